What follows belongs to an exercise in optimizing a design on an open flow for small area, a short achievable clock period and few clock cycles; a production flow would make more cautious choices. Only simulation tests tie the RTL to the original design; equivalence was not proved. Runs are listed by start time; runs that overlapped did not see each other's results, and the first one shown may already differ from the original design. Not every run is shown, and edits may drop behaviour that the tests do not exercise. Power is estimated from default activity; no workload was simulated.

===== flow/run.sh =====
#!/bin/bash
# synth_recipe.tcl (not shown) runs the flow's synth.tcl, then flattens the netlist and writes it again
# the make line also repeats each setting of config.mk as NAME=value (left out here)
make -C /OpenROAD-flow-scripts/flow DESIGN_CONFIG=/design/flow/config.mk WORK_HOME=/design/flow/orfs CLKGATE_MAP_FILE= SYNTH_SCRIPT=/design/flow/synth_recipe.tcl finish

===== flow/config.mk =====
export PLATFORM = sky130hd
export DESIGN_NAME = lm32_top
export DESIGN_NICKNAME = lm32_top
export VERILOG_FILES = /design/flow/design.v
export SDC_FILE = /design/flow/constraint.sdc
export NUM_CORES = 4
export LEC_CHECK = 0
export ABC_CLOCK_PERIOD_IN_PS = 5000
export CAP_MARGIN = 20
export CORE_MARGIN = 2
export CORE_UTILIZATION = 40
export SETUP_SLACK_MARGIN = 4.0
export SLEW_MARGIN = 20

===== flow/constraint.sdc =====
create_clock -name core_clock -period 9.0 [get_ports {clk_i}]
set_input_delay 1.8000 -clock core_clock [delete_from_list [all_inputs] [get_ports {clk_i}]]
set_output_delay 1.8000 -clock core_clock [all_outputs]
set_load 0.01 [all_outputs]

===== flow/design.v =====
module lm32_top (
    clk_i,
    rst_i,
    interrupt,
    I_DAT_I,
    I_ACK_I,
    I_ERR_I,
    I_RTY_I,
    D_DAT_I,
    D_ACK_I,
    D_ERR_I,
    D_RTY_I,
    I_DAT_O,
    I_ADR_O,
    I_CYC_O,
    I_SEL_O,
    I_STB_O,
    I_WE_O,
    I_CTI_O,
    I_LOCK_O,
    I_BTE_O,
    D_DAT_O,
    D_ADR_O,
    D_CYC_O,
    D_SEL_O,
    D_STB_O,
    D_WE_O,
    D_CTI_O,
    D_LOCK_O,
    D_BTE_O
    );
input clk_i;
input rst_i;
input [31:0] interrupt;
input [31:0] I_DAT_I;
input I_ACK_I;
input I_ERR_I;
input I_RTY_I;
input [31:0] D_DAT_I;
input D_ACK_I;
input D_ERR_I;
input D_RTY_I;
output [31:0] I_DAT_O;
output [31:0] I_ADR_O;
output I_CYC_O;
output [3:0] I_SEL_O;
output I_STB_O;
output I_WE_O;
output [2:0] I_CTI_O;
output I_LOCK_O;
output [1:0] I_BTE_O;
output [31:0] D_DAT_O;
output [31:0] D_ADR_O;
output D_CYC_O;
output [3:0] D_SEL_O;
output D_STB_O;
output D_WE_O;
output [2:0] D_CTI_O;
output D_LOCK_O;
output [1:0] D_BTE_O;
reg boot;                
reg ex;                  
reg [1:0] mc;            
reg i_pend;              
reg i_got;               
reg d_pend;              
reg [29:0] pc;           
reg [31:0] ir;
reg [31:0] opa;          
reg [31:0] opb;          
reg [31:0] sd;           
reg c_sub, c_load, c_store, c_mul, c_we, c_pcsel;
reg c_bcond, c_bimm, c_breg, c_eret, c_wcsr, c_scall;
reg s_csr, s_sext, s_logic, s_cmp, s_shift, s_link;
reg [4:0] c_wa;
reg [1:0] c_size;
reg c_sx;
reg [29:0] c_off;
reg [31:0] macc;
reg ie, eie;
reg [31:0] im, ip;
reg [23:0] eba;
reg irq_q;
reg [31:0] rf [0:31];
wire [31:0] bx = opb ^ {32{c_sub}};
wire [32:0] sum33 = {1'b0, opa} + {1'b0, bx} + {32'd0, c_sub};
wire [31:0] sum = sum33[31:0];
wire cmp_carry = sum33[32];
wire cmp_zero = opa == opb;
wire cmp_neg = sum[31];
wire cmp_ovf = (opa[31] == bx[31]) & (sum[31] != opa[31]);
wire i_ok = i_pend ? I_ACK_I : i_got;
wire d_ok = !d_pend | D_ACK_I;
wire ready = !ex & (mc == 2'd0) & !boot & i_ok & d_ok;
wire [31:0] inst = i_pend ? I_DAT_I : ir;
wire ld_ack = !ex & d_pend & D_ACK_I & c_load;
reg [31:0] ld_data;
always @(*)
begin
    casez ({c_size, sum[1:0]})
    4'b0011: ld_data = {{24{c_sx & D_DAT_I[7]}}, D_DAT_I[7:0]};
    4'b0010: ld_data = {{24{c_sx & D_DAT_I[15]}}, D_DAT_I[15:8]};
    4'b0001: ld_data = {{24{c_sx & D_DAT_I[23]}}, D_DAT_I[23:16]};
    4'b0000: ld_data = {{24{c_sx & D_DAT_I[31]}}, D_DAT_I[31:24]};
    4'b111?: ld_data = {{16{c_sx & D_DAT_I[15]}}, D_DAT_I[15:0]};
    4'b110?: ld_data = {{16{c_sx & D_DAT_I[31]}}, D_DAT_I[31:16]};
    default: ld_data = D_DAT_I;
    endcase
end
wire [4:0] ra = inst[25:21];
wire [4:0] rb = inst[20:16];
wire [31:0] va = (ld_ack && c_wa == ra) ? ld_data : rf[ra];
wire [31:0] vb = (ld_ack && c_wa == rb) ? ld_data : rf[rb];
wire [5:0] op = inst[31:26];
wire [4:0] op5 = inst[30:26];
wire d_and   = op5 == 5'h08;
wire d_nor   = op5 == 5'h01;
wire d_or    = op5 == 5'h0e;
wire d_xor   = op5 == 5'h06;
wire d_xnor  = op5 == 5'h09;
wire d_andhi = op == 6'h18;
wire d_orhi  = op == 6'h1e;
wire d_logic = d_and | d_nor | d_or | d_xor | d_xnor | d_andhi | d_orhi;
wire d_cmpu  = (op5 == 5'h1c) | (op5 == 5'h1d);
wire d_cmp   = (op5 == 5'h19) | (op5 == 5'h1a) | (op5 == 5'h1b) | d_cmpu | (op5 == 5'h1f);
wire d_bcond = (op == 6'h11) | (op == 6'h12) | (op == 6'h13) | (op == 6'h14) | (op == 6'h15) | (op == 6'h17);
wire d_bi    = op == 6'h38;
wire d_b     = op == 6'h30;
wire d_call  = op == 6'h36;
wire d_calli = op == 6'h3e;
wire d_bra   = d_b | d_bi | d_bcond;
wire d_shift = (op5 == 5'h0f) | (op5 == 5'h05) | (op5 == 5'h00);
wire d_mul   = op5 == 5'h02;
wire d_sext  = (op == 6'h2c) | (op == 6'h37);
wire d_load  = (op == 6'h04) | (op == 6'h10) | (op == 6'h07) | (op == 6'h0b) | (op == 6'h0a);
wire d_store = (op == 6'h0c) | (op == 6'h03) | (op == 6'h16);
wire d_sub   = op == 6'h32;
wire d_raise = op == 6'h2b;
wire d_scall = d_raise & inst[2];
wire d_rcsr  = op == 6'h24;
wire d_wcsr  = op == 6'h34;
wire d_use_imm = !inst[31] & !d_bra;
wire d_sx_imm = !(d_and | d_cmpu | d_nor | d_or | d_xnor | d_xor);
wire [31:0] d_imm = (d_andhi | d_orhi) ? {inst[15:0], 16'h0000}
                                       : {{16{d_sx_imm & inst[15]}}, inst[15:0]};
wire d_wen = !(d_bra | d_raise | d_store | d_wcsr);
wire [4:0] d_wa = (d_call | d_calli) ? 5'd29 : (!inst[31] ? inst[20:16] : inst[15:11]);
wire [29:0] d_off = (d_bi | d_calli) ? {{4{inst[25]}}, inst[25:0]} : {{14{inst[15]}}, inst[15:0]};
reg [31:0] d_sd;
always @(*)
begin
    case (inst[27:26])
    2'b00:   d_sd = {4{vb[7:0]}};
    2'b11:   d_sd = {2{vb[15:0]}};
    default: d_sd = vb;
    endcase
end
wire irq_take = ex & irq_q;
reg cond;
always @(*)
begin
    case (ir[28:26])
    3'b001:  cond = cmp_zero;
    3'b111:  cond = !cmp_zero;
    3'b010:  cond = !cmp_zero && (cmp_neg == cmp_ovf);
    3'b011:  cond = cmp_neg == cmp_ovf;
    3'b100:  cond = cmp_carry;
    3'b101:  cond = cmp_carry && !cmp_zero;
    default: cond = 1'b1;
    endcase
end
reg [31:0] logic_r;
integer li;
always @(*)
    for (li = 0; li < 32; li = li + 1)
        logic_r[li] = ir[26 + {opb[li], opa[li]}];
wire sh_left = ir[29];
wire sh_fill = ir[28] & !sh_left & opa[31];
reg [31:0] sh_in, sh_out;
integer si;
always @(*)
    for (si = 0; si < 32; si = si + 1)
        sh_in[si] = sh_left ? opa[31 - si] : opa[si];
wire [31:0] sh_1 = opb[0] ? {sh_fill, sh_in[31:1]} : sh_in;
wire [31:0] sh_2 = opb[1] ? {{2{sh_fill}}, sh_1[31:2]} : sh_1;
wire [31:0] sh_4 = opb[2] ? {{4{sh_fill}}, sh_2[31:4]} : sh_2;
wire [31:0] sh_8 = opb[3] ? {{8{sh_fill}}, sh_4[31:8]} : sh_4;
wire [31:0] sh_r = opb[4] ? {{16{sh_fill}}, sh_8[31:16]} : sh_8;
always @(*)
    for (si = 0; si < 32; si = si + 1)
        sh_out[si] = sh_left ? sh_r[31 - si] : sh_r[si];
wire [31:0] sext_r = (ir[27:26] == 2'b00) ? {{24{opa[7]}}, opa[7:0]} : {{16{opa[15]}}, opa[15:0]};
reg [31:0] csr_r;
always @(*)
begin
    case (ir[24:21])
    4'h0:    csr_r = {30'd0, eie, ie};
    4'h1:    csr_r = im;
    4'h2:    csr_r = ip;
    4'h6:    csr_r = 32'h0802000d;
    4'h7:    csr_r = {eba, 8'h00};
    default: csr_r = 32'd0;
    endcase
end
wire pcsel = irq_take | c_pcsel;
reg [31:0] e_res;
always @(*)
begin
    if (pcsel)        e_res = {pc, 2'b00};
    else if (s_link)  e_res = {pcn, 2'b00};
    else if (s_cmp)   e_res = {31'd0, cond};
    else if (s_logic) e_res = logic_r;
    else if (s_shift) e_res = sh_out;
    else if (s_sext)  e_res = sext_r;
    else if (s_csr)   e_res = csr_r;
    else              e_res = sum;
end
wire [29:0] pcn = pc + 30'd1;
wire [29:0] btgt = pc + c_off;
wire [29:0] next_pc = (irq_take | c_scall) ? {eba, 2'b11, !irq_take, 3'b000}
                    : (c_bimm | (c_bcond & cond)) ? btgt
                    : c_breg ? opa[31:2]
                    : pcn;
wire mem_go = ex & (c_load | c_store) & !irq_take;
reg [3:0] sel_c;
always @(*)
begin
    casez ({c_size, sum[1:0]})
    4'b0011: sel_c = 4'b0001;
    4'b0010: sel_c = 4'b0010;
    4'b0001: sel_c = 4'b0100;
    4'b0000: sel_c = 4'b1000;
    4'b111?: sel_c = 4'b0011;
    4'b110?: sel_c = 4'b1100;
    default: sel_c = 4'b1111;
    endcase
end
wire [31:0] mres = (ex ? 32'd0 : macc) + opa * opb[7:0];
wire m_last = mc == 2'd1;
wire rf_we = ld_ack | m_last | (ex & (irq_take | c_we));
wire [4:0] rf_wa = irq_take ? 5'd30 : c_wa;
wire [31:0] rf_wd = ld_ack ? ld_data : m_last ? mres : e_res;
always @(posedge clk_i)
    if (rf_we)
        rf[rf_wa] <= rf_wd;
always @(posedge clk_i)
begin
    if (rst_i) begin
        boot <= 1'b1;
        ex <= 1'b0;
        mc <= 2'd0;
        i_pend <= 1'b0;
        i_got <= 1'b0;
        d_pend <= 1'b0;
        pc <= 30'd0;
    end else begin
        boot <= 1'b0;
        if (mc != 2'd0)
            mc <= mc - 2'd1;
        if (boot)
            i_pend <= 1'b1;
        if (ex) begin
            ex <= 1'b0;
            pc <= next_pc;
            i_pend <= 1'b1;
            d_pend <= mem_go;
            if (c_mul & !irq_take)
                mc <= 2'd3;
        end else begin
            if (i_pend & I_ACK_I) begin
                i_pend <= 1'b0;
                i_got <= !ready;
            end else if (ready)
                i_got <= 1'b0;
            if (d_pend & D_ACK_I)
                d_pend <= 1'b0;
            if (ready)
                ex <= 1'b1;
        end
    end
end
always @(posedge clk_i)
begin
    if (!ex && I_ACK_I && i_pend)
        ir <= I_DAT_I;
    if (ready) begin
        opa <= va;
        opb <= d_use_imm ? d_imm : vb;
        sd <= d_sd;
        c_off <= d_off;
        c_size <= inst[27:26];
        c_sx <= inst[28];
        c_sub <= d_sub | d_cmp | d_bra;
        c_load <= d_load;
        c_store <= d_store;
        c_mul <= d_mul;
        c_we <= (d_wen & !d_load & !d_mul) | d_scall;
        c_pcsel <= d_scall;
        c_wa <= d_scall ? 5'd30 : d_wa;
        c_bcond <= d_bcond;
        c_bimm <= d_bi | d_calli;
        c_breg <= d_b | d_call;
        c_eret <= d_b & (inst[25:21] == 5'd30);
        c_wcsr <= d_wcsr;
        c_scall <= d_scall;
        s_csr <= d_rcsr;
        s_sext <= d_sext;
        s_logic <= d_logic;
        s_cmp <= d_cmp;
        s_shift <= d_shift;
        s_link <= d_call | d_calli;
    end
    if ((ex & c_mul) | (mc != 2'd0)) begin
        macc <= mres;
        opa <= {opa[23:0], 8'h00};
        opb <= {8'h00, opb[31:8]};
    end
end
always @(posedge clk_i)
begin
    if (rst_i) begin
        ie <= 1'b0;
        eie <= 1'b0;
        im <= 32'd0;
        ip <= 32'd0;
        eba <= 24'd0;
        irq_q <= 1'b0;
    end else begin
        ip <= ip | interrupt;
        irq_q <= ie & (|(ip & im));
        if (ex) begin
            if (irq_take | c_scall) begin
                eie <= ie;
                ie <= 1'b0;
            end else if (c_eret)
                ie <= eie;
            else if (c_wcsr) begin
                case (ir[24:21])
                4'h0: begin
                    ie <= opb[0];
                    eie <= opb[1];
                end
                4'h1: im <= opb;
                4'h2: ip <= (ip | interrupt) & ~opb;
                4'h7: eba <= opb[31:8];
                default: ;
                endcase
            end
        end
    end
end
assign I_ADR_O = {ex ? next_pc : pc, 2'b00};
assign I_CYC_O = ex | i_pend;
assign I_STB_O = ex | i_pend;
assign I_DAT_O = 32'd0;
assign I_SEL_O = 4'b1111;
assign I_WE_O = 1'b0;
assign I_CTI_O = 3'b111;
assign I_LOCK_O = 1'b0;
assign I_BTE_O = 2'b00;
assign D_ADR_O = sum;
assign D_SEL_O = sel_c;
assign D_WE_O = c_store;
assign D_CYC_O = mem_go | d_pend;
assign D_STB_O = mem_go | d_pend;
assign D_DAT_O = sd;
assign D_CTI_O = 3'b111;
assign D_LOCK_O = 1'b0;
assign D_BTE_O = 2'b00;
endmodule

==> summary.txt, run 1 <==
Logic synthesis
  • Top post-synthesis cells by area: edfxtp_1 (44%), mux4_2 (9.1%), nand2_1 (6.4%), fa_1 (4.5%), dfxtp_1 (3.5%)
  • Fraction of registers with async set/reset: 0%
  • Count of cell types in the netlist: 92
  • Post-Syn Area: 0.0828 mm^2
  • Top cell type by total area after synthesis: edfxtp_1
  • Syn Area/Cell: 10.8 um^2
  • Primary FF master, synth: edfxtp_1
  • Synth top cells by count: nand2_1 (1422), edfxtp_1 (1219), clkbuf_1 (469)
  • Yosys top cell area share: between 40% and 50%
  • Post-synthesis sequential area ratio: 47.7%
  • Top-count cell post-synth: nand2_1
  • EDFF count, synth: approximately 1.2k
  • Yosys warnings: 1
  • FF+latch count, synth: between 1k and 1.5k
  • Syn Inst Count: 7672

Die
  • Core Rows: 167
  • Core area: 0.206 mm^2
  • Die Height: between 400 and 500 um
  • Die ar.: 0.211 mm^2
  • Die W: 459 um
  • # IOs: around 260
  • Initial Util: 40.1%

STA
  • Slew HR: -63.6%
  • Slew @ Worst Pin: ~2.4 ns
  • Final number of setup-violating endpoints: 0
  • Max-slew violations: 20
  • Setup_tns: 0 ns
  • Fmax: 147 MHz
  • Final Hold Fails: 0
  • RSZ-0062 raised after global routing: yes
  • Setup Skew: 0.0739 ns
  • Tmin final: 6.79 ns
  • Worst setup margin: between 2 and 2.5 ns
  • Fin crit share: 75.5%

Status
  • Status: failed layout checks
  • SO Viols: max-capacitance violations, max-slew violations

Worst setup path
  • Delay of the slowest critical-path stage: 0.42 ns
  • Crit Path Max Fanout: 8
  • Worst Path Arrival: about 5 ns
  • Worst reg2reg path endpoint: rf[7][31]
  • Worst r2r src: opb[3]
  • Setup CP Type: flop to primary output
  • Reg2reg setup slack: 2.56 ns
  • Worst Path Buf+Inv: 7
  • Endpoint type of the worst setup path: primary output
  • Critical path cell sequence: buf_12 -> clkbuf_16 -> xor2_1 -> ha_4 -> and4_1 -> nor4b_4 -> nand2_2 -> nor4b_4 -> buf_4 -> o31ai_4 -> buf_6 -> buf_6 -> buf_12 -> o311a_4 -> o31ai_4 -> nor2_2 -> o31ai_4 -> buf_2
  • Worst path required time: 7.20 ns
  • FF-to-FF path depth: 27
  • Crit path top cell by count: o31ai_4
  • CP delay by family, top: buffers and inverters
  • Crit path max-delay cell type: edfxtp_1
  • Critical path launch point type: flop

Finish
  • Share of cells above drive strength 1: between 20% and 30%
  • NumNets Final: 8469
  • Layout area overhead: 23.0%
  • # fillers: about 18k
  • Fin cells: 10.9k
  • Fin util: 49.4%

Global route
  • GRT Total Usage: 33.7%
  • Initial antenna violation count: 11
  • Number of global-route vias before repair: 66.9k
  • First-pass GRT wire length: 507000 um
  • Largest net degree at the start of global routing: 145
  • Remaining Overflow, GRT: 0

CTS
  • Clk sinks: approximately 1.4k
  • Hold buffers post-CTS: 0
  • Inserted Clock Buffers: 151
  • CTS tree: built
  • Clock slew at reported path FFs: 0.06 ns
  • Worst-Skew Late Latency: 0.84 ns
  • H-tree depth: 4
  • Max Buffers Root-to-Sink: 3
  • Root buffer cell: clkbuf_16

Power
  • Combinational Power Share: 60.6%
  • Pint: between 0.02 and 0.025 W
  • Clock share of power: 17.8%
  • NetSw: 0.0153 W
  • Sequential share of power: 21.6%
  • Power Density: 354 mW/mm^2
  • Peak VDD IR: 711 uV
  • Sw Ratio: 42.4%
  • PnR Total Power: 0.0361 W
  • Leak pwr: 36.3 nW

Detailed routing
  • Antenna Nets Post-Route: 0
  • DR iter-0 viols: 11.7k
  • Routed WL: 377000 um
  • Vias post-DR: 71.8k
  • Drt first pass iters: 9
  • Post-DR wirelength/cell: 34.6 um
  • Vias per cell: 6.59
  • DRC violations left: 0

Min path
  • Hold Path Cell Cnt: 2
  • Hold path endpoint: opb[28]
  • HP Start: opb[28]
  • Hold Crit Class: flop to flop

Run
  • Maxcap violations: 4

Place
  • DPL Wire Length: 224000 um
  • DP Cell Count: around 10k
  • I/O Buffers: around 200
  • GPL Wtd Cong: 1.07
  • Worst slack at placement: between 1.5 and 2 ns
-- per-layer routing --
metal / vias to the layer above / GRT usage [%] / wire (um)
met2: 5416 / 50.4 / 162000
met1: 35900 / 41.7 / 131000
met3: 1262 / 10.4 / 51200
met4: 4 / 23.6 / 31800
li1: 29300 / - / -
met5: - / 0 / 23
-- registers in the layout (all words and copies together) (netlist names), 2 cells and up --
name / count
ip: 32
pc: 30
sd: 32
c_size: 2
rf: 1024
mc: 2
c_wa: 5
eba: 24
macc: 32
im: 32
ir: 32
opb: 32
opa: 32
c_off: 26
-- worst max-delay path by stage --
stage	start	to	slack (ns)	cells past startpoint
floorplan	opb[3]	rf[0][31]	3.09	25
global placement	opa[10]	rf[23][31]	1.59	21
detailed placement	opa[10]	rf[22][31]	1.60	21
CTS	c_sub	I_ADR_O[22]	2.32	15
global route	c_sub	I_ADR_O[27]	2.16	18
finish	c_sub	I_ADR_O[5]	2.21	18
-- power by group through the flow --
| stage | Combinational, W | Sequential, W | Clock [W] |
|---|---|---|---|
| 2_1_floorplan | 0.00773 | 0.00776 | 0 |
| 3_3_place_gp | 0.0117 | 0.00795 | 0 |
| 3_5_place_dp | 0.0117 | 0.00796 | 0 |
| 4_1_cts | 0.0169 | 0.00777 | 0.00644 |
| 5_1_grt | 0.0226 | 0.00778 | 0.00668 |
| 6_report | 0.0219 | 0.00780 | 0.00642 |
-- worst reg2reg max path: stages (launching register included) --
cell and delay (ns):
edfxtp_1 0.53, buf_12 0.22, buf_8 0.14, buf_12 0.11, and2_4 0.15, fa_2 0.55
fa_2 0.44, fa_1 0.51, inv_2 0.04, fa_1 0.49, inv_2 0.05, ha_4 0.27
buf_6 0.09, o21ai_4 0.07, o2bb2ai_4 0.15, a211oi_4 0.23, o21ai_4 0.11, a31oi_4 0.31
buf_6 0.16, a311oi_4 0.09, o41ai_2 0.38, a21oi_2 0.13, xnor2_2 0.33, nor2_4 0.08
buf_6 0.14, o22ai_4 0.19, buf_12 0.18, clkbuf_16 0.15
-- cell type report --
type,instances,area (um^2),share of cell area [%]
sequential,1363,39500,38.8
clock buffer,190,4010,3.93
tap,2704,3380,3.32
timing repair inverter,1,6.26,0.00614
multi-input combinational,5441,44400,43.5
clock inverter,83,1030,1.01
inverter,273,1070,1.05
timing repair buffer,831,8560,8.39
antenna,6,15.0,0.0147
-- repair_timing --
item,CTS,global route
gates resized for setup,543,443
hold endpoints to repair,0,0
cloned,54,33
endpoints found under the setup margin,1226,1110
buffers inserted,202,130
pin swaps,98,171
-- layout by cell type (no fill, tap or decap), types with 224 or more instances in the layout --
cell and instances:
inv_1 244, o21ai_0 224, mux4_2 334, and2_1 308, a21oi_1 377, nand2_1 1398, a211oi_1 241, nor2_1 285
buf_4 406, edfxtp_1 1219
-- logic make-up after synthesis --
group	share of synthesized area, %
buffers and inverters	4.86
adder cells (fa/ha/maj)	6.28
other	0.00907
XOR/XNOR	1.95
AND/OR/NAND/NOR	13.7
flip-flops	47.7
AO/OA/AOI/OAI	14.1
multiplexers	11.5
-- stage by stage --
step | instance area (um^2) | hold slack, ns
finish | 102000 | 0.461
floorplan | 84000 | 0.444
CTS | 98400 | 0.460
detailed placement | 88700 | 0.451
global route | 102000 | 0.481
global placement | 88600 | 0.443
Testbench counts, summed over its fixed seeds: cycles 144,853.
==> run 2: changes to the inputs <==
--- a/flow/design.v
+++ b/flow/design.v
@@ -62,13 +62,14 @@
 reg ex;                  
-reg [1:0] mc;            
-reg i_pend;              
+reg [2:0] mc;            
+reg [29:0] fpc;          
+reg i_req;               
 reg i_got;               
-reg d_pend;              
-reg [29:0] pc;           
-reg [31:0] ir;
+reg kill;                
+reg kill_irq;            
+reg [29:0] epc;          
+reg [31:0] ir;           
 reg [31:0] opa;          
 reg [31:0] opb;          
-reg [31:0] sd;           
 reg c_sub, c_load, c_store, c_mul, c_we, c_pcsel;
-reg c_bcond, c_bimm, c_breg, c_eret, c_wcsr, c_scall;
+reg c_bcond, c_pred, c_eret, c_wcsr, c_scall;
 reg s_csr, s_sext, s_logic, s_cmp, s_shift, s_link;
@@ -77,3 +78,12 @@
 reg c_sx;
-reg [29:0] c_off;
+reg [29:0] c_alt;        
+reg [15:0] c_imm;
+reg [8:0] c_fn;          
+reg d_req;
+reg d_ld;
+reg [31:0] dadr;
+reg [31:0] ddat;
+reg [3:0] dsel;
+reg dwe;
+reg [31:0] p_s, p_c;
 reg [31:0] macc;
@@ -84,14 +94,7 @@
 reg [31:0] rf [0:31];
-wire [31:0] bx = opb ^ {32{c_sub}};
-wire [32:0] sum33 = {1'b0, opa} + {1'b0, bx} + {32'd0, c_sub};
-wire [31:0] sum = sum33[31:0];
-wire cmp_carry = sum33[32];
-wire cmp_zero = opa == opb;
-wire cmp_neg = sum[31];
-wire cmp_ovf = (opa[31] == bx[31]) & (sum[31] != opa[31]);
-wire i_ok = i_pend ? I_ACK_I : i_got;
-wire d_ok = !d_pend | D_ACK_I;
-wire ready = !ex & (mc == 2'd0) & !boot & i_ok & d_ok;
-wire [31:0] inst = i_pend ? I_DAT_I : ir;
-wire ld_ack = !ex & d_pend & D_ACK_I & c_load;
+wire i_ack = i_req & I_ACK_I;
+wire ld_ack = d_req & D_ACK_I & d_ld;
+wire ready = !ex & (mc == 3'd0) & !boot & ((i_ack & !kill) | i_got)
+           & !(d_req & d_ld & !D_ACK_I);
+wire [31:0] inst = i_got ? ir : I_DAT_I;
 reg [31:0] ld_data;
@@ -99,3 +102,3 @@
 begin
-    casez ({c_size, sum[1:0]})
+    casez ({c_size, dadr[1:0]})
     4'b0011: ld_data = {{24{c_sx & D_DAT_I[7]}}, D_DAT_I[7:0]};
@@ -141,3 +144,3 @@
 wire d_wcsr  = op == 6'h34;
-wire d_use_imm = !inst[31] & !d_bra;
+wire d_use_imm = !inst[31] & !d_bra & !d_store;
 wire d_sx_imm = !(d_and | d_cmpu | d_nor | d_or | d_xnor | d_xor);
@@ -147,13 +150,20 @@
 wire [4:0] d_wa = (d_call | d_calli) ? 5'd29 : (!inst[31] ? inst[20:16] : inst[15:11]);
-wire [29:0] d_off = (d_bi | d_calli) ? {{4{inst[25]}}, inst[25:0]} : {{14{inst[15]}}, inst[15:0]};
-reg [31:0] d_sd;
-always @(*)
-begin
-    case (inst[27:26])
-    2'b00:   d_sd = {4{vb[7:0]}};
-    2'b11:   d_sd = {2{vb[15:0]}};
-    default: d_sd = vb;
-    endcase
-end
+wire d_long = d_bi | d_calli;
+wire [29:0] d_off = d_long ? {{4{inst[25]}}, inst[25:0]} : {{14{inst[15]}}, inst[15:0]};
+wire d_pred = d_bcond & inst[15];
+wire [29:0] f_inc = fpc + 30'd1;
+wire [29:0] f_tgt = fpc + d_off;
+wire [29:0] pred = d_scall ? {eba, 6'b111000}
+                 : (d_b | d_call) ? va[31:2]
+                 : (d_long | d_pred) ? f_tgt
+                 : f_inc;
+wire [29:0] d_alt = (d_bcond & !d_pred) ? f_tgt : f_inc;
 wire irq_take = ex & irq_q;
+wire e_go = ex & (irq_q | !((c_load | c_store) & d_req & !D_ACK_I));
+wire [31:0] bx = opb ^ {32{c_sub}};
+wire [32:0] sum33 = {opa, 1'b1} + {bx, c_sub};
+wire [31:0] sum = sum33[32:1];
+wire cmp_eq = opa == opb;
+wire cmp_ltu = opa < opb;
+wire cmp_lt = (opa[31] != opb[31]) ? opa[31] : cmp_ltu;
 reg cond;
@@ -161,9 +171,9 @@
 begin
-    case (ir[28:26])
-    3'b001:  cond = cmp_zero;
-    3'b111:  cond = !cmp_zero;
-    3'b010:  cond = !cmp_zero && (cmp_neg == cmp_ovf);
-    3'b011:  cond = cmp_neg == cmp_ovf;
-    3'b100:  cond = cmp_carry;
-    3'b101:  cond = cmp_carry && !cmp_zero;
+    case (c_fn[7:5])
+    3'b001:  cond = cmp_eq;
+    3'b111:  cond = !cmp_eq;
+    3'b010:  cond = !cmp_eq && !cmp_lt;
+    3'b011:  cond = !cmp_lt;
+    3'b100:  cond = !cmp_ltu;
+    3'b101:  cond = !cmp_ltu && !cmp_eq;
     default: cond = 1'b1;
@@ -175,5 +185,5 @@
     for (li = 0; li < 32; li = li + 1)
-        logic_r[li] = ir[26 + {opb[li], opa[li]}];
-wire sh_left = ir[29];
-wire sh_fill = ir[28] & !sh_left & opa[31];
+        logic_r[li] = c_fn[5 + {opb[li], opa[li]}];
+wire sh_left = c_fn[8];
+wire sh_fill = c_fn[7] & !sh_left & opa[31];
 reg [31:0] sh_in, sh_out;
@@ -191,3 +201,3 @@
         sh_out[si] = sh_left ? sh_r[31 - si] : sh_r[si];
-wire [31:0] sext_r = (ir[27:26] == 2'b00) ? {{24{opa[7]}}, opa[7:0]} : {{16{opa[15]}}, opa[15:0]};
+wire [31:0] sext_r = (c_size == 2'b00) ? {{24{opa[7]}}, opa[7:0]} : {{16{opa[15]}}, opa[15:0]};
 reg [31:0] csr_r;
@@ -195,3 +205,3 @@
 begin
-    case (ir[24:21])
+    case (c_fn[3:0])
     4'h0:    csr_r = {30'd0, eie, ie};
@@ -208,4 +218,4 @@
 begin
-    if (pcsel)        e_res = {pc, 2'b00};
-    else if (s_link)  e_res = {pcn, 2'b00};
+    if (pcsel)        e_res = {epc, 2'b00};
+    else if (s_link)  e_res = {c_alt, 2'b00};
     else if (s_cmp)   e_res = {31'd0, cond};
@@ -217,9 +227,6 @@
 end
-wire [29:0] pcn = pc + 30'd1;
-wire [29:0] btgt = pc + c_off;
-wire [29:0] next_pc = (irq_take | c_scall) ? {eba, 2'b11, !irq_take, 3'b000}
-                    : (c_bimm | (c_bcond & cond)) ? btgt
-                    : c_breg ? opa[31:2]
-                    : pcn;
-wire mem_go = ex & (c_load | c_store) & !irq_take;
+wire redirect = irq_take | (c_bcond & (cond != c_pred));
+wire [29:0] target = irq_take ? {eba, 6'b110000} : c_alt;
+wire mem_go = e_go & (c_load | c_store) & !irq_take;
+wire [31:0] addr = opa + {{16{c_imm[15]}}, c_imm};
 reg [3:0] sel_c;
@@ -227,3 +234,3 @@
 begin
-    casez ({c_size, sum[1:0]})
+    casez ({c_size, addr[1:0]})
     4'b0011: sel_c = 4'b0001;
@@ -237,5 +244,36 @@
 end
-wire [31:0] mres = (ex ? 32'd0 : macc) + opa * opb[7:0];
-wire m_last = mc == 2'd1;
-wire rf_we = ld_ack | m_last | (ex & (irq_take | c_we));
+reg [31:0] st_data;
+always @(*)
+begin
+    case (c_size)
+    2'b00:   st_data = {4{opb[7:0]}};
+    2'b11:   st_data = {2{opb[15:0]}};
+    default: st_data = opb;
+    endcase
+end
+wire [31:0] pr0 = opb[0] ? opa : 32'd0;
+wire [31:0] pr1 = opb[1] ? {opa[30:0], 1'b0} : 32'd0;
+wire [31:0] pr2 = opb[2] ? {opa[29:0], 2'b0} : 32'd0;
+wire [31:0] pr3 = opb[3] ? {opa[28:0], 3'b0} : 32'd0;
+wire [31:0] pr4 = opb[4] ? {opa[27:0], 4'b0} : 32'd0;
+wire [31:0] pr5 = opb[5] ? {opa[26:0], 5'b0} : 32'd0;
+wire [31:0] pr6 = opb[6] ? {opa[25:0], 6'b0} : 32'd0;
+wire [31:0] pr7 = opb[7] ? {opa[24:0], 7'b0} : 32'd0;
+wire [31:0] sa = pr0 ^ pr1 ^ pr2;
+wire [31:0] ca = {((pr0 & pr1) | (pr0 & pr2) | (pr1 & pr2)), 1'b0};
+wire [31:0] sb = pr3 ^ pr4 ^ pr5;
+wire [31:0] cb = {((pr3 & pr4) | (pr3 & pr5) | (pr4 & pr5)), 1'b0};
+wire [31:0] sc = sa ^ ca ^ sb;
+wire [31:0] cc = {((sa & ca) | (sa & sb) | (ca & sb)), 1'b0};
+wire [31:0] sd = cb ^ pr6 ^ pr7;
+wire [31:0] cd = {((cb & pr6) | (cb & pr7) | (pr6 & pr7)), 1'b0};
+wire [31:0] se = sc ^ cc ^ sd;
+wire [31:0] ce = {((sc & cc) | (sc & sd) | (cc & sd)), 1'b0};
+wire [31:0] sf = se ^ ce ^ cd;
+wire [31:0] cf = {((se & ce) | (se & cd) | (ce & cd)), 1'b0};
+wire [31:0] sg = macc ^ p_s ^ p_c;
+wire [31:0] cg = {((macc & p_s) | (macc & p_c) | (p_s & p_c)), 1'b0};
+wire [31:0] mres = sg + cg;
+wire m_last = mc == 3'd1;
+wire rf_we = ld_ack | m_last | (e_go & (irq_take | c_we));
 wire [4:0] rf_wa = irq_take ? 5'd30 : c_wa;
@@ -250,31 +288,48 @@
         ex <= 1'b0;
-        mc <= 2'd0;
-        i_pend <= 1'b0;
+        mc <= 3'd0;
+        fpc <= 30'd0;
+        i_req <= 1'b0;
         i_got <= 1'b0;
-        d_pend <= 1'b0;
-        pc <= 30'd0;
+        kill <= 1'b0;
+        d_req <= 1'b0;
     end else begin
         boot <= 1'b0;
-        if (mc != 2'd0)
-            mc <= mc - 2'd1;
         if (boot)
-            i_pend <= 1'b1;
-        if (ex) begin
+            i_req <= 1'b1;
+        if (mc != 3'd0)
+            mc <= mc - 3'd1;
+        if (i_ack) begin
+            i_req <= 1'b0;
+            if (kill) begin
+                kill <= 1'b0;
+                fpc <= kill_irq ? {eba, 6'b110000} : c_alt;
+                i_req <= 1'b1;
+            end else if (!ready)
+                i_got <= 1'b1;
+        end
+        if (ready) begin
+            i_got <= 1'b0;
+            fpc <= pred;
+            i_req <= 1'b1;
+            ex <= 1'b1;
+        end
+        if (e_go) begin
             ex <= 1'b0;
-            pc <= next_pc;
-            i_pend <= 1'b1;
-            d_pend <= mem_go;
             if (c_mul & !irq_take)
-                mc <= 2'd3;
-        end else begin
-            if (i_pend & I_ACK_I) begin
-                i_pend <= 1'b0;
-                i_got <= !ready;
-            end else if (ready)
-                i_got <= 1'b0;
-            if (d_pend & D_ACK_I)
-                d_pend <= 1'b0;
-            if (ready)
-                ex <= 1'b1;
+                mc <= 3'd4;
+            if (redirect) begin
+                if (i_req & !I_ACK_I) begin
+                    kill <= 1'b1;
+                    kill_irq <= irq_take;
+                end else begin
+                    fpc <= target;
+                    i_req <= 1'b1;
+                    i_got <= 1'b0;
+                end
+            end
         end
+        if (d_req & D_ACK_I)
+            d_req <= 1'b0;
+        if (mem_go)
+            d_req <= 1'b1;
     end
@@ -283,12 +338,14 @@
 begin
-    if (!ex && I_ACK_I && i_pend)
+    if (i_ack & !kill)
         ir <= I_DAT_I;
     if (ready) begin
+        epc <= fpc;
         opa <= va;
         opb <= d_use_imm ? d_imm : vb;
-        sd <= d_sd;
-        c_off <= d_off;
+        c_alt <= d_alt;
+        c_imm <= inst[15:0];
+        c_fn <= inst[29:21];
         c_size <= inst[27:26];
         c_sx <= inst[28];
-        c_sub <= d_sub | d_cmp | d_bra;
+        c_sub <= d_sub;
         c_load <= d_load;
@@ -300,4 +357,3 @@
         c_bcond <= d_bcond;
-        c_bimm <= d_bi | d_calli;
-        c_breg <= d_b | d_call;
+        c_pred <= d_pred;
         c_eret <= d_b & (inst[25:21] == 5'd30);
@@ -312,4 +368,6 @@
     end
-    if ((ex & c_mul) | (mc != 2'd0)) begin
-        macc <= mres;
+    p_s <= sf;
+    p_c <= cf;
+    if ((ex & c_mul) | (mc != 3'd0)) begin
+        macc <= ex ? 32'd0 : mres;
         opa <= {opa[23:0], 8'h00};
@@ -317,2 +375,9 @@
     end
+    if (mem_go) begin
+        dadr <= addr;
+        dsel <= sel_c;
+        dwe <= c_store;
+        d_ld <= c_load;
+        ddat <= st_data;
+    end
 end
@@ -330,3 +395,3 @@
         irq_q <= ie & (|(ip & im));
-        if (ex) begin
+        if (e_go) begin
             if (irq_take | c_scall) begin
@@ -337,3 +402,3 @@
             else if (c_wcsr) begin
-                case (ir[24:21])
+                case (c_fn[3:0])
                 4'h0: begin
@@ -351,5 +416,5 @@
 end
-assign I_ADR_O = {ex ? next_pc : pc, 2'b00};
-assign I_CYC_O = ex | i_pend;
-assign I_STB_O = ex | i_pend;
+assign I_ADR_O = {fpc, 2'b00};
+assign I_CYC_O = i_req;
+assign I_STB_O = i_req;
 assign I_DAT_O = 32'd0;
@@ -360,8 +425,8 @@
 assign I_BTE_O = 2'b00;
-assign D_ADR_O = sum;
-assign D_SEL_O = sel_c;
-assign D_WE_O = c_store;
-assign D_CYC_O = mem_go | d_pend;
-assign D_STB_O = mem_go | d_pend;
-assign D_DAT_O = sd;
+assign D_ADR_O = dadr;
+assign D_SEL_O = dsel;
+assign D_WE_O = dwe;
+assign D_CYC_O = d_req;
+assign D_STB_O = d_req;
+assign D_DAT_O = ddat;
 assign D_CTI_O = 3'b111;
--- a/flow/config.mk
+++ b/flow/config.mk
@@ -7,3 +7,3 @@
 export LEC_CHECK = 0
-export ABC_CLOCK_PERIOD_IN_PS = 5000
+export ABC_CLOCK_PERIOD_IN_PS = 4000
 export CAP_MARGIN = 20
@@ -11,3 +11,3 @@
 export CORE_UTILIZATION = 40
-export SETUP_SLACK_MARGIN = 4.0
+export SETUP_SLACK_MARGIN = 5.0
 export SLEW_MARGIN = 20
==> run 2 against run 1 <==
Net effect: setup slack improved by 2.3 ns; wire length increased by 15%; utilization is 1.3 points higher; die area is 8.7% higher; sequential share of layout area shrank 0.49 points; sequential power rose by 28%; synthesized cell count increased by 6.8%; now clean on timing, DRC and antenna.
==> summary.txt, run 2 <==
CTS
  • Root buffer cell: clkbuf_16
  • Hold buffers post-CTS: 0
  • H-tree depth: 4
  • Max Buffers Root-to-Sink: 3
  • Clk sinks: 1517
  • CTS tree: built
  • Clock slew at reported path FFs: 0.06 ns
  • Inserted Clock Buffers: 169
  • Worst-Skew Late Latency: ~0.86 ns

Global route
  • Largest net degree at the start of global routing: 95
  • GRT Total Usage: 35.6%
  • Number of global-route vias before repair: around 73k
  • Remaining Overflow, GRT: 0
  • Initial antenna violation count: 31
  • First-pass GRT wire length: 574000 um

Detailed routing
  • Antenna Nets Post-Route: 0
  • Routed WL: 431000 um
  • Post-DR wirelength/cell: ~36 um
  • DR iter-0 viols: ~14k
  • Drt first pass iters: 7
  • DRC violations left: 0
  • Vias post-DR: 79.3k
  • Vias per cell: 6.66

STA
  • Fmax: 222 MHz
  • Fin crit share: 50.1%
  • Tmin final: about 4.5 ns
  • Final number of setup-violating endpoints: 0
  • Setup_tns: 0 ns
  • Final Hold Fails: 0
  • Max-slew violations: 0
  • Slew @ Worst Pin: 1.26 ns
  • Setup Skew: 0.0599 ns
  • Slew HR: between 15 and 20%
  • RSZ-0062 raised after global routing: yes

Finish
  • Largest reg by FF count: rf
  • Commonest non-fill, non-tap cell in the layout: nand2_1
  • Layout area overhead: 26.3%
  • Share of cells above drive strength 1: about a quarter
  • NumNets Final: 9235
  • Most frequent cells in the layout: nand2_1 (1419), edfxtp_1 (1312), buf_4 (482), nand3_1 (459), a21oi_1 (416)
  • Max reg flops: 1024

Worst setup path
  • Worst path required time: 9.73 ns
  • Endpoint type of the worst setup path: flop
  • Critical path launch point type: input pin
  • Worst Path Arrival: 5.24 ns
  • Crit Path Max Fanout: 5
  • Setup CP Type: input pin to flop

Die
  • Core Rows: 174
  • # IOs: 258
  • Core area: 0.224 mm^2
  • Die Height: 479 um
  • Die W: ~480 um
  • Initial Util: 40.1%
  • Die ar.: between 0.2 and 0.25 mm^2

Logic synthesis
  • Post-Syn Area: between 0.09 and 0.1 mm^2
  • Fraction of registers with async set/reset: 0%
  • Yosys top cell area share: between 40% and 50%
  • Count of cell types in the netlist: 92
  • Syn Inst Count: 8197
  • Synth Area in Adders: 6.69%
  • Largest family of logic cells by synthesized area: simple AND/OR/NAND/NOR gates
  • Primary FF master, synth: edfxtp_1
  • Syn Area/Cell: 11.0 um^2
  • Top post-synthesis cells by area: edfxtp_1 (44%), mux4_2 (9.9%), nand2_1 (6.0%), dfxtp_1 (4.6%), fa_1 (4.1%)
  • Yosys warnings: 1
  • Top-count cell post-synth: nand2_1
  • Portion of netlist area occupied by mux cells: about an eighth
  • Post-synthesis sequential area ratio: 48.3%
  • EDFF count, synth: around 1.3k
  • Synth Area in Compound Gates: 11.8%
  • Synth top cells by count: nand2_1 (1441), edfxtp_1 (1312), a21oi_1 (479)
  • FF+latch count, synth: 1517
  • XOR/XNOR share of the synthesized area: 1.95%
  • Simple-gate portion of the synthesized area: 14.2%
  • Top cell type by total area after synthesis: edfxtp_1

Power
  • Pint: around 0.022 W
  • Combinational Power Share: 55.8%
  • Sw Ratio: around 44%
  • PnR Total Power: 0.0391 W
  • Leak pwr: 41.4 nW
  • Clock share of power: a little under a fifth
  • Power Density: 344 mW/mm^2
  • NetSw: 0.0172 W
  • Sequential share of power: roughly 26%
  • Peak VDD IR: 535 uV

Min path
  • Hold Crit Class: flop to flop

Place
  • I/O Buffers: ~200
  • DPL Wire Length: 243000 um
  • GPL Wtd Cong: 0.996

Run
  • Maxcap violations: 0

Status
  • Status: no timing/DRC/antenna violations
==> run 2: changes by cell type in the layout (fill, tap and decap cells not counted), sizes merged, moves of 63 or more <==
cell	change
mux2i	+63
a211oi	-129
buf	+81
and2	-153
nand3	+294
a31oi	-80
edfxtp	+93
ha	+69
==> run 2: layer usage <==
metal	vias to the layer above	GRT usage, %	routed length (um)
li1	31600	-	-
met1	39200	43.5	145000
met2	6743	51.2	180000
met3	1708	13.5	66400
met4	26	26.2	39600
met5	-	0	279
==> run 2: cells by family (layout without fill, tap and decap cells) <==
group           Yosys count  in the layout
simple gates           2879           2881
other cells               2             65
flops                  1517           1517
compound gates         1623           1639
xor+xnor                201            201
mux                     644            647
buf+inv                 961           1597
fa+ha+maj               370            370
==> run 2: timing repair <==
action / 4_1_cts / 5_1_grt
buffers inserted: 303 / 166
resized for setup: 768 / 329
setup endpoints to repair: 2291 / 1451
gates cloned: 76 / 30
pin swaps: 152 / 130
==> run 2: area by class of cell <==
| cell class | count | area, um^2 |
|---|---|---|
| repair buffers | 995 | 11900 |
| flip-flops and latches | 1517 | 43500 |
| clock buffers | 205 | 4570 |
| fillers | 19300 | 111000 |
| clock inverters | 108 | 1180 |
| repair inverters | 9 | 91.3 |
| multi-input cells | 5789 | 47500 |
| diodes | 14 | 35.0 |
| inverters | 280 | 1180 |
| well taps | 2992 | 3740 |
==> run 2: critical path, cell delays in order <==
cell	delay, ns
clkdlybuf4s50_1	0.43
mux2_4	0.32
ha_2	0.32
a2111oi_2	0.43
o21ai_1	0.14
a32o_2	0.28
buf_4	0.14
buf_4	0.12
buf_6	0.13
a41oi_4	0.17
o21a_1	0.20
o21ai_1	0.08
xnor2_1	0.13
buf_4	0.15
o21a_1	0.19
o32ai_2	0.20
==> run 2: stage by stage <==
| step | utilization, % | hold slack [ns] | setup WS (ns) | instance area (um^2) | cells |
|---|---|---|---|---|---|
| finish | 50.7 | 0.473 | 4.49 | 114000 | 11900 |
| global route | 50.7 | 0.492 | 4.42 | 114000 | 11900 |
| CTS | 49.1 | 0.476 | 4.49 | 110000 | 11700 |
| detailed placement | 42.9 | 0.467 | 2.34 | 96400 | 11000 |
| global placement | 42.9 | 0.456 | 2.43 | 96200 | 11000 |
| floorplan | - | 0.446 | 4.21 | 91500 | 8246 |
==> run 2: power groups by stage <==
stage | Combinational (W) | Sequential (W) | Clock (W)
6_report | 0.0218 | 0.0100 | 0.00725
5_1_grt | 0.0227 | 0.0100 | 0.00754
4_1_cts | 0.0195 | 0.00999 | 0.00727
3_5_place_dp | 0.0155 | 0.0104 | 0
3_3_place_gp | 0.0153 | 0.0104 | 0
2_1_floorplan | 0.00987 | 0.0100 | 0
==> run 2: worst paths after layout <==
| check | slack, ns | depth (start not counted) | endpoint | from |
|---|---|---|---|---|
| max reg2reg | 4.74 | 11 | rf[16][29] | c_size[0] |
| min reg2reg | 0.47 | 2 | im[24] | im[24] |
| max | 4.49 | 16 | fpc[26] | I_DAT_I[13] |
| min | 0.47 | 2 | im[24] | im[24] |
Testbench counts for the RTL of run 2, summed over its fixed seeds: cycles 159,743.
==> run 3: changes to the inputs <==
--- a/flow/design.v
+++ b/flow/design.v
@@ -87,2 +87,7 @@
 reg dwe;
+reg [4:0] lrd;           
+reg [1:0] lsz;
+reg lsx;
+reg [31:0] lbuf;         
+reg lbuf_v;
 reg [31:0] p_s, p_c;
@@ -96,4 +101,2 @@
 wire ld_ack = d_req & D_ACK_I & d_ld;
-wire ready = !ex & (mc == 3'd0) & !boot & ((i_ack & !kill) | i_got)
-           & !(d_req & d_ld & !D_ACK_I);
 wire [31:0] inst = i_got ? ir : I_DAT_I;
@@ -102,9 +105,9 @@
 begin
-    casez ({c_size, dadr[1:0]})
-    4'b0011: ld_data = {{24{c_sx & D_DAT_I[7]}}, D_DAT_I[7:0]};
-    4'b0010: ld_data = {{24{c_sx & D_DAT_I[15]}}, D_DAT_I[15:8]};
-    4'b0001: ld_data = {{24{c_sx & D_DAT_I[23]}}, D_DAT_I[23:16]};
-    4'b0000: ld_data = {{24{c_sx & D_DAT_I[31]}}, D_DAT_I[31:24]};
-    4'b111?: ld_data = {{16{c_sx & D_DAT_I[15]}}, D_DAT_I[15:0]};
-    4'b110?: ld_data = {{16{c_sx & D_DAT_I[31]}}, D_DAT_I[31:16]};
+    casez ({lsz, dadr[1:0]})
+    4'b0011: ld_data = {{24{lsx & D_DAT_I[7]}}, D_DAT_I[7:0]};
+    4'b0010: ld_data = {{24{lsx & D_DAT_I[15]}}, D_DAT_I[15:8]};
+    4'b0001: ld_data = {{24{lsx & D_DAT_I[23]}}, D_DAT_I[23:16]};
+    4'b0000: ld_data = {{24{lsx & D_DAT_I[31]}}, D_DAT_I[31:24]};
+    4'b111?: ld_data = {{16{lsx & D_DAT_I[15]}}, D_DAT_I[15:0]};
+    4'b110?: ld_data = {{16{lsx & D_DAT_I[31]}}, D_DAT_I[31:16]};
     default: ld_data = D_DAT_I;
@@ -114,4 +117,4 @@
 wire [4:0] rb = inst[20:16];
-wire [31:0] va = (ld_ack && c_wa == ra) ? ld_data : rf[ra];
-wire [31:0] vb = (ld_ack && c_wa == rb) ? ld_data : rf[rb];
+wire [31:0] va = (ld_ack && lrd == ra) ? ld_data : rf[ra];
+wire [31:0] vb = (ld_ack && lrd == rb) ? ld_data : rf[rb];
 wire [5:0] op = inst[31:26];
@@ -150,7 +153,20 @@
 wire [4:0] d_wa = (d_call | d_calli) ? 5'd29 : (!inst[31] ? inst[20:16] : inst[15:11]);
+wire ld_busy = (d_req & d_ld & !D_ACK_I) | lbuf_v;
+wire ld_dep = (inst[25:21] == lrd) | (inst[20:16] == lrd) | (d_wa == lrd);
+wire ready = !ex & (mc == 3'd0) & !boot & ((i_ack & !kill) | i_got)
+           & !(ld_busy & ld_dep);
 wire d_long = d_bi | d_calli;
-wire [29:0] d_off = d_long ? {{4{inst[25]}}, inst[25:0]} : {{14{inst[15]}}, inst[15:0]};
 wire d_pred = d_bcond & inst[15];
 wire [29:0] f_inc = fpc + 30'd1;
-wire [29:0] f_tgt = fpc + d_off;
+wire [16:0] t_lo = {1'b0, fpc[15:0]} + {1'b0, inst[15:0]};
+wire [10:0] t_mid0 = {1'b0, fpc[25:16]} + {1'b0, inst[25:16]};
+wire [10:0] t_mid1 = {1'b0, fpc[25:16]} + {1'b0, inst[25:16]} + 11'd1;
+wire [10:0] t_mid = t_lo[16] ? t_mid1 : t_mid0;
+wire [13:0] h16_p = fpc[29:16] + 14'd1;
+wire [13:0] h16_m = fpc[29:16] - 14'd1;
+wire [13:0] t_h16 = inst[15] ? (t_lo[16] ? fpc[29:16] : h16_m) : (t_lo[16] ? h16_p : fpc[29:16]);
+wire [3:0] h26_p = fpc[29:26] + 4'd1;
+wire [3:0] h26_m = fpc[29:26] - 4'd1;
+wire [3:0] t_h26 = inst[25] ? (t_mid[10] ? fpc[29:26] : h26_m) : (t_mid[10] ? h26_p : fpc[29:26]);
+wire [29:0] f_tgt = d_long ? {t_h26, t_mid[9:0], t_lo[15:0]} : {t_h16, t_lo[15:0]};
 wire [29:0] pred = d_scall ? {eba, 6'b111000}
@@ -160,4 +176,4 @@
 wire [29:0] d_alt = (d_bcond & !d_pred) ? f_tgt : f_inc;
-wire irq_take = ex & irq_q;
-wire e_go = ex & (irq_q | !((c_load | c_store) & d_req & !D_ACK_I));
+wire irq_take = ex & irq_q & !(d_req & d_ld) & !lbuf_v;
+wire e_go = ex & (irq_take | !((c_load | c_store) & d_req & !D_ACK_I));
 wire [31:0] bx = opb ^ {32{c_sub}};
@@ -277,5 +293,7 @@
 wire m_last = mc == 3'd1;
-wire rf_we = ld_ack | m_last | (e_go & (irq_take | c_we));
-wire [4:0] rf_wa = irq_take ? 5'd30 : c_wa;
-wire [31:0] rf_wd = ld_ack ? ld_data : m_last ? mres : e_res;
+wire e_wr = e_go & (irq_take | c_we);
+wire ld_now = ld_ack & !e_wr & !m_last;
+wire rf_we = lbuf_v | ld_now | m_last | e_wr;
+wire [4:0] rf_wa = (lbuf_v | ld_now) ? lrd : irq_take ? 5'd30 : c_wa;
+wire [31:0] rf_wd = lbuf_v ? lbuf : ld_now ? ld_data : m_last ? mres : e_res;
 always @(posedge clk_i)
@@ -294,3 +312,5 @@
         d_req <= 1'b0;
+        lbuf_v <= 1'b0;
     end else begin
+        lbuf_v <= ld_ack & !ld_now;
         boot <= 1'b0;
@@ -368,2 +388,4 @@
     end
+    if (ld_ack)
+        lbuf <= ld_data;
     p_s <= sf;
@@ -381,2 +403,5 @@
         ddat <= st_data;
+        lrd <= c_wa;
+        lsz <= c_size;
+        lsx <= c_sx;
     end
--- a/flow/config.mk
+++ b/flow/config.mk
@@ -13 +13,2 @@
 export SLEW_MARGIN = 20
+export TNS_END_PERCENT = 10
==> run 3 against run 2 <==
Net effect: sequential share of layout area is 2.1 points higher; first-iteration DRC count is 11% lower; wire length is 6.3% lower; synthesized area is 2.9% higher; design area is 2.5% lower; non-clock buffer count is 206 lower; largest cell class unchanged; register-to-register slack worse by 0.48 ns.
==> summary.txt, run 3 <==
Worst setup path
  • CP startpoint: I_DAT_I[17]
  • Worst r2r src: i_got
  • Critical path launch point type: input pin
  • Crit path max-delay cell type: o311ai_0
  • Stages on worst setup path: 11
  • Worst Path Arrival: 5.37 ns
  • FF-to-FF path depth: 11
  • CP delay by family, top: compound AO/OA/AOI/OAI gates
  • Setup CP Type: input pin to flop
  • Endpoint type of the worst setup path: flop
  • Worst path required time: 9.55 ns
  • Critical path cell sequence: buf_2 -> mux2i_4 -> buf_12 -> buf_4 -> buf_12 -> and3_1 -> a311oi_1 -> o311ai_0 -> a311oi_1 -> a311oi_1 -> a21oi_1
  • Crit path top cell by count: a311oi_1
  • Worst Path Buf+Inv: 4
  • Delay of the slowest critical-path stage: about 0.8 ns
  • Crit Path Max Fanout: ~110

Die
  • Core area: 0.230 mm^2
  • Die Height: 485 um
  • Core Rows: 176
  • Die W: 485 um
  • # IOs: 258
  • Die ar.: 0.236 mm^2
  • Initial Util: 40.3%

Logic synthesis
  • Fraction of registers with async set/reset: 0%
  • Synth top cells by count: nand2_1 (1837), edfxtp_1 (1352), clkbuf_1 (475)
  • Post-Syn Area: 0.0927 mm^2
  • Yosys warnings: 1
  • Count of cell types in the netlist: 102
  • FF+latch count, synth: between 1.5k and 2k
  • Syn Area/Cell: about 11 um^2
  • Top cell type by total area after synthesis: edfxtp_1
  • Primary FF master, synth: edfxtp_1
  • Top-count cell post-synth: nand2_1
  • Yosys top cell area share: about 44%
  • EDFF count, synth: 1352
  • Top post-synthesis cells by area: edfxtp_1 (44%), mux4_2 (7.8%), nand2_1 (7.4%), dfxtp_1 (4.4%), fa_1 (4.0%)
  • Syn Inst Count: 8647
  • Post-synthesis sequential area ratio: 48.2%

Finish
  • # fillers: between 20k and 25k
  • Fin util: 48.2%
  • Multi-input logic area: 0.0464 mm^2
  • Share of cells above drive strength 1: 18.0%
  • Register area: 0.0447 mm^2
  • Fin cells: 12.1k
  • Max reg flops: around 1.0k
  • Most frequent cells in the layout: nand2_1 (1812), edfxtp_1 (1352), a21oi_1 (382), buf_4 (375), nor2_1 (337)
  • Largest reg by FF count: rf
  • NumNets Final: 9430
  • Commonest non-fill, non-tap cell in the layout: nand2_1
  • Layout area overhead: 19.7%
  • Final instance area: around 0.11 mm^2

STA
  • RSZ-0062 raised after global routing: yes
  • Fin crit share: 53.6%
  • Final number of setup-violating endpoints: 0
  • Setup_tns: 0 ns
  • Max-slew violations: 0
  • Worst setup margin: 4.18 ns
  • Fmax: between 200 and 250 MHz
  • Slew HR: 14.0%
  • Tmin final: about 4.8 ns
  • Setup Skew: between 0.04 and 0.05 ns
  • Slew @ Worst Pin: 1.28 ns
  • Final Hold Fails: 0

Detailed routing
  • Routed WL: 404000 um
  • DR iter-0 viols: 12.4k
  • Drt first pass iters: 9
  • Antenna Nets Post-Route: 0
  • Post-DR wirelength/cell: 33.3 um
  • Vias post-DR: 79.3k
  • Vias per cell: 6.54
  • DRC violations left: 0

Place
  • Area post-placement: 0.0983 mm^2
  • I/O Buffers: around 200
  • DPL Wire Length: 242000 um
  • Worst slack at placement: about 2.0 ns
  • GPL Wtd Cong: 1.03
  • DP Cell Count: 11.5k

CTS
  • Clock slew at reported path FFs: approximately 0.060 ns
  • CTS tree: built
  • Root buffer cell: clkbuf_16
  • Inserted Clock Buffers: 172
  • Max Buffers Root-to-Sink: 3
  • Worst-Skew Late Latency: 0.86 ns
  • H-tree depth: 4
  • Clk sinks: 1558

Global route
  • Number of global-route vias before repair: 74.7k
  • Remaining Overflow, GRT: 0
  • Largest net degree at the start of global routing: around 140
  • Initial antenna violation count: 23
  • First-pass GRT wire length: approximately 550000 um
  • GRT Total Usage: 32.8%

Min path
  • Hold Path Cell Cnt: 2
  • HP Start: opa[5]
  • Hold Crit Class: flop to flop

Power
  • Leak pwr: ~40 nW
  • Peak VDD IR: just over 500 uV
  • Power Density: 325 mW/mm^2

Status
  • Status: no timing/DRC/antenna violations

Run
  • Maxcap violations: 0
[run 3: metrics by stage]
stage	power, W	hold WS (ns)
5_1_grt	0.0374	0.475
2_1_floorplan	0.0195	0.419
3_3_place_gp	0.0252	0.436
6_report	0.0361	0.463
3_5_place_dp	0.0253	0.446
4_1_cts	0.0337	0.461
[run 3: tightest hold or removal path, cell delays in order, from the launching register on]
cell and delay (ns):
dfxtp_1 0.31, nand2_1 0.05, o21ai_1 0.05
[run 3: layout make-up]
type                            instances  share of cell area [%]
Multi-Input combinational cell       6120                    41.8
Clock inverter                         86                   0.790
Inverter                              300                    1.15
Clock buffer                          225                    4.25
Sequential cell                      1558                    40.3
Timing Repair inverter                 12                   0.173
Antenna cell                            7                  0.0158
Tap cell                             3026                    3.41
Timing Repair Buffer                  789                    8.05
[run 3: where the power goes]
group	switching [W]	leakage, nW	total (W)	internal, W
Sequential	0.000471	14.0	0.0102	0.00975
Clock	0.00307	2.72	0.00712	0.00404
Combinational	0.0119	23.5	0.0187	0.00684
Total	0.0154	40.2	0.0361	0.0206
[run 3: cell families after synthesis]
group                    share of synthesized area (%)
AO/OA/AOI/OAI                                     12.9
adder cells (fa/ha/maj)                           6.56
buffers and inverters                             4.92
multiplexers                                      9.88
flip-flops                                        48.2
XOR/XNOR                                          2.08
AND/OR/NAND/NOR                                   15.5
other                                          0.00810
[run 3: final timing paths]
path                   to  slack, ns
setup reg to reg  opb[12]       4.26
hold / removal     opa[5]       0.46
hold reg to reg    opa[5]       0.46
setup / recovery  opb[12]       4.18
[run 3: metal layers]
metal | vias to the layer above | GRT usage [%] | share of wire [%] | routed length (um)
met3 | 1449 | 10.0 | 14 | 55000
met1 | 39200 | 40.4 | 35 | 140000
li1 | 32500 | - | - | -
met4 | 14 | 23.0 | 8.7 | 35100
met2 | 6081 | 49.1 | 43 | 174000
met5 | - | 0 | 0.022 | 88
[run 3: repair_timing]
item	CTS	global route
hold endpoints to repair	0	0
buffers inserted	199	77
cloned	46	24
setup endpoints to repair	2420	2338
hold buffers	0	0
pin swaps	102	69
gates resized for setup	439	172
Testbench counts for the RTL of run 3, summed over its fixed seeds: cycles 153,383.
==> run 4: changes to the inputs <==
--- a/flow/design.v
+++ b/flow/design.v
@@ -90,4 +90,3 @@
 reg lsx;
-reg [31:0] lbuf;         
-reg lbuf_v;
+reg lbuf_v;              
 reg [31:0] p_s, p_c;
@@ -155,4 +154,4 @@
 wire ld_dep = (inst[25:21] == lrd) | (inst[20:16] == lrd) | (d_wa == lrd);
-wire ready = !ex & (mc == 3'd0) & !boot & ((i_ack & !kill) | i_got)
-           & !(ld_busy & ld_dep);
+wire ready_b = !ex & (mc == 3'd0) & !boot & ((i_ack & !kill) | i_got);
+wire ready = ready_b & !(ld_busy & ld_dep);
 wire d_long = d_bi | d_calli;
@@ -293,3 +292,3 @@
 wire m_last = mc == 3'd1;
-wire e_wr = e_go & (irq_take | c_we);
+wire e_wr = ex & (irq_take | c_we);
 wire ld_now = ld_ack & !e_wr & !m_last;
@@ -297,3 +296,3 @@
 wire [4:0] rf_wa = (lbuf_v | ld_now) ? lrd : irq_take ? 5'd30 : c_wa;
-wire [31:0] rf_wd = lbuf_v ? lbuf : ld_now ? ld_data : m_last ? mres : e_res;
+wire [31:0] rf_wd = lbuf_v ? ddat : ld_now ? ld_data : m_last ? macc : e_res;
 always @(posedge clk_i)
@@ -335,6 +334,7 @@
         end
-        if (e_go) begin
+        if (e_go)
             ex <= 1'b0;
+        if (ex) begin
             if (c_mul & !irq_take)
-                mc <= 3'd4;
+                mc <= 3'd5;
             if (redirect) begin
@@ -360,3 +360,3 @@
         ir <= I_DAT_I;
-    if (ready) begin
+    if (ready_b) begin
         epc <= fpc;
@@ -388,4 +388,4 @@
     end
-    if (ld_ack)
-        lbuf <= ld_data;
+    if (ld_ack & !ld_now)
+        ddat <= ld_data;
     p_s <= sf;
@@ -420,3 +420,3 @@
         irq_q <= ie & (|(ip & im));
-        if (e_go) begin
+        if (ex) begin
             if (irq_take | c_scall) begin
==> run 4 against run 3 <==
Net effect: wire length increased by 14%; global-route usage increased by 4.9 points; still clean on timing, DRC and antenna; register-to-register slack improved by 0.25 ns; worst hold slack improved by 0.0040 ns; synthesized cell count increased by 12%; largest power group unchanged; combinational power decreased by 9%; utilization increased by 0.75 points; highest routed layer unchanged.
==> summary.txt, run 4 <==
STA
  • Final Hold Fails: 0
  • Fmax: 223 MHz
  • RSZ-0062 raised after global routing: yes
  • Setup Skew: 0.0651 ns
  • Setup_tns: 0 ns
  • Final number of setup-violating endpoints: 0
  • WHS: 0.467 ns
  • Slew HR: 11.2%
  • Max-slew violations: 0
  • Tmin final: roughly 4.5 ns
  • Slew @ Worst Pin: 1.32 ns
  • Fin crit share: approximately 50%

Finish
  • Commonest non-fill, non-tap cell in the layout: nand2_1
  • Most frequent cells in the layout: nand2_1 (2364), edfxtp_1 (1320), nand3_1 (845), buf_4 (428), a21oi_1 (377)
  • Share of cells above drive strength 1: 15.4%
  • Max reg flops: just over 1k
  • # fillers: 20.7k
  • Layout area overhead: 22.0%
  • NumNets Final: 10.5k
  • Largest reg by FF count: rf

Place
  • I/O Buffers: 202
  • DPL Wire Length: 270000 um
  • GPL Wtd Cong: 1.04

Logic synthesis
  • Primary FF master, synth: edfxtp_1
  • Count of cell types in the netlist: 107
  • FF+latch count, synth: around 1.5k
  • Synth top cells by count: nand2_1 (2374), edfxtp_1 (1320), nand3_1 (856)
  • Yosys warnings: 1
  • Top-count cell post-synth: nand2_1
  • Fraction of registers with async set/reset: 0%
  • EDFF count, synth: 1320
  • Post-Syn Area: a little over 0.09 mm^2
  • Top cell type by total area after synthesis: edfxtp_1
  • Syn Area/Cell: 9.58 um^2
  • Yosys top cell area share: 42.6%
  • Top post-synthesis cells by area: edfxtp_1 (43%), nand2_1 (9.6%), nand3_1 (4.6%), dfxtp_1 (4.4%), fa_1 (4.0%)
  • Syn Inst Count: ~10k
  • Post-synthesis sequential area ratio: a little under half

Worst setup path
  • Delay of the slowest critical-path stage: 0.90 ns
  • Worst path required time: 9.71 ns
  • Critical path launch point type: flop
  • Crit path top cell by count: buf_4
  • Endpoint type of the worst setup path: flop
  • Worst Path Arrival: between 5 and 6 ns
  • Crit Path Max Fanout: 45
  • Crit path max-delay cell type: o21ai_0
  • Critical path cell sequence: clkinv_1 -> buf_4 -> nand4_1 -> buf_4 -> inv_1 -> nor2_4 -> buf_4 -> nor2_1 -> o21ai_0 -> nor2_1 -> o311a_1 -> a211oi_4 -> buf_12 -> buf_16
  • Setup CP Type: flop to flop

CTS
  • Clock slew at reported path FFs: 0.07 ns
  • Inserted Clock Buffers: 174
  • Max Buffers Root-to-Sink: 3
  • Hold buffers post-CTS: 0
  • Clk sinks: about 1.5k
  • Root buffer cell: clkbuf_16
  • CTS tree: built
  • Worst-Skew Late Latency: 0.89 ns
  • H-tree depth: 4

Die
  • Core Rows: 177
  • Die Height: around 490 um
  • Initial Util: 40.1%
  • Core area: 0.232 mm^2
  • Die W: between 400 and 500 um
  • Die ar.: 0.236 mm^2
  • # IOs: 258

Global route
  • Largest net degree at the start of global routing: 119
  • Met1 Usage GRT: 46.5%
  • GRT busiest layer: met2
  • Initial antenna violation count: 34
  • Remaining Overflow, GRT: 0
  • M3 GR Usage: 13.1%
  • GRT Total Usage: between 30% and 40%
  • Grt met2 use: 53.7%
  • Number of global-route vias before repair: 81.8k
  • First-pass GRT wire length: 633000 um

Detailed routing
  • Vias post-DR: 88.4k
  • DR iter-0 viols: about 15k
  • Antenna Nets Post-Route: 0
  • Vias per cell: 6.67
  • Drt first pass iters: 8
  • DRC violations left: 0
  • Post-DR wirelength/cell: 34.9 um
  • Routed WL: 462000 um

Min path
  • Hold Crit Class: flop to flop

Power
  • Clock share of power: 21.1%
  • NetSw: 0.0145 W
  • Sequential share of power: 28.7%
  • Power Density: 300 mW/mm^2
  • Peak VDD IR: 183 uV
  • Sw Ratio: 42.6%
  • Combinational Power Share: about 50%
  • Pint: 0.0196 W
  • PnR Total Power: 0.0341 W
  • Leak pwr: 42.6 nW

Status
  • Status: no timing/DRC/antenna violations

Run
  • Maxcap violations: 0
[run 4: final timing paths]
kind | startpoint | endpoint | slack, ns | cells past startpoint
worst max-delay path | lbuf_v | rf[6][23] | 4.51 | 14
worst min-delay path | c_wa[1] | lrd[1] | 0.47 | 0
worst max register to register | lbuf_v | rf[6][23] | 4.51 | 14
worst min register to register | c_wa[1] | lrd[1] | 0.47 | 0
[run 4: timing repair]
item                                    4_1_cts  5_1_grt
setup buffers                               282       35
resized for setup                           737      129
cloned                                       69       14
pin swaps                                   163       54
endpoints found under the setup margin     2357     1982
[run 4: area by class of cell]
cell class	count	area, um^2	area share [%]
Multi-Input combinational cell	7127	47900	42.2
Sequential cell	1526	43800	38.6
Timing Repair Buffer	898	10900	9.57
Clock buffer	222	4680	4.12
Tap cell	3043	3810	3.35
Inverter	305	1320	1.16
Clock inverter	91	960	0.845
Timing Repair inverter	16	143	0.126
Antenna cell	23	57.6	0.0507
[run 4: critical path, delay by kind of cell, from the launching register on]
family	cells	cell delay (ns)
AOI/OAI and AO/OA	3	1.44
buffers and inverters	7	1.72
DFF	1	0.34
and+or+nand+nor	4	0.74
[run 4: cell families after synthesis]
family,share of synthesized area [%]
buf+inv,5.06
fa+ha+maj,6.54
flops,47.0
xor+xnor,1.91
other cells,0.00807
mux,5.44
compound gates,13.7
simple gates,20.3
[run 4: power groups by stage]
stage / Combinational, W / Sequential, W / Clock [W]
2_1_floorplan: 0.00912 / 0.00969 / 0
3_3_place_gp: 0.0139 / 0.0100 / 0
3_5_place_dp: 0.0140 / 0.0100 / 0
4_1_cts: 0.0160 / 0.00975 / 0.00721
5_1_grt: 0.0181 / 0.00979 / 0.00752
6_report: 0.0171 / 0.00979 / 0.00720
[run 4: per-stage QoR]
stage	area (um^2)	util (%)	cells	setup slack, ns
after floorplan	93800	-	9762	3.88
after global placement	99000	42.7	12500	2.38
after detailed placement	99100	42.8	12500	2.36
after CTS	112000	48.4	13200	4.69
after global routing	113000	48.9	13200	4.46
final	114000	49.0	13300	4.51
[run 4: routing by layer]
layer  vias up  wire length, um  share of wire [%]
li1      36000                -                  -
met2      7355           189000                 41
met1     43100           159000                 34
met3      1925            67400                 15
met4        28            46200                 10
met5         -              389              0.084
Testbench counts for the RTL of run 4, summed over its fixed seeds: cycles 154,606.
==> run 5: changes to the inputs <==
--- a/flow/design.v
+++ b/flow/design.v
@@ -74,2 +74,3 @@
 reg c_bcond, c_pred, c_eret, c_wcsr, c_scall;
+reg c_breg;              
 reg s_csr, s_sext, s_logic, s_cmp, s_shift, s_link;
@@ -91,4 +92,3 @@
 reg lbuf_v;              
-reg [31:0] p_s, p_c;
-reg [31:0] macc;
+reg [31:0] ms, mcy;
 reg ie, eie;
@@ -116,4 +116,4 @@
 wire [4:0] rb = inst[20:16];
-wire [31:0] va = (ld_ack && lrd == ra) ? ld_data : rf[ra];
-wire [31:0] vb = (ld_ack && lrd == rb) ? ld_data : rf[rb];
+wire [31:0] va = rf[ra];
+wire [31:0] vb = rf[rb];
 wire [5:0] op = inst[31:26];
@@ -152,3 +152,3 @@
 wire [4:0] d_wa = (d_call | d_calli) ? 5'd29 : (!inst[31] ? inst[20:16] : inst[15:11]);
-wire ld_busy = (d_req & d_ld & !D_ACK_I) | lbuf_v;
+wire ld_busy = (d_req & d_ld) | lbuf_v;
 wire ld_dep = (inst[25:21] == lrd) | (inst[20:16] == lrd) | (d_wa == lrd);
@@ -171,3 +171,2 @@
 wire [29:0] pred = d_scall ? {eba, 6'b111000}
-                 : (d_b | d_call) ? va[31:2]
                  : (d_long | d_pred) ? f_tgt
@@ -276,17 +275,21 @@
 wire [31:0] pr7 = opb[7] ? {opa[24:0], 7'b0} : 32'd0;
-wire [31:0] sa = pr0 ^ pr1 ^ pr2;
-wire [31:0] ca = {((pr0 & pr1) | (pr0 & pr2) | (pr1 & pr2)), 1'b0};
-wire [31:0] sb = pr3 ^ pr4 ^ pr5;
-wire [31:0] cb = {((pr3 & pr4) | (pr3 & pr5) | (pr4 & pr5)), 1'b0};
-wire [31:0] sc = sa ^ ca ^ sb;
-wire [31:0] cc = {((sa & ca) | (sa & sb) | (ca & sb)), 1'b0};
-wire [31:0] sd = cb ^ pr6 ^ pr7;
-wire [31:0] cd = {((cb & pr6) | (cb & pr7) | (pr6 & pr7)), 1'b0};
-wire [31:0] se = sc ^ cc ^ sd;
-wire [31:0] ce = {((sc & cc) | (sc & sd) | (cc & sd)), 1'b0};
-wire [31:0] sf = se ^ ce ^ cd;
-wire [31:0] cf = {((se & ce) | (se & cd) | (ce & cd)), 1'b0};
-wire [31:0] sg = macc ^ p_s ^ p_c;
-wire [31:0] cg = {((macc & p_s) | (macc & p_c) | (p_s & p_c)), 1'b0};
-wire [31:0] mres = sg + cg;
+wire [31:0] as = ex ? 32'd0 : ms;
+wire [31:0] ac = ex ? 32'd0 : mcy;
+wire [31:0] l1a_s = pr0 ^ pr1 ^ pr2;
+wire [31:0] l1a_c = {((pr0 & pr1) | (pr0 & pr2) | (pr1 & pr2)), 1'b0};
+wire [31:0] l1b_s = pr3 ^ pr4 ^ pr5;
+wire [31:0] l1b_c = {((pr3 & pr4) | (pr3 & pr5) | (pr4 & pr5)), 1'b0};
+wire [31:0] l1c_s = pr6 ^ pr7 ^ as;
+wire [31:0] l1c_c = {((pr6 & pr7) | (pr6 & as) | (pr7 & as)), 1'b0};
+wire [31:0] l2a_s = l1a_s ^ l1a_c ^ l1b_s;
+wire [31:0] l2a_c = {((l1a_s & l1a_c) | (l1a_s & l1b_s) | (l1a_c & l1b_s)), 1'b0};
+wire [31:0] l2b_s = l1b_c ^ l1c_s ^ l1c_c;
+wire [31:0] l2b_c = {((l1b_c & l1c_s) | (l1b_c & l1c_c) | (l1c_s & l1c_c)), 1'b0};
+wire [31:0] l3_s = l2a_s ^ l2a_c ^ l2b_s;
+wire [31:0] l3_c = {((l2a_s & l2a_c) | (l2a_s & l2b_s) | (l2a_c & l2b_s)), 1'b0};
+wire [31:0] l4_s = l3_s ^ l3_c ^ l2b_c;
+wire [31:0] l4_c = {((l3_s & l3_c) | (l3_s & l2b_c) | (l3_c & l2b_c)), 1'b0};
+wire [31:0] l5_s = l4_s ^ l4_c ^ ac;
+wire [31:0] l5_c = {((l4_s & l4_c) | (l4_s & ac) | (l4_c & ac)), 1'b0};
+wire [31:0] mres = ms + mcy;
 wire m_last = mc == 3'd1;
@@ -296,3 +299,3 @@
 wire [4:0] rf_wa = (lbuf_v | ld_now) ? lrd : irq_take ? 5'd30 : c_wa;
-wire [31:0] rf_wd = lbuf_v ? ddat : ld_now ? ld_data : m_last ? macc : e_res;
+wire [31:0] rf_wd = lbuf_v ? ddat : ld_now ? ld_data : m_last ? mres : e_res;
 always @(posedge clk_i)
@@ -336,5 +339,7 @@
             ex <= 1'b0;
+        if (ex & c_breg)
+            fpc <= opa[31:2];
         if (ex) begin
             if (c_mul & !irq_take)
-                mc <= 3'd5;
+                mc <= 3'd4;
             if (redirect) begin
@@ -377,2 +382,3 @@
         c_bcond <= d_bcond;
+        c_breg <= d_b | d_call;
         c_pred <= d_pred;
@@ -390,6 +396,5 @@
         ddat <= ld_data;
-    p_s <= sf;
-    p_c <= cf;
     if ((ex & c_mul) | (mc != 3'd0)) begin
-        macc <= ex ? 32'd0 : mres;
+        ms <= l5_s;
+        mcy <= l5_c;
         opa <= {opa[23:0], 8'h00};
@@ -441,3 +446,3 @@
 end
-assign I_ADR_O = {fpc, 2'b00};
+assign I_ADR_O = {(ex & c_breg) ? opa[31:2] : fpc, 2'b00};
 assign I_CYC_O = i_req;
--- a/flow/config.mk
+++ b/flow/config.mk
@@ -7,2 +7,3 @@
 export LEC_CHECK = 0
+export ABC_AREA = 1
 export ABC_CLOCK_PERIOD_IN_PS = 4000
==> run 5 against run 4 <==
Net effect: clock skew is 0.013 ns lower; combinational power increased by 18%; global-route usage decreased by 2.8 points; non-clock buffer count fell by 205; largest cell class unchanged; first-iteration DRC count decreased by 6.9%; clock power shrank 2%; worst hold slack lost 0.017 ns; register-to-register slack gained 0.25 ns; design area down 2.9%; power is 10% higher.
==> summary.txt, run 5 <==
Place
  • I/O Buffers: a little over 200
  • DPL Wire Length: 266000 um
  • Worst slack at placement: 2.13 ns
  • GPL Wtd Cong: 1.03

Logic synthesis
  • Post-Syn Area: 0.0939 mm^2
  • Top post-synthesis cells by area: edfxtp_1 (43%), nand2_1 (8.9%), o21ai_0 (7.0%), a21oi_1 (4.9%), fa_1 (4.6%)
  • Syn Inst Count: 11.1k
  • Top cell type by total area after synthesis: edfxtp_1
  • EDFF count, synth: 1350
  • FF+latch count, synth: 1497
  • Largest family of logic cells by synthesized area: compound AO/OA/AOI/OAI gates
  • Count of cell types in the netlist: 67
  • Yosys top cell area share: 43.2%
  • Portion of netlist area occupied by mux cells: 0.0213%
  • Simple-gate portion of the synthesized area: 16.8%
  • Yosys warnings: 1
  • Primary FF master, synth: edfxtp_1
  • Synth Area in Compound Gates: 20.2%
  • XOR/XNOR share of the synthesized area: under 10%
  • Synth Area in Adders: 7.08%
  • Fraction of registers with async set/reset: 0%
  • Post-synthesis sequential area ratio: 46.3%
  • Synth top cells by count: nand2_1 (2238), edfxtp_1 (1350), o21ai_0 (1304)
  • Top-count cell post-synth: nand2_1
  • Syn Area/Cell: 8.49 um^2

STA
  • Setup_tns: 0 ns
  • Fin crit share: 48.0%
  • Slew @ Worst Pin: 1.38 ns
  • Setup Skew: between 0.05 and 0.06 ns
  • Slew HR: 7.94%
  • Final number of setup-violating endpoints: 0
  • Max-slew violations: 0
  • Tmin final: 4.32 ns
  • Final Hold Fails: 0
  • Fmax: about 230 MHz
  • Worst setup margin: 4.68 ns
  • RSZ-0062 raised after global routing: yes

Worst setup path
  • Worst Path Arrival: 4.83 ns
  • Worst path required time: 9.50 ns
  • Crit Path Max Fanout: 16
  • Endpoint type of the worst setup path: flop
  • Setup CP Type: input pin to flop
  • Critical path launch point type: input pin

Finish
  • NumNets Final: approximately 12k
  • Max reg flops: 1024
  • Layout area overhead: 17.4%
  • Largest reg by FF count: rf
  • Most frequent cells in the layout: nand2_1 (2135), edfxtp_1 (1350), o21ai_0 (1251), inv_1 (947), a21oi_1 (906)
  • Commonest non-fill, non-tap cell in the layout: nand2_1
  • Share of cells above drive strength 1: 10.9%

Detailed routing
  • DRC violations left: 0
  • Vias post-DR: 90.1k
  • Vias per cell: 6.23
  • Routed WL: roughly 440000 um
  • Post-DR wirelength/cell: 30.2 um
  • DR iter-0 viols: 13.7k
  • Antenna Nets Post-Route: 0
  • Drt first pass iters: 8

Die
  • Core area: 0.233 mm^2
  • Die Height: between 400 and 500 um
  • # IOs: 258
  • Initial Util: approximately 40%
  • Die W: 489 um
  • Core Rows: 177
  • Die ar.: 0.239 mm^2

CTS
  • Root buffer cell: clkbuf_16
  • Inserted Clock Buffers: 170
  • Clk sinks: 1497
  • Worst-Skew Late Latency: 0.86 ns
  • Max Buffers Root-to-Sink: 3
  • Clock slew at reported path FFs: 0.06 ns
  • CTS tree: built
  • H-tree depth: 4
  • Hold buffers post-CTS: 0

Global route
  • Largest net degree at the start of global routing: approximately 200
  • Initial antenna violation count: 19
  • Number of global-route vias before repair: 84.0k
  • GRT Total Usage: 35.0%
  • Remaining Overflow, GRT: 0
  • First-pass GRT wire length: 603000 um

Power
  • Peak VDD IR: 335 uV
  • Leak pwr: about 43 nW
  • Power Density: 340 mW/mm^2

Run
  • Maxcap violations: 0

Min path
  • Hold Crit Class: flop to flop

Status
  • Status: no timing/DRC/antenna violations
[run 5: cell types whose count changed after synthesis, moves of 137 or more]
cell,before,now
a21oi_1,416,926
a311oi_1,320,0
and2_1,155,1
and3_1,219,0
inv_1,291,994
mux2i_1,223,2
nand3_1,856,577
nor2_1,403,892
o211ai_1,52,257
o21ai_0,270,1304
o221ai_1,15,152
[run 5: critical path, stage by stage]
cell,delay [ns]
clkdlybuf4s50_1,0.52
nand2_1,0.11
o21ai_0,0.11
o21ai_0,0.38
a21oi_4,0.20
a21oi_1,0.80
o21ai_0,0.32
o21ai_4,0.26
nand2_2,0.31
[run 5: area by class of cell]
type,count,area (um^2)
diodes,10,25.0
clock buffers,221,4590
clock inverters,92,931
fillers,22000,123000
inverters,1033,4210
multi-input cells,7762,45500
flip-flops and latches,1497,43500
well taps,3132,3920
repair buffers,693,7470
repair inverters,10,82.6
[run 5: where the power goes]
part           leakage (nW)  total [W]  internal, W  switching [W]
Sequential             13.6     0.0103      0.00985       0.000418
Combinational          26.3     0.0202      0.00670         0.0135
Clock                  2.68    0.00706      0.00396        0.00310
[run 5: timing repair]
action / in CTS / in global routing
setup buffers: 214 / 40
pin swaps: 89 / 30
setup endpoints to repair: 2397 / 2254
cloned: 32 / 18
resized for setup: 668 / 189
[run 5: per-stage QoR]
stage / power (W) / util (%) / hold WS [ns] / instance area [um^2] / std cells
after floorplan: 0.0217 / - / 0.403 / 94200 / 11100
after global placement: 0.0279 / 42.4 / 0.435 / 98700 / 13800
after detailed placement: 0.0283 / 42.4 / 0.434 / 98700 / 13800
after CTS: 0.0364 / 46.7 / 0.447 / 109000 / 14400
after global routing: 0.0395 / 47.3 / 0.480 / 110000 / 14400
final: 0.0375 / 47.3 / 0.450 / 110000 / 14500
[run 5: layer usage]
layer,share of wire (%),vias up,global-route usage [%]
met5,0.035,-,0
met4,8.8,8,26.2
met3,13,1555,9.01
met2,43,6469,52.6
met1,35,43400,43.2
li1,-,38600,-
[run 5: final timing paths]
| check | start | end | slack (ns) | depth (start not counted) |
|---|---|---|---|---|
| min reg2reg | c_load | d_ld | 0.45 | 0 |
| max | D_DAT_I[23] | rf[9][19] | 4.68 | 9 |
| max reg2reg | c_sub | rf[15][10] | 4.76 | 20 |
| min | c_load | d_ld | 0.45 | 0 |
[run 5: cell families after synthesis]
family          after synthesis
compound gates             3236
mux                           2
xor+xnor                    173
other cells                   2
fa+ha+maj                   402
simple gates               3878
buf+inv                    1868
flops                      1497
Testbench counts for the RTL of run 5, summed over its fixed seeds: cycles 153,737.
==> run 6: changes to the inputs <==
--- a/flow/config.mk
+++ b/flow/config.mk
@@ -11,3 +11,3 @@
 export CORE_MARGIN = 2
-export CORE_UTILIZATION = 40
+export CORE_UTILIZATION = 55
 export SETUP_SLACK_MARGIN = 5.0
==> run 6 against run 5 <==
Net effect: still clean; wire length is 2.8% lower; clock-buffer cell count is 14 lower; critical path depth is 11 higher; fmax is 1.4% lower; largest cell class unchanged.
==> summary.txt, run 6 <==
Global route
  • First-pass GRT wire length: 589000 um
  • Met1 Usage GRT: 56.6%
  • GRT busiest layer: met2
  • Initial antenna violation count: 29
  • Number of global-route vias before repair: 83.6k
  • GRT Total Usage: 47.2%
  • Largest net degree at the start of global routing: 202
  • Remaining Overflow, GRT: 0
  • Grt met2 use: 69.5%
  • M3 GR Usage: 14.0%

Logic synthesis
  • Post-Syn Area: 0.0939 mm^2
  • Top post-synthesis cells by area: edfxtp_1 (43%), nand2_1 (8.9%), o21ai_0 (7.0%), a21oi_1 (4.9%), fa_1 (4.6%)
  • Synth top cells by count: nand2_1 (2238), edfxtp_1 (1350), o21ai_0 (1304)
  • Primary FF master, synth: edfxtp_1
  • Yosys top cell area share: 43.2%
  • Syn Area/Cell: roughly 8.5 um^2
  • EDFF count, synth: 1350
  • Top-count cell post-synth: nand2_1
  • FF+latch count, synth: ~1.5k
  • Syn Inst Count: between 10k and 15k
  • Fraction of registers with async set/reset: 0%
  • Post-synthesis sequential area ratio: 46.3%
  • Count of cell types in the netlist: 67
  • Top cell type by total area after synthesis: edfxtp_1
  • Yosys warnings: 1

Power
  • Power Density: 340 mW/mm^2
  • Leak pwr: 42.3 nW
  • Peak VDD IR: 287 uV

Detailed routing
  • Drt first pass iters: 11
  • DR iter-0 viols: 15.6k
  • Post-DR wirelength/cell: 31.3 um
  • Routed WL: 423000 um
  • Antenna Nets Post-Route: 0
  • DRC violations left: 0
  • Vias per cell: 6.73
  • Vias post-DR: 90.8k

Worst setup path
  • Worst path required time: ~9.5 ns
  • Endpoint type of the worst setup path: flop
  • Crit Path Max Fanout: 32
  • Critical path launch point type: flop
  • Setup CP Type: flop to flop
  • Worst Path Arrival: 4.89 ns

Run
  • Maxcap violations: 0

Place
  • Area post-placement: 0.0975 mm^2
  • GPL Wtd Cong: 1.06
  • I/O Buffers: 202
  • DPL Wire Length: about 250000 um

CTS
  • CTS tree: built
  • H-tree depth: 4
  • Clock slew at reported path FFs: 0.06 ns
  • Worst-Skew Late Latency: 0.86 ns
  • Inserted Clock Buffers: 165
  • Clk sinks: approximately 1.5k
  • Root buffer cell: clkbuf_16
  • Hold buffers post-CTS: 0
  • Max Buffers Root-to-Sink: 3

STA
  • Setup_tns: 0 ns
  • Setup Skew: 0.0650 ns
  • Final number of setup-violating endpoints: 0
  • Final Hold Fails: 0
  • Slew @ Worst Pin: about 1.4 ns
  • Tmin final: 4.38 ns
  • Fmax: 228 MHz
  • Slew HR: 6.80%
  • Fin crit share: about half
  • Max-slew violations: 0
  • RSZ-0062 raised after global routing: yes

Finish
  • Layout area overhead: 15.4%
  • Final instance area: 0.108 mm^2
  • Largest reg by FF count: rf
  • Most frequent cells in the layout: nand2_1 (2153), edfxtp_1 (1350), o21ai_0 (1239), inv_1 (949), a21oi_1 (900)
  • NumNets Final: 11.6k
  • Share of cells above drive strength 1: 10.4%
  • Commonest non-fill, non-tap cell in the layout: nand2_1
  • Max reg flops: between 1k and 1.5k

Die
  • Die Height: between 400 and 500 um
  • Initial Util: approximately 55%
  • Die W: 417 um
  • Core Rows: 151
  • Core area: 0.169 mm^2
  • Die ar.: roughly 0.17 mm^2
  • # IOs: around 260

Min path
  • Hold Crit Class: flop to flop

Status
  • Status: no timing/DRC/antenna violations
[run 6: cell counts after synthesis]
No cell type changed its count.
[run 6: repair_timing]
action	in CTS	in global routing
gates cloned	37	10
setup endpoints to repair	2304	2343
pin swaps	97	34
setup buffers	200	39
gates resized for setup	537	224
[run 6: cells by family (layout without fill, tap and decap cells)]
logic type / after synthesis / count (layout) / synth area share, %
multiplexers: 2 / 2 / 0.0213
AO/OA/AOI/OAI: 3236 / 3236 / 20.2
adder cells (fa/ha/maj): 402 / 402 / 7.08
flip-flops: 1497 / 1497 / 46.3
other: 2 / 73 / 0.00800
XOR/XNOR: 173 / 173 / 1.61
AND/OR/NAND/NOR: 3878 / 3887 / 16.8
buffers and inverters: 1868 / 2019 / 8.04
[run 6: worst paths after layout]
kind / slack (ns) / endpoint / startpoint / depth (start not counted)
worst min register to register: 0.44 / d_ld / c_load / 0
worst min-delay path: 0.44 / d_ld / c_load / 0
worst max-delay path: 4.62 / rf[31][25] / opb[14] / 20
worst max register to register: 4.62 / rf[31][25] / opb[14] / 20
[run 6: power breakdown]
part	internal (W)	switching [W]
registers	0.00985	0.000436
logic	0.00646	0.0133
clock network	0.00386	0.00301
[run 6: metrics by stage]
step | worst slack, ns | hold WS, ns | total power [W] | util (%) | std cells
after CTS | 4.75 | 0.433 | 0.0358 | 63.1 | 13400
after floorplan | 4.10 | 0.403 | 0.0217 | - | 11100
after detailed placement | 2.41 | 0.436 | 0.0280 | 57.5 | 12900
after global routing | 4.63 | 0.461 | 0.0387 | 63.9 | 13500
final | 4.62 | 0.441 | 0.0369 | 64.0 | 13500
after global placement | 2.43 | 0.432 | 0.0276 | 57.4 | 12900
[run 6: critical path, stage by stage, from the launching register on]
cell and delay, ns:
edfxtp_1 0.92, xor2_1 0.19, ha_1 0.40, a21oi_1 0.11, o21ai_0 0.33, a21oi_1 0.11
or2_2 0.32, nand3_1 0.11, nand2_1 0.06, nand3_1 0.06, nand2_1 0.06, nand2_1 0.06
nand2_1 0.05, nand2_1 0.07, nand2_1 0.05, nand2_1 0.18, nand2_1 0.07, nand2_1 0.25
nand2_1 0.27, nand2_1 0.17, nand2_4 0.20
[run 6: per-layer routing]
layer  wire (um)  vias to the layer above  part of all wire, %
met4       45100                        6                   11
li1            -                    38500                    -
met3       58800                     2021                   14
met2      179000                     7336                   42
met1      141000                    42900                   33
met5          46                        -                0.011
[run 6: area by class of cell]
cell class	instances	area, um^2
inverter	1033	4190
fill	14000	61100
multi-input combinational	7751	45200
sequential	1497	43500
clock buffer	207	4470
tap	2218	2780
clock inverter	94	937
timing repair buffer	670	7140
timing repair inverter	15	129
antenna	22	55.1
==> run 7: changes to the inputs <==
--- a/flow/design.v
+++ b/flow/design.v
@@ -75,3 +75,3 @@
 reg c_breg;              
-reg s_csr, s_sext, s_logic, s_cmp, s_shift, s_link;
+reg s_csr, s_sext, s_logic, s_cmp, s_shift, s_link, s_add;
 reg [4:0] c_wa;
@@ -229,14 +229,10 @@
 wire pcsel = irq_take | c_pcsel;
-reg [31:0] e_res;
-always @(*)
-begin
-    if (pcsel)        e_res = {epc, 2'b00};
-    else if (s_link)  e_res = {c_alt, 2'b00};
-    else if (s_cmp)   e_res = {31'd0, cond};
-    else if (s_logic) e_res = logic_r;
-    else if (s_shift) e_res = sh_out;
-    else if (s_sext)  e_res = sext_r;
-    else if (s_csr)   e_res = csr_r;
-    else              e_res = sum;
-end
+wire [31:0] e_res = ({32{pcsel}} & {epc, 2'b00})
+                  | ({32{s_link & !irq_take}} & {c_alt, 2'b00})
+                  | ({32{s_cmp & !irq_take}} & {31'd0, cond})
+                  | ({32{s_logic & !irq_take}} & logic_r)
+                  | ({32{s_shift & !irq_take}} & sh_out)
+                  | ({32{s_sext & !irq_take}} & sext_r)
+                  | ({32{s_csr & !irq_take}} & csr_r)
+                  | ({32{s_add & !irq_take}} & sum);
 wire redirect = irq_take | (c_bcond & (cond != c_pred));
@@ -299,3 +295,3 @@
 wire [4:0] rf_wa = (lbuf_v | ld_now) ? lrd : irq_take ? 5'd30 : c_wa;
-wire [31:0] rf_wd = lbuf_v ? ddat : ld_now ? ld_data : m_last ? mres : e_res;
+wire [31:0] rf_wd = e_wr ? e_res : lbuf_v ? ddat : ld_now ? ld_data : mres;
 always @(posedge clk_i)
@@ -393,2 +389,3 @@
         s_link <= d_call | d_calli;
+        s_add <= !(d_scall | d_call | d_calli | d_cmp | d_logic | d_shift | d_sext | d_rcsr);
     end
--- a/flow/config.mk
+++ b/flow/config.mk
@@ -11,3 +11,3 @@
 export CORE_MARGIN = 2
-export CORE_UTILIZATION = 55
+export CORE_UTILIZATION = 40
 export SETUP_SLACK_MARGIN = 5.0
==> run 7 against run 6 <==
Net effect: utilization is 17 points lower; design area is 0.34% higher; critical path depth down 5; die area rose by 35%; still clean; sequential power increased by 15%; highest routed layer unchanged; clock skew increased by 0.058 ns; first-iteration DRC count shrank 9.7%.
==> summary.txt, run 7 <==
Place
  • I/O Buffers: 202
  • DPL Wire Length: 267000 um
  • GPL Wtd Cong: 1.04

Worst setup path
  • Worst r2r src: c_sub
  • Critical path cell sequence: clkdlybuf4s50_1 -> nand2_1 -> nand2_4 -> nand2_2 -> nor2_4 -> inv_1 -> nand2_1 -> nor3_4 -> nor4_1 -> nand2_2 -> inv_2 -> o2111ai_1 -> nand3_1 -> o211ai_1 -> inv_1
  • Endpoint type of the worst setup path: flop
  • Crit Path Max Fanout: 18
  • FF-to-FF path depth: 14
  • Setup CP Type: input pin to flop
  • Critical path launch point type: input pin
  • Delay of the slowest critical-path stage: 0.57 ns
  • Worst path required time: a little under 10 ns
  • CP delay by family, top: simple AND/OR/NAND/NOR gates
  • Worst Path Arrival: 5.03 ns
  • CP startpoint: I_DAT_I[27]
  • Stages on worst setup path: 15
  • Worst Path Buf+Inv: 4
  • Crit path max-delay cell type: o2111ai_1

Power
  • Power Density: between 300 and 400 mW/mm^2
  • Combinational Power Share: 54.3%
  • Clock share of power: 17.1%
  • Peak VDD IR: 326 uV
  • Sequential share of power: 28.7%
  • Sw Ratio: 46.5%
  • NetSw: between 0.015 and 0.02 W
  • Leak pwr: approximately 42 nW
  • Pint: approximately 0.022 W

Status
  • Status: no timing/DRC/antenna violations

Logic synthesis
  • EDFF count, synth: 1351
  • Yosys top cell area share: 44.0%
  • Fraction of registers with async set/reset: 0%
  • Syn Area/Cell: 8.65 um^2
  • FF+latch count, synth: approximately 1.5k
  • Top-count cell post-synth: nand2_1
  • Synth top cells by count: nand2_1 (2057), edfxtp_1 (1351), o21ai_0 (1327)
  • Post-Syn Area: 0.0923 mm^2
  • Top cell type by total area after synthesis: edfxtp_1
  • Top post-synthesis cells by area: edfxtp_1 (44%), nand2_1 (8.4%), o21ai_0 (7.2%), fa_1 (4.7%), a21oi_1 (4.6%)
  • Primary FF master, synth: edfxtp_1
  • Post-synthesis sequential area ratio: 47.1%
  • Yosys warnings: 1
  • Syn Inst Count: ~11k
  • Count of cell types in the netlist: 71

STA
  • Final Hold Fails: 0
  • Fin crit share: 47.5%
  • Fmax: 234 MHz
  • Final number of setup-violating endpoints: 0
  • Tmin final: 4.28 ns
  • Max-slew violations: 0
  • RSZ-0062 raised after global routing: yes
  • Setup_tns: 0 ns
  • Slew @ Worst Pin: between 1 and 1.5 ns
  • Setup Skew: 0.124 ns
  • Slew HR: between 10 and 15%

Detailed routing
  • Post-DR wirelength/cell: between 30 and 40 um
  • Drt first pass iters: 7
  • DRC violations left: 0
  • Vias per cell: 6.31
  • Routed WL: 431000 um
  • Antenna Nets Post-Route: 0
  • Vias post-DR: 88.3k
  • DR iter-0 viols: 14.1k

Global route
  • First-pass GRT wire length: 596000 um
  • GRT Total Usage: 35.1%
  • Number of global-route vias before repair: ~81k
  • Largest net degree at the start of global routing: 186
  • Initial antenna violation count: 33
  • Remaining Overflow, GRT: 0

CTS
  • Root buffer cell: clkbuf_16
  • Max Buffers Root-to-Sink: 3
  • Inserted Clock Buffers: 169
  • Worst-Skew Late Latency: 0.91 ns
  • CTS tree: built
  • Clk sinks: 1498
  • Clock slew at reported path FFs: approximately 0.05 ns
  • H-tree depth: 4

Min path
  • Hold Path Cell Cnt: 0
  • HP Start: c_wa[3]
  • Hold Crit Class: flop to flop

Finish
  • Max reg flops: 1024
  • Fin util: 47.4%
  • Largest reg by FF count: rf
  • Layout area overhead: 17.8%
  • Share of cells above drive strength 1: 11.1%
  • Most frequent cells in the layout: nand2_1 (2012), edfxtp_1 (1351), o21ai_0 (1269), inv_1 (892), a21oi_1 (827)
  • Commonest non-fill, non-tap cell in the layout: nand2_1
  • NumNets Final: roughly 11k

Die
  • Die W: 484 um
  • Core area: 0.230 mm^2
  • Core Rows: 176
  • Initial Util: 40.2%
  • Die Height: 484 um
  • # IOs: 258
  • Die ar.: 0.235 mm^2

Run
  • Maxcap violations: 0
-- run 7: cell count changes after synthesis, moves of 34 or more --
| cell | before | now |
|---|---|---|
| a21oi_1 | 926 | 854 |
| buf_2 | 183 | 133 |
| a31oi_1 | 100 | 66 |
| o22ai_1 | 86 | 126 |
| nand2_1 | 2238 | 2057 |
| inv_1 | 994 | 943 |
| o211ai_1 | 257 | 222 |
-- run 7: routing by layer --
metal	vias up	GRT usage [%]	share of wire, %
li1	37600	-	-
met1	42700	46.2	37
met2	6616	51.6	42
met3	1362	9.10	13
met4	28	21.5	7.2
met5	-	0	0.12
-- run 7: power groups by stage --
stage / logic (W) / clock network, W / registers (W)
after CTS: 0.0213 / 0.00704 / 0.0118
final: 0.0223 / 0.00700 / 0.0118
after global routing: 0.0241 / 0.00732 / 0.0118
after global placement: 0.0197 / 0 / 0.0119
after floorplan: 0.0119 / 0 / 0.0119
after detailed placement: 0.0202 / 0 / 0.0119
-- run 7: repair_timing --
action / in CTS / in global routing
gates resized for setup: 636 / 193
setup endpoints to repair: 2461 / 2312
hold endpoints to repair: 0 / 0
hold buffers: 0 / 0
setup buffers: 133 / 53
cloned: 39 / 9
pin swaps: 51 / 47
-- run 7: layout make-up --
class	instances	area (um^2)
fillers	21400	121000
diodes	23	57.6
clock buffers	220	4530
repair inverters	13	111
flip-flops and latches	1498	43500
repair buffers	685	7590
inverters	980	4050
clock inverters	90	1050
well taps	3026	3790
multi-input cells	7464	44100
-- run 7: kinds of logic after synthesis --
kind of cell	Yosys count	share of synthesized area, %
flops	1498	47.1
xor+xnor	159	1.51
compound gates	3175	20.2
simple gates	3660	16.1
buf+inv	1773	7.68
fa+ha+maj	401	7.19
other cells	2	0.00814
mux	8	0.0868
-- run 7: worst paths after layout --
path / slack (ns) / to
max reg2reg: 4.74 / rf[2][30]
max: 4.72 / opb[31]
min reg2reg: 0.48 / lrd[3]
min: 0.48 / lrd[3]
-- run 7: worst register-to-register path, cell delays in order (launching register included) --
cell      delay, ns
edfxtp_1       0.52
buf_6          0.24
xor2_1         0.61
ha_1           0.40
nand2_1        0.13
inv_1          0.07
a21oi_1        0.19
o221ai_1       0.25
a21oi_1        0.18
o21ai_0        0.25
o21ai_0        0.45
nand4_1        0.14
nand2_1        0.13
o21ai_4        0.07
buf_6          0.20
-- run 7: through the flow --
step,hold slack [ns],cell area [um^2],std cells,worst slack (ns),total power (W)
after floorplan,0.403,92600,10700,4.00,0.0238
after global placement,0.439,97800,13400,2.52,0.0316
after detailed placement,0.450,97800,13400,2.52,0.0321
after CTS,0.475,107000,13900,4.77,0.0401
after global routing,0.498,109000,14000,4.70,0.0432
final,0.476,109000,14000,4.72,0.0411
Testbench counts for the RTL of run 7, summed over its fixed seeds: cycles 153,737.
==> run 8: changes to the inputs <==
--- a/flow/config.mk
+++ b/flow/config.mk
@@ -11,3 +11,3 @@
 export CORE_MARGIN = 2
-export CORE_UTILIZATION = 40
+export CORE_UTILIZATION = 55
 export SETUP_SLACK_MARGIN = 5.0
==> run 8 against run 7 <==
Net effect: sequential cell count is the same; clock-buffer cell count is 11 lower; non-clock buffer count decreased by 6; cell count decreased by 6.0%; largest power group unchanged; clock power decreased by 3%; largest cell class unchanged; now fails the layout checks on max-capacitance violations, max-slew violations; register-to-register slack worse by 0.08 ns; sequential power barely moved; wire length fell by 4.2%.
==> summary.txt, run 8 <==
Run
  • Maxcap violations: 1

Power
  • Power Density: 382 mW/mm^2
  • NetSw: 0.0190 W
  • Leak pwr: 41.7 nW
  • Clock share of power: 16.6%
  • Sw Ratio: 46.3%
  • Sequential share of power: 28.8%
  • Combinational Power Share: 54.6%
  • Peak VDD IR: 361 uV
  • Pint: 0.0220 W

Detailed routing
  • Vias post-DR: 89.4k
  • Drt first pass iters: 10
  • DRC violations left: 0
  • DR iter-0 viols: roughly 15k
  • Vias per cell: 6.79
  • Routed WL: 413000 um
  • Post-DR wirelength/cell: 31.4 um
  • Antenna Nets Post-Route: 0

Global route
  • GRT Total Usage: about 46%
  • Number of global-route vias before repair: 81.8k
  • Met1 Usage GRT: 57.8%
  • First-pass GRT wire length: 570000 um
  • Initial antenna violation count: 30
  • Grt met2 use: 67.9%
  • M3 GR Usage: 15.6%
  • Remaining Overflow, GRT: 0
  • Largest net degree at the start of global routing: 184
  • GRT busiest layer: met2

Die
  • Core Rows: 150
  • Die W: 414 um
  • Die ar.: 0.171 mm^2
  • # IOs: 258
  • Initial Util: 55.3%
  • Die Height: 414 um
  • Core area: 0.167 mm^2

STA
  • Final Hold Fails: 0
  • RSZ-0062 raised after global routing: yes
  • Worst setup margin: about 4.7 ns
  • Slew HR: -80.3%
  • Max-slew violations: 3
  • Tmin final: 4.34 ns
  • WHS: 0.431 ns
  • Final number of setup-violating endpoints: 0
  • Slew @ Worst Pin: between 2 and 3 ns
  • Fmax: about 230 MHz
  • Setup_tns: 0 ns
  • Setup Skew: 0.0775 ns
  • Fin crit share: 48.2%

Finish
  • Largest reg by FF count: rf
  • Multi-input logic area: 0.0439 mm^2
  • Commonest non-fill, non-tap cell in the layout: nand2_1
  • Register area: 0.0435 mm^2
  • Most frequent cells in the layout: nand2_1 (1997), edfxtp_1 (1351), o21ai_0 (1262), inv_1 (887), a21oi_1 (832)
  • Max reg flops: approximately 1.0k
  • # fillers: approximately 14k
  • Layout area overhead: 16.2%
  • NumNets Final: 11.3k
  • Share of cells above drive strength 1: ~11%
  • Final instance area: between 0.1 and 0.15 mm^2
  • Fin cells: 13.2k

Worst setup path
  • Worst path required time: about 9.5 ns
  • FF-to-FF path depth: 10
  • Setup CP Type: flop to flop
  • Crit Path Max Fanout: 10
  • Worst r2r src: opa[11]
  • Critical path launch point type: flop
  • Reg2reg setup slack: between 4 and 5 ns
  • Worst reg2reg path endpoint: dadr[23]
  • Endpoint type of the worst setup path: flop
  • Worst Path Arrival: 4.80 ns

Logic synthesis
  • Top cell type by total area after synthesis: edfxtp_1
  • Post-synthesis sequential area ratio: 47.1%
  • Synth top cells by count: nand2_1 (2057), edfxtp_1 (1351), o21ai_0 (1327)
  • Primary FF master, synth: edfxtp_1
  • Synth Area in Compound Gates: 20.2%
  • Yosys warnings: 1
  • Yosys top cell area share: between 40% and 50%
  • XOR/XNOR share of the synthesized area: 1.51%
  • Portion of netlist area occupied by mux cells: less than 1%
  • FF+latch count, synth: 1498
  • Count of cell types in the netlist: 71
  • EDFF count, synth: 1351
  • Syn Inst Count: 10.7k
  • Top-count cell post-synth: nand2_1
  • Synth Area in Adders: 7.19%
  • Syn Area/Cell: 8.65 um^2
  • Top post-synthesis cells by area: edfxtp_1 (44%), nand2_1 (8.4%), o21ai_0 (7.2%), fa_1 (4.7%), a21oi_1 (4.6%)
  • Fraction of registers with async set/reset: 0%
  • Post-Syn Area: between 0.09 and 0.1 mm^2
  • Largest family of logic cells by synthesized area: compound AO/OA/AOI/OAI gates
  • Simple-gate portion of the synthesized area: 16.1%

CTS
  • CTS tree: built
  • H-tree depth: 4
  • Root buffer cell: clkbuf_16
  • Worst-Skew Late Latency: 0.88 ns
  • Inserted Clock Buffers: 165
  • Hold buffers post-CTS: 0
  • Clock slew at reported path FFs: approximately 0.070 ns
  • Max Buffers Root-to-Sink: 3
  • Clk sinks: 1498

Status
  • Status: failed layout checks
  • SO Viols: max-capacitance violations, max-slew violations

Min path
  • Hold Crit Class: flop to flop
  • HP Start: c_wa[2]
  • Hold path endpoint: lrd[2]
  • Hold Path Cell Cnt: 0

Place
  • DPL Wire Length: 249000 um
  • Worst slack at placement: 2.38 ns
  • I/O Buffers: 202
  • GPL Wtd Cong: roughly 1.1
  • DP Cell Count: approximately 13k
  • Area post-placement: 0.0967 mm^2
==> run 8: cell counts after synthesis <==
Identical to the previous run, type by type.
==> run 8: cell type report <==
class | instances | share of cell area, %
Clock buffer | 209 | 4.12
Tap cell | 2204 | 2.57
Multi-Input combinational cell | 7465 | 41.0
Inverter | 980 | 3.78
Timing Repair Buffer | 679 | 6.93
Clock inverter | 99 | 0.914
Timing Repair inverter | 15 | 0.120
Sequential cell | 1498 | 40.6
Antenna cell | 14 | 0.0327
==> run 8: through the flow <==
step | total power [W] | util [%]
global route | 0.0429 | 64.3
finish | 0.0410 | 64.3
global placement | 0.0310 | 57.9
detailed placement | 0.0316 | 58.0
floorplan | 0.0238 | -
CTS | 0.0395 | 63.4
==> run 8: what timing repair did <==
item | 4_1_cts | 5_1_grt
gates cloned | 38 | 9
pin swaps | 72 | 65
gates resized for setup | 470 | 249
setup endpoints to repair | 2386 | 2342
buffers inserted | 166 | 55
==> run 8: worst max-delay path by stage <==
stage                 from           to  cells past startpoint
2_1_floorplan  I_DAT_I[16]      fpc[26]                     29
3_3_place_gp    I_DAT_I[0]      fpc[19]                     23
3_5_place_dp    I_DAT_I[0]      fpc[25]                     24
4_1_cts             c_breg  I_ADR_O[22]                      6
5_1_grt             c_breg  I_ADR_O[27]                      7
6_report           opa[11]     dadr[23]                     10
==> run 8: kinds of logic after synthesis <==
logic type	Yosys count
adders and majority gates	401
muxes	8
xor gates and xnor gates	159
AOI/OAI and AO/OA	3175
other	2
and+or+nand+nor	3660
buffers and inverters	1773
DFF	1498
==> run 8: power by group through the flow <==
stage	sequential, W	clock (W)	combinational, W
after floorplan	0.0119	0	0.0119
after global placement	0.0120	0	0.0190
after detailed placement	0.0120	0	0.0196
after CTS	0.0118	0.00681	0.0209
after global routing	0.0118	0.00709	0.0240
final	0.0118	0.00682	0.0224
==> run 8: critical path, cell delays in order (launching register included) <==
cell      delay (ns)
edfxtp_1        0.52
buf_4           0.26
buf_4           0.23
ha_1            0.42
nand4_1         0.17
nor3_1          0.23
nand3_1         0.11
nand3_1         0.15
nand3_1         0.60
nand2_1         0.33
xor2_1          0.94
==> run 8: layer usage <==
layer	wire (um)	up-vias	part of all wire [%]
met1	141000	42400	34
met2	174000	7489	42
li1	-	37600	-
met3	61900	1852	15
met5	292	-	0.071
met4	35800	28	8.7
==> run 9: changes to the inputs <==
--- a/flow/config.mk
+++ b/flow/config.mk
@@ -11,5 +11,5 @@
 export CORE_MARGIN = 2
-export CORE_UTILIZATION = 55
+export CORE_UTILIZATION = 40
 export SETUP_SLACK_MARGIN = 5.0
 export SLEW_MARGIN = 20
-export TNS_END_PERCENT = 10
+export TNS_END_PERCENT = 30
==> run 9 against run 8 <==
Net effect: the run now finishes clean; wire length increased by 4.3%; clock-buffer cell count rose by 10; combinational power barely moved; cell count is 6.5% higher; clock skew down 0.0030 ns; worst hold slack improved by 0.027 ns; die area rose by 37%; global-route usage fell by 11 points; design area increased by 2.1%; non-clock buffer count up 39; synthesized area stayed put; sequential power about the same.
==> summary.txt, run 9 <==
CTS
  • H-tree depth: 4
  • Max Buffers Root-to-Sink: 3
  • Clock slew at reported path FFs: 0.07 ns
  • Hold buffers post-CTS: 0
  • CTS tree: built
  • Clk sinks: 1498
  • Worst-Skew Late Latency: 0.89 ns
  • Inserted Clock Buffers: 172
  • Root buffer cell: clkbuf_16

Worst setup path
  • Worst path required time: 9.52 ns
  • Endpoint type of the worst setup path: flop
  • Crit path max-delay cell type: a211oi_1
  • Crit Path Max Fanout: 32
  • CP delay by family, top: buffers and inverters
  • Worst Path Buf+Inv: 8
  • Worst Path Arrival: roughly 4.8 ns
  • Crit path top cell by count: buf_4
  • Setup CP Type: flop to flop
  • Critical path launch point type: flop
  • Delay of the slowest critical-path stage: ~0.67 ns
  • Critical path cell sequence: buf_4 -> inv_2 -> buf_6 -> nand4_1 -> inv_2 -> buf_4 -> nor2_2 -> inv_2 -> buf_4 -> nand2_1 -> nand3_1 -> a211oi_1 -> nand3_1 -> nand2_1 -> o21ai_2 -> buf_4

Finish
  • Max reg flops: just over 1k
  • NumNets Final: 11.3k
  • Share of cells above drive strength 1: a little under an eighth
  • Multi-input logic area: 0.0444 mm^2
  • Most frequent cells in the layout: nand2_1 (1989), edfxtp_1 (1351), o21ai_0 (1254), inv_1 (886), a21oi_1 (821)
  • Commonest non-fill, non-tap cell in the layout: nand2_1
  • Largest reg by FF count: rf
  • Layout area overhead: 18.7%
  • Fin util: 47.7%
  • # fillers: 21.4k
  • Register area: 0.0435 mm^2

STA
  • Tmin final: 4.28 ns
  • Setup Skew: between 0.07 and 0.08 ns
  • WHS: 0.458 ns
  • Slew HR: 11.7%
  • RSZ-0062 raised after global routing: yes
  • Final Hold Fails: 0
  • Fin crit share: 47.5%
  • Slew @ Worst Pin: 1.32 ns
  • Max-slew violations: 0
  • Setup_tns: 0 ns
  • Final number of setup-violating endpoints: 0
  • Worst setup margin: 4.72 ns
  • Fmax: around 230 MHz

Logic synthesis
  • Primary FF master, synth: edfxtp_1
  • Top cell type by total area after synthesis: edfxtp_1
  • Top-count cell post-synth: nand2_1
  • Post-Syn Area: 0.0923 mm^2
  • Syn Inst Count: 10.7k
  • Synth top cells by count: nand2_1 (2057), edfxtp_1 (1351), o21ai_0 (1327)
  • Count of cell types in the netlist: 71
  • Yosys top cell area share: between 40% and 50%
  • Syn Area/Cell: 8.65 um^2
  • EDFF count, synth: 1351
  • Yosys warnings: 1
  • FF+latch count, synth: 1498
  • Top post-synthesis cells by area: edfxtp_1 (44%), nand2_1 (8.4%), o21ai_0 (7.2%), fa_1 (4.7%), a21oi_1 (4.6%)
  • Fraction of registers with async set/reset: 0%
  • Post-synthesis sequential area ratio: 47.1%

Detailed routing
  • Antenna Nets Post-Route: 0
  • Drt first pass iters: 7
  • Post-DR wirelength/cell: 30.7 um
  • Routed WL: 431000 um
  • Vias per cell: 6.31
  • DR iter-0 viols: 13.9k
  • DRC violations left: 0
  • Vias post-DR: 88.5k

Die
  • Initial Util: 40.2%
  • Core Rows: 176
  • Die Height: between 400 and 500 um
  • Core area: 0.230 mm^2
  • Die ar.: between 0.2 and 0.25 mm^2
  • Die W: 484 um
  • # IOs: 258

Place
  • DPL Wire Length: between 200000 and 300000 um
  • GPL Wtd Cong: 1.05
  • I/O Buffers: 202
  • Worst slack at placement: 2.26 ns

Global route
  • Number of global-route vias before repair: 81.5k
  • First-pass GRT wire length: 596000 um
  • Remaining Overflow, GRT: 0
  • GRT Total Usage: 35.1%
  • Largest net degree at the start of global routing: ~210
  • Initial antenna violation count: 26

Power
  • Leak pwr: about 42 nW
  • Power Density: 377 mW/mm^2
  • Peak VDD IR: 344 uV

Min path
  • Hold Crit Class: flop to flop

Run
  • Maxcap violations: 0

Status
  • Status: no timing/DRC/antenna violations
[run 9: cell counts after synthesis]
Identical to the previous run, type by type.
[run 9: kinds of logic (layout without fill, tap and decap cells)]
| kind of cell | count (synthesis) | in the layout | share of synthesized area (%) |
|---|---|---|---|
| AO/OA/AOI/OAI | 3175 | 3175 | 20.2 |
| XOR/XNOR | 159 | 159 | 1.51 |
| adder cells (fa/ha/maj) | 401 | 401 | 7.19 |
| buffers and inverters | 1773 | 2028 | 7.68 |
| flip-flops | 1498 | 1498 | 47.1 |
| multiplexers | 8 | 8 | 0.0868 |
| other | 2 | 61 | 0.00814 |
| AND/OR/NAND/NOR | 3660 | 3669 | 16.1 |
[run 9: repair_timing]
action	4_1_cts	5_1_grt
pin swaps	79	77
gates cloned	37	7
hold endpoints to repair	0	0
buffers inserted	169	67
setup endpoints to repair	2402	2249
resized for setup	672	287
[run 9: per-stage QoR]
| step | cells | total power (W) | cell area (um^2) |
|---|---|---|---|
| 3_5_place_dp | 13400 | 0.0321 | 97700 |
| 5_1_grt | 14000 | 0.0435 | 110000 |
| 3_3_place_gp | 13400 | 0.0315 | 97700 |
| 2_1_floorplan | 10700 | 0.0238 | 92700 |
| 6_report | 14000 | 0.0413 | 110000 |
| 4_1_cts | 13900 | 0.0401 | 108000 |
[run 9: where the power goes]
group / internal (W) / leakage, nW / total [W] / switching, W
logic: 0.00677 / 26.0 / 0.0224 / 0.0156
registers: 0.0114 / 13.5 / 0.0118 / 0.000399
clock network: 0.00407 / 2.75 / 0.00719 / 0.00312
[run 9: final cells by class]
type	count	area share, %
Antenna cell	10	0.0228
Clock buffer	219	4.14
Clock inverter	100	1.06
Inverter	980	3.69
Multi-Input combinational cell	7463	40.5
Sequential cell	1498	39.7
Tap cell	3026	3.46
Timing Repair Buffer	718	7.27
Timing Repair inverter	11	0.0868
[run 9: routing by layer]
layer | vias to the layer above | share of wire (%) | global-route usage, % | wire, um
met5 | - | 0.027 | 0 | 116
met4 | 18 | 7.5 | 22.1 | 32400
met3 | 1481 | 13 | 9.57 | 57000
met2 | 6523 | 42 | 51.9 | 183000
met1 | 42900 | 37 | 45.5 | 159000
li1 | 37600 | - | - | -
[run 9: path summary, 6_finish.rpt]
| path | from | to | slack [ns] | cells past startpoint |
|---|---|---|---|---|
| worst max-delay path | lbuf_v | rf[6][19] | 4.72 | 16 |
| worst min-delay path | c_wa[0] | lrd[0] | 0.46 | 0 |
| worst max register to register | lbuf_v | rf[6][19] | 4.72 | 16 |
| worst min register to register | c_wa[0] | lrd[0] | 0.46 | 0 |
[run 9: worst reg2reg max path: stages (launching register included)]
cell and delay [ns]:
dfxtp_1 0.31, buf_4 0.26, inv_2 0.08, buf_6 0.20, nand4_1 0.21, inv_2 0.06, buf_4 0.24, nor2_2 0.28
inv_2 0.19, buf_4 0.31, nand2_1 0.21, nand3_1 0.15, a211oi_1 0.67, nand3_1 0.27, nand2_1 0.13, o21ai_2 0.07
buf_4 0.24

-- what the ideal ports hide --
The flow's constraints put no driver on any port. The routed layouts listed below were extracted and timed again, unchanged, in two steps. Step 1 assumes that a clkbuf_16 drives the clock port and a buf_2 every other input. Step 2 times the ports against the registers' clock, not the clock port: input delays grow and output delays shrink by t, the midpoint of the rising clock arrivals with the driver on. Slacks: ideal / step 1 / step 2; pairs: ideal / step 1.
run | t, ns | setup WS [ns] | worst slew at a driven data input, ns
run 1 | 0.885 | 2.205 / 2.121 / 2.517 | 0.10
run 2 | 0.925 | 4.489 / 4.551 / 3.626 | 0.13
run 3 | 0.921 | 4.180 / 4.238 / 3.317 | 0.09
run 4 | 0.947 | 4.510 / 4.510 / 3.679 | 0.12
run 5 | 0.933 | 4.677 / 4.687 / 3.818 | 0.07
run 6 | 0.934 | 4.617 / 4.579 / 3.822 | 0.07
run 7 | 0.950 | 4.721 / 4.650 / 3.843 | 0.08
run 8 | 0.928 | 4.662 / 4.620 / 3.828 | 0.06
run 9 | 0.955 | 4.723 / 4.688 / 3.888 | 0.08
The setup slack of run 7, which loses most, moves by -0.071 ns with the drivers and by -0.878 ns with both steps.
